This is an optimization exercise on Yosys and OpenROAD, whose aim is small area, not a production implementation. Where RTL was checked, it was by simulation tests only, not by an equivalence proof against the original. The runs stand in the order in which they began. Some may have run side by side, so a run need not build on the results above it, and the first need not be the original design. Some runs may be left out. An edit can pass the tests and still lose a function that they never use. Function not checked in run 1: the RTL went through the layout flow alone. Power and IR drop assume default switching activity. The clock port is modelled as an ideal driver; clocking choices that lean on that would not hold on a real chip.

File: flow/config.mk
export PLATFORM = sky130hd
export DESIGN_NAME = SCALER_TOPv2
export DESIGN_NICKNAME = SCALER_TOPv2
export VERILOG_FILES = /design/flow/design.v
export SDC_FILE = /design/flow/constraint.sdc
export NUM_CORES = 4
export LEC_CHECK = 0
export CAP_MARGIN = 20
export CORE_MARGIN = 2
export CORE_UTILIZATION = 40
export PLACE_DENSITY = 0.6
export SLEW_MARGIN = 20
File: flow/constraint.sdc
create_clock -name core_clock -period 10.0 [get_ports {clk33_i}]
set_input_delay 2.0000 -clock core_clock [delete_from_list [all_inputs] [get_ports {clk33_i}]]
set_output_delay 2.0000 -clock core_clock [all_outputs]
set_load 0.01 [all_outputs]
File: flow/design.v
`timescale 1ns / 1ps
module SCALER_CLOCK_v2(
		input clk33_i,
		input rst_i,
		output khz_clk_o
    );
	localparam [15:0] MATCH = 33333;
	reg [15:0] counter;
	reg khz_clk;
	always @(posedge clk33_i) begin
		if (rst_i) begin
			counter <= {16{1'b0}};
			khz_clk <= 1'b0;
		end else begin
			if (khz_clk) counter <= {16{1'b0}};
			else counter <= counter + 1;
			khz_clk <= (counter == MATCH);
		end
	end
	assign khz_clk_o = khz_clk;
endmodule
`timescale 1ns / 1ps
module ANITA3_scaler(
		clk_i,
		rst_i,
		pps_i,
		count_i,
		scaler_o
    );
	parameter WIDTH = 8;
	parameter PRESCALE = 0;
	input clk_i;
	input rst_i;
	input pps_i;
	input count_i;
	output [WIDTH-1:0] scaler_o;
	reg [WIDTH+PRESCALE-1:0] counter;
	wire [WIDTH+PRESCALE:0] counter_plus_one = counter + 1;
	reg [WIDTH-1:0] scaler;
	always @(posedge clk_i) begin
		if (rst_i) begin
			counter <= {WIDTH+PRESCALE{1'b0}};
			scaler <= {WIDTH{1'b0}};
		end else begin
			if (pps_i) counter <= {WIDTH+PRESCALE{1'b0}};
			else if (count_i && !counter_plus_one[WIDTH+PRESCALE]) counter <= counter_plus_one;
			if (pps_i) scaler <= counter[PRESCALE +: WIDTH];
		end
	end
	assign scaler_o = scaler;
endmodule
`timescale 1ns / 1ps
module SCALER_TOPv2(
		input clk33_i,
		input rst_i,
		input [16:0] scal_i,
		input [4:0] scal_addr_i,
		input scal_rd_i,
		output [15:0] scal_dat_o,
		output [15:0] refpulse_cnt_o
    );
	wire update_scalers;
	SCALER_CLOCK_v2 u_clk(.clk33_i(clk33_i),
								 .rst_i(rst_i),
								 .khz_clk_o(update_scalers));
	wire [15:0] scaler_data_out[31:0];
	reg [1:0] ref_pulse_reg;
	reg [15:0] ref_pulse_counter;
	reg [15:0] ref_pulse_count;
	reg [15:0] gated_scaler;
	wire [15:0] ref_pulse_in = {16{scal_i[0]}};
	always @(posedge clk33_i) begin
		if (rst_i) begin
			gated_scaler <= {16{1'b0}};
			ref_pulse_reg <= {2{1'b0}};
			ref_pulse_counter <= {16{1'b0}};
			ref_pulse_count <= {16{1'b0}};
		end else begin
			gated_scaler <= ref_pulse_in & scal_i[16:1];
			ref_pulse_reg <= {ref_pulse_reg[0],scal_i[0]};
			if (update_scalers) ref_pulse_counter <= {16{1'b0}};
			else if (ref_pulse_reg[0] && !ref_pulse_reg[1]) ref_pulse_counter <= ref_pulse_counter + 1;
			if (update_scalers) ref_pulse_count <= ref_pulse_counter;
		end
	end
	generate
		genvar trig, ant;
		for (trig=0;trig<4;trig=trig+1) begin : L1
			ANITA3_scaler #(.WIDTH(16),.PRESCALE(0)) u_l1_scaler(.clk_i(clk33_i),
																				  .rst_i(rst_i),
																				  .pps_i(update_scalers),
																				  .count_i(scal_i[1+trig]),
																				  .scaler_o(scaler_data_out[12+trig]));
			ANITA3_scaler #(.WIDTH(16),.PRESCALE(0)) u_l1_mon_scaler(.clk_i(clk33_i),
																				  .rst_i(rst_i),
																				  .pps_i(update_scalers),
																				  .count_i(gated_scaler[trig]),
																				  .scaler_o(scaler_data_out[28+trig]));
		end
		for (ant=0;ant<12;ant=ant+1) begin : ANT
			ANITA3_scaler #(.WIDTH(16),.PRESCALE(0)) u_ant_scaler(.clk_i(clk33_i),
																					.rst_i(rst_i),
																					.pps_i(update_scalers),
																					.count_i(scal_i[5+ant]),
																					.scaler_o(scaler_data_out[ant]));
			ANITA3_scaler #(.WIDTH(16),.PRESCALE(0)) u_ant_mon_scaler(.clk_i(clk33_i),
																					.rst_i(rst_i),
																					.pps_i(update_scalers),
																					.count_i(gated_scaler[4+ant]),
																					.scaler_o(scaler_data_out[16+ant]));
		end
	endgenerate
	reg scaler_bank;
	reg [31:0] scaler_ram[63:0];
	reg [31:0] scaler_out;
	reg reading;
	reg updating;
	reg was_updating;
	reg maybe_reading_too_slow;
	reg [4:0] scaler_addr_count;
	wire [5:0] scaler_addr_count_plus_one = scaler_addr_count + 1;
	always @(posedge clk33_i) begin
		if (updating && !rst_i)
			scaler_ram[{scaler_bank,scaler_addr_count}] <= {ref_pulse_count,scaler_data_out[scaler_addr_count]};
		scaler_out <= scaler_ram[{!scaler_bank,scal_addr_i}];
	end
	always @(posedge clk33_i) begin	
		if (rst_i) begin
			scaler_bank <= 1'b0;
			reading <= 1'b0;
			updating <= 1'b0;
			was_updating <= 1'b0;
			maybe_reading_too_slow <= 1'b0;
			scaler_addr_count <= {5{1'b0}};
		end else begin
		if (update_scalers) updating <= 1;
		else if (scaler_addr_count_plus_one[5]) updating <= 0;
		if (updating) scaler_addr_count <= scaler_addr_count_plus_one;
		if ((scal_addr_i == {5{1'b0}}) && scal_rd_i)
			reading <= 1;
		else if ((scal_addr_i == {5{1'b1}}) && scal_rd_i) 
			reading <= 0;
		else if (update_scalers && maybe_reading_too_slow)
			reading <= 0;
		if (!reading) maybe_reading_too_slow <= 0;
		else if (update_scalers && reading) maybe_reading_too_slow <= 1;
		was_updating <= updating;
		if (!updating && was_updating && !reading) scaler_bank <= ~scaler_bank;		
		end
	end
	assign scal_dat_o = scaler_out[15:0];
	assign refpulse_cnt_o = scaler_out[31:16];
endmodule
File: flow/run.sh
#!/bin/bash
# synth_recipe.tcl (not shown) runs the flow's synth.tcl, then flattens the netlist and writes it again
# the make line also repeats each setting of config.mk as NAME=value (left out here)
make -C /OpenROAD-flow-scripts/flow DESIGN_CONFIG=/design/flow/config.mk WORK_HOME=/design/flow/orfs CLKGATE_MAP_FILE= SYNTH_SCRIPT=/design/flow/synth_recipe.tcl finish
==> results by group, run 1 <==
Status
  • Status: complete, no violations

Critical path
  • WS Path Type: flip-flop to flip-flop
  • CP startpoint kind: flip-flop
  • R2r setup slk: 4800 ps
  • CP arrival: 5800 ps
  • Worst setup EP type: flip-flop
  • CP peak stage delay: 660 ps
  • RR Startpoint: scaler_addr_count[3]
  • Worst flop-to-flop path endpoint: scaler_ram[48][15]
  • Cell repeated most along the worst path: buf_4
  • CP Max Fanout: 64
  • FF-to-FF path depth: 9
  • CP Cell Sequence: buf_4, buf_4, nor2b_2, buf_4, a222oi_1, o21ai_0, a2111oi_0, a41oi_4, buf_4
  • WP data required: 10610 ps
  • CP max-delay cell: buf_4

Cells and area
  • Largest Register: scaler_ram
  • # fillers: 28.02k
  • Final instance area: 146200 µm²
  • Share of cells above drive strength 1: 16.00%
  • Most frequent cells in the layout: edfxtp_1 (2048), dfxtp_1 (1113), nor2_1 (1033), mux2i_1 (754), mux4_2 (553)
  • Syn-to-layout area delta: 13.61%
  • Max FFs per register: 2048
  • Final net count: 8929
  • Commonest non-fill, non-tap cell in the layout: edfxtp_1

Drt
  • Vias per inst: 5.853
  • # DRC: 0
  • Routed len/inst: 28.22 µm
  • 1st-pass router iterations: 6
  • Vias: 78.77k
  • WL final: 379.8 mm
  • Drt first-iter violations: 9143
  • Post-route ant nets: 0

Place
  • GP Congestion: 0.9841
  • Placed cell area: 134700 µm²
  • DP HPWL: 229.6 mm
  • Port buffer count: 56

Hold path
  • Hold Path Stages: 2
  • WHS Endpoint: maybe_reading_too_slow
  • Hold Path Origin: maybe_reading_too_slow
  • Hold crit path type: flip-flop to flip-flop

Clocking
  • Post-CTS Resized: 0
  • CTS hold repair buffers: 0
  • Clk root buf: clkbuf_16
  • CTS Buf Count: 339
  • CTS tree: yes
  • Maximum clock path buffer count: 4
  • Sink Count: 3181
  • Post-CTS setup buffer count: 0
  • Clock Latency Late Sink: 940 ps
  • Htree depth: 5
  • Clock transition at path regs: 60 ps

STA
  • TNS Setup: 0 ps
  • Max Freq: 0.1924 GHz
  • Final Hold Viols: 0
  • Final setup skew: 86.76 ps
  • Min Tclk post-route: 5197 ps
  • RSZ-0062 raised after global routing: no
  • Final Max Slew Viols: 0
  • Final period util: 51.97%
  • Final setup violation count: 0
  • Least-Margin Pin Slew: 1206 ps
  • Slew headroom: 18.49%

Die
  • Die Ht: 571.2 µm
  • Core Rows: 208
  • Initial core utilization: 40.13%
  • Num ports: 57
  • Core ar.: 320600 µm²
  • Die X: 571.2 µm
  • Die Area: 326300 µm²

GRT
  • Largest net degree at the start of global routing: 181
  • Number of global-route vias before repair: 75.55k
  • First-pass GRT wire length: 541.4 mm
  • Initial antenna violation count: 18
  • GRT Total Usage: 22.73%
  • Global route overflow: 0

Synthesis
  • Synthesized area: 128700 µm²
  • Yosys cell types: 81
  • Syn_area_per_cell: 14.67 µm²
  • Mapped Cells: 8774
  • Ys Warns: 3
  • Asr flop ratio synth: 0%
  • Leading area contributor after synthesis: edfxtp_1
  • Post-synth EDFFs: 2048
  • Mapped Nets: 8840
  • FF+latch count, synth: 3181
  • Main synth FF type: edfxtp_1
  • Yosys top cell area share: 47.79%
  • Seq/Total Area, Yosys: 65.42%
  • Main area contributors after synthesis: edfxtp_1 (48%), dfxtp_1 (18%), mux4_2 (9.7%)

Power
  • PwrDens: 188.4 nW/µm²
  • Pleak: 46.90 nW
  • Peak supply drop: 136.8 µV
  • Total power: 27.54 mW

Flow run
  • Max-cap violations: 0
## worst max-delay path by stage
| stage | from | to | slack (ps) | cells past startpoint |
|---|---|---|---|---|
| after floorplan | scaler_addr_count[0] | scaler_ram[0][13] | 4630 | 13 |
| after global placement | scal_addr_i[0] | scaler_out[17] | 4030 | 8 |
| after detailed placement | scal_addr_i[0] | scaler_out[17] | 4000 | 8 |
| after CTS | scaler_addr_count[3] | scaler_ram[40][15] | 4870 | 9 |
| after global routing | scaler_addr_count[3] | scaler_ram[52][15] | 4720 | 9 |
| final | scaler_addr_count[3] | scaler_ram[48][15] | 4800 | 9 |
## critical path: cells and delay by family (launching register included)
kind	cells	cell delay [ps]
buffers and inverters	4	2030
DFF	1	600
AOI/OAI and AO/OA	4	1470
and+or+nand+nor	1	610
## cell usage after synthesis (all sizes together), types with 79 or more instances
cell type	instances
edfxtp	2048
dfxtp	1133
nor2	1102
mux2i	754
mux4	553
nand2	321
clkbuf	260
buf	236
nand3	210
xor2	174
xnor2	156
a21oi	151
nand4	143
o21ai	139
a22oi	112
a211oi	102
and3	93
and4	84
inv	79
## stage by stage
stage          cells  worst slack, ps  util, %  hold WS (ps)
2_1_floorplan   8774             4634        -         429.7
3_3_place_gp   12820             4030    42.00         443.4
3_5_place_dp   12830             3996    42.03         459.4
4_1_cts        13450             4874    45.58         480.9
5_1_grt        13450             4724    45.59         506.9
6_report       13460             4803    45.60         482.1
## per-layer routing
layer | vias to the layer above | track usage [%] | part of all wire (%)
met5 | - | 0 | 0.011
li1 | 34190 | - | -
met1 | 40470 | 30.73 | 41
met4 | 6 | 9.966 | 4.9
met2 | 3386 | 36.03 | 46
met3 | 726 | 3.888 | 7.7
## where the power goes
part | total [mW] | internal, mW | switching, mW | leakage, nW
clock | 12.8 | 7.56 | 5.25 | 5.57
sequential | 13.9 | 13.8 | 0.0654 | 28.1
combinational | 0.815 | 0.346 | 0.469 | 13.2
total | 27.5 | 21.8 | 5.78 | 46.9
## cell families after synthesis
kind of cell,share of synthesized area (%)
fa+ha+maj,0.3986
flops,65.42
compound gates,5.210
buf+inv,2.053
xor+xnor,2.246
mux,16.08
simple gates,8.599
## layout make-up
| cell class | instances | area [µm²] | area share [%] |
|---|---|---|---|
| inverter | 79 | 296.5 | 0.2028 |
| tap | 4305 | 5386 | 3.684 |
| sequential | 3181 | 84220 | 57.61 |
| clock inverter | 169 | 1999 | 1.368 |
| clock buffer | 454 | 9402 | 6.431 |
| multi-input combinational | 5018 | 42740 | 29.24 |
| timing repair buffer | 244 | 2131 | 1.457 |
| antenna | 9 | 22.52 | 0.01540 |
==> run 2, diff against run 1 <==
==> flow/design.v (replaced) <==
`timescale 1ns / 1ps
module SCALER_CLOCK_v2(
		input clk33_i,
		input rst_i,
		output khz_clk_o
    );
	localparam [15:0] MATCH = 33333;
	reg [15:0] counter;
	reg khz_clk;
	always @(posedge clk33_i) begin
		if (rst_i) begin
			counter <= {16{1'b0}};
			khz_clk <= 1'b0;
		end else begin
			if (khz_clk) counter <= {16{1'b0}};
			else counter <= counter + 1;
			khz_clk <= (counter == MATCH);
		end
	end
	assign khz_clk_o = khz_clk;
endmodule
`timescale 1ns / 1ps
module ANITA3_scaler(
		clk_i,
		rst_i,
		pps_i,
		count_i,
		scaler_o
    );
	parameter WIDTH = 8;
	parameter PRESCALE = 0;
	input clk_i;
	input rst_i;
	input pps_i;
	input count_i;
	output [WIDTH-1:0] scaler_o;
	reg [WIDTH+PRESCALE-1:0] counter;
	wire [WIDTH+PRESCALE:0] counter_plus_one = counter + 1;
	reg [WIDTH-1:0] scaler;
	always @(posedge clk_i) begin
		if (rst_i) begin
			counter <= {WIDTH+PRESCALE{1'b0}};
			scaler <= {WIDTH{1'b0}};
		end else begin
			if (pps_i) counter <= {WIDTH+PRESCALE{1'b0}};
			else if (count_i && !counter_plus_one[WIDTH+PRESCALE]) counter <= counter_plus_one;
			if (pps_i) scaler <= counter[PRESCALE +: WIDTH];
		end
	end
	assign scaler_o = scaler;
endmodule
`timescale 1ns / 1ps
module SCALER_TOPv2(
		input clk33_i,
		input rst_i,
		input [16:0] scal_i,
		input [4:0] scal_addr_i,
		input scal_rd_i,
		output [15:0] scal_dat_o,
		output [15:0] refpulse_cnt_o
    );
	localparam [15:0] MATCH = 33333;
	reg [15:0] tcnt;
	reg tick;
	always @(posedge clk33_i) begin
		if (rst_i) begin
			tcnt <= {16{1'b0}};
			tick <= 1'b0;
		end else begin
			if (tick) tcnt <= {16{1'b0}};
			else tcnt <= tcnt + 1;
			tick <= (tcnt == MATCH);
		end
	end
	wire pre_tick = (tcnt == MATCH);         
	wire at_e34 = (tcnt == 16'd32);
	wire at_e35 = (tcnt == 16'd33);
	reg reading;
	reg maybe_reading_too_slow;
	always @(posedge clk33_i) begin
		if (rst_i) begin
			reading <= 1'b0;
			maybe_reading_too_slow <= 1'b0;
		end else begin
			if ((scal_addr_i == {5{1'b0}}) && scal_rd_i)
				reading <= 1;
			else if ((scal_addr_i == {5{1'b1}}) && scal_rd_i)
				reading <= 0;
			else if (tick && maybe_reading_too_slow)
				reading <= 0;
			if (!reading) maybe_reading_too_slow <= 0;
			else if (tick && reading) maybe_reading_too_slow <= 1;
		end
	end
	reg swap;
	always @(posedge clk33_i) swap <= at_e34 && !reading;
	reg rp0;
	always @(posedge clk33_i) begin
		if (rst_i) rp0 <= 1'b0;
		else rp0 <= scal_i[0];
	end
	wire [32:0] cin;
	genvar k;
	generate
		for (k=0;k<16;k=k+1) begin : IN
			assign cin[k] = scal_i[1 + ((k+4) % 16)];
			assign cin[16+k] = scal_i[0] & scal_i[1 + ((k+4) % 16)];
		end
	endgenerate
	assign cin[32] = scal_i[0] && !rp0;
	wire clr_hi = rst_i | at_e35;
	wire clr_lo_u = rst_i | tick;
	wire clr_lo_g = rst_i | pre_tick;
	reg [15:0] rbuf [31:0];
	reg [15:0] rp_buf;
	generate
		for (k=0;k<33;k=k+1) begin : CNT
			wire grp_g = (k >= 16);
			wire clr_lo = grp_g ? clr_lo_g : clr_lo_u;
			wire snap = grp_g ? pre_tick : tick;
			reg [5:0] lo;
			reg [9:0] hi;
			reg [5:0] hold;
			wire [6:0] lo_inc = lo + cin[k];
			always @(posedge clk33_i) begin
				if (clr_lo) lo <= 6'd0;
				else lo <= lo_inc[5:0];
				if (clr_hi) hi <= 10'd0;
				else if (lo_inc[6] && !clr_lo) hi <= hi + 1;
				if (snap) hold <= lo;
			end
			if (k < 32) begin : RB
				always @(posedge clk33_i)
					if (swap) rbuf[k] <= {hi, hold};
			end else begin : RP
				always @(posedge clk33_i)
					if (swap) rp_buf <= {hi, hold};
			end
		end
	endgenerate
	reg [4:0] addr_q;
	always @(posedge clk33_i) addr_q <= scal_addr_i;
	assign scal_dat_o = rbuf[addr_q];
	assign refpulse_cnt_o = rp_buf;
endmodule
==> run 2 against run 1 <==
Against the previous run:
- still clean on timing, DRC and antenna
- via count shrank 61%
- power is 61% lower
- combinational power down 62%
- hold slack lost 83 ps
- first-iteration DRC count fell by 65%
- sequential share of layout area increased by 1.6 points
- routed wire length shrank 60%
- clock skew decreased by 42 ps
- synthesized area down 62%
- final cell count fell by 58%
- critical path type is now flip-flop to output pin
- critical endpoint is now scal_dat_o[5]
==> results by group, run 2 <==
Drt
  • # DRC: 0 (unchanged)
  • WL final: 152.2 mm (-60%)
  • Routed len/inst: 26.93 µm (-4.6%)
  • Vias per inst: 5.485 (-6.3%)
  • 1st-pass router iterations: 5 (-1)
  • Vias: 31.01k (-61%)
  • Drt first-iter violations: 3156 (-65%)
  • Post-route ant nets: 0 (unchanged)

GRT
  • Initial antenna violation count: 0 (-18)
  • Number of global-route vias before repair: 29.29k (-61%)
  • GRT Total Usage: 24.28% (+1.6 points)
  • Global route overflow: 0 (unchanged)
  • First-pass GRT wire length: 215.6 mm (-60%)
  • Largest net degree at the start of global routing: 187 (+3.3%)

Place
  • Placed cell area: 51250 µm² (-62%)
  • Place WS: 3855 ps (-140.6 ps)
  • DP HPWL: 110.9 mm (-52%)
  • Port buffer count: 56 (unchanged)
  • GP Congestion: 1.002 (+1.8%)

Power
  • PwrDens: 193.2 nW/µm² (+2.6%)
  • Total power: 10.74 mW (-61%)
  • Peak supply drop: 169.0 µV (+24%)
  • Pleak: 18.23 nW (-61%)

Cells and area
  • # fillers: 10.90k (-61%)
  • Most frequent cells in the layout: edfxtp_1 (726), dfxtp_1 (547), nor2_1 (497), xor2_1 (267), nand2_1 (201)
  • Biggest registers after layout: rbuf x512, CNT.hi x330
  • Share of cells above drive strength 1: 8.093% (-7.9 points)
  • Final net count: 4042 (-55%)
  • Final instance area: 55600 µm² (-62%)
  • Largest Register: rbuf
  • Max FFs per register: 512 (-75%)
  • Syn-to-layout area delta: 14.14%
  • Commonest non-fill, non-tap cell in the layout: edfxtp_1

Critical path
  • CP startpoint kind: flip-flop
  • CP arrival: 5110 ps (-690 ps)
  • CP Max Fanout: 32 (-50%)
  • WS Path Type: flip-flop to output pin
  • WP data required: 8000 ps (-2610 ps)
  • Worst setup EP type: output pin
  • CP peak stage delay: 1030 ps (+370 ps)
  • CP max-delay cell: nor2_1
  • Buf+Inv Stages, Crit Path: 3 (-1)
  • CP top delay family: simple AND/OR/NAND/NOR gates
  • CP Cell Sequence: buf_4, buf_4, nand2_1, nor2_1, a22oi_1, nand2_1, a2111oi_0, a21oi_1, clkdlybuf4s50_1

STA
  • Min Tclk post-route: 7114 ps (+1917 ps)
  • RSZ-0062 raised after global routing: no
  • Least-Margin Pin Slew: 1146 ps (-59.85 ps)
  • Slew headroom: 23.33% (+4.8 points)
  • Max Freq: 0.1406 GHz (-27%)
  • TNS Setup: 0 ps (unchanged)
  • Final setup skew: 44.31 ps (-42.44 ps)
  • Final setup violation count: 0 (unchanged)
  • Final period util: 71.14% (+19 points)
  • Final Hold Viols: 0 (unchanged)
  • Final Max Slew Viols: 0 (unchanged)
  • Fin worst setup slack: 2886 ps (-1917 ps)

Synthesis
  • Main synth FF type: edfxtp_1
  • Syn_area_per_cell: 12.86 µm² (-12%)
  • Count leader, synth: edfxtp_1
  • Synthesized area: 48710 µm² (-62%)
  • Mapped Cells: 3788 (-57%)
  • Ys Warns: 2 (-1)
  • Mapped Nets: 3915 (-56%)
  • Post-synth top cells: edfxtp_1 (726), dfxtp_1 (554), nor2_1 (504)
  • Yosys cell types: 65 (-20%)
  • Seq/Total Area, Yosys: 67.52% (+2.1 points)
  • Main area contributors after synthesis: edfxtp_1 (45%), dfxtp_1 (23%), xor2_1 (4.8%)
  • Leading area contributor after synthesis: edfxtp_1
  • FF+latch count, synth: 1280 (-60%)
  • Post-synth EDFFs: 726 (-65%)
  • Asr flop ratio synth: 0% (unchanged)
  • Yosys top cell area share: 44.75% (-3.0 points)

Clocking
  • Maximum clock path buffer count: 3 (-1)
  • Sink Count: 1280 (-60%)
  • CTS hold repair buffers: 0 (unchanged)
  • CTS Buf Count: 135 (-60%)
  • Clock transition at path regs: 60 ps (about the same)
  • Clock Latency Late Sink: 780 ps (-160 ps)
  • Post-CTS Resized: 0 (unchanged)
  • Clk root buf: clkbuf_16
  • Post-CTS setup buffer count: 0 (unchanged)
  • CTS tree: yes
  • Htree depth: 4 (-1)

Flow run
  • Max-cap violations: 0 (unchanged)

Die
  • Core ar.: 121200 µm² (-62%)
  • Die X: 353.0 µm (-38%)
  • Die Area: 124600 µm² (-62%)
  • Initial core utilization: 40.18% (+0.045 points)
  • Die Ht: 353.0 µm (-38%)
  • Core Rows: 128 (-38%)
  • Num ports: 57 (unchanged)

Status
  • Status: complete, no violations

Hold path
  • Hold crit path type: flip-flop to flip-flop
run 2: where the power goes:
part | switching [mW] | internal (mW) | total [mW]
combinational | 0.207 | 0.105 | 0.313
sequential | 0.0228 | 5.53 | 5.56
clock | 2.14 | 2.73 | 4.87
total | 2.37 | 8.37 | 10.7
run 2: cell type report:
type | count | area, µm² | share of cell area (%)
timing repair buffer | 123 | 1096 | 1.971
tap | 1625 | 2033 | 3.657
clock inverter | 69 | 635.6 | 1.143
inverter | 13 | 48.80 | 0.08776
antenna | 1 | 2.502 | 0.004500
multi-input combinational | 2362 | 15170 | 27.28
clock buffer | 181 | 3712 | 6.676
sequential | 1280 | 32910 | 59.18
run 2: path summary, 6_finish.rpt:
path | startpoint | end | slack (ps) | cells past startpoint
min reg2reg | CNT[20].hold[0] | rbuf[20][0] | 400 | 0
max | addr_q[2] | scal_dat_o[5] | 2890 | 9
min | CNT[20].hold[0] | rbuf[20][0] | 400 | 0
max reg2reg | tcnt[11] | CNT[26].hi[6] | 5950 | 8
run 2: worst reg2reg max path, cell delays in order (launching register included):
cell,delay (ps)
dfxtp_1,350
or4_1,590
nor4_4,210
buf_4,570
and3_1,320
a21o_4,140
buf_12,460
buf_4,1000
nor2_1,220
run 2: cell families after synthesis:
kind of cell,count (synthesis),share of synthesized area [%]
AOI/OAI and AO/OA,444,6.275
muxes,63,1.328
adders and majority gates,102,2.620
buffers and inverters,146,1.443
and+or+nand+nor,1370,13.93
xor gates and xnor gates,383,6.886
DFF,1280,67.52
run 2: per-stage QoR:
| step | cells | hold slack (ps) | util, % |
|---|---|---|---|
| floorplan | 3788 | 400.3 | - |
| global placement | 5403 | 400.6 | 42.26 |
| detailed placement | 5403 | 404.5 | 42.27 |
| CTS | 5653 | 404.5 | 45.86 |
| global route | 5653 | 410.2 | 45.86 |
| finish | 5654 | 399.0 | 45.86 |
run 2: per-layer routing:
layer	track usage, %	up-vias	wire, µm
met5	0	-	0
met4	11.31	0	7591
met3	4.667	294	10040
met2	37.82	1133	69140
met1	32.82	15440	65470
li1	-	14150	-
==> run 3, diff against run 2 <==
--- a/flow/design.v
+++ b/flow/design.v
@@ -119,15 +119,21 @@
 			wire clr_lo = grp_g ? clr_lo_g : clr_lo_u;
 			wire snap = grp_g ? pre_tick : tick;
-			reg [5:0] lo;
-			reg [9:0] hi;
+			reg [15:0] c;
 			reg [5:0] hold;
-			wire [6:0] lo_inc = lo + cin[k];
-			always @(posedge clk33_i) begin
-				if (clr_lo) lo <= 6'd0;
-				else lo <= lo_inc[5:0];
-				if (clr_hi) hi <= 10'd0;
-				else if (lo_inc[6] && !clr_lo) hi <= hi + 1;
-				if (snap) hold <= lo;
+			wire [16:0] t;
+			assign t[0] = cin[k];
+			genvar i;
+			for (i=0;i<16;i=i+1) begin : B
+				if (i == 5) begin : C5
+					assign t[i+1] = t[i] & c[i] & !clr_lo;
+				end else begin : CI
+					assign t[i+1] = t[i] & c[i];
+				end
+				wire clr = (i < 6) ? clr_lo : clr_hi;
+				always @(posedge clk33_i) c[i] <= !clr & (c[i] ^ t[i]);
 			end
+			always @(posedge clk33_i)
+				if (snap) hold <= c[5:0];
+			wire [9:0] hi = c[15:6];
 			if (k < 32) begin : RB
 				always @(posedge clk33_i)
--- a/flow/config.mk
+++ b/flow/config.mk
@@ -8,5 +8,8 @@
 export CAP_MARGIN = 20
 export CORE_MARGIN = 2
-export CORE_UTILIZATION = 40
-export PLACE_DENSITY = 0.6
+export CORE_UTILIZATION = 60
+export CTS_BUF_LIST = sky130_fd_sc_hd__clkbuf_8
+export CTS_CLUSTER_DIAMETER = 40
+export CTS_CLUSTER_SIZE = 14
+export PLACE_DENSITY = 0.75
 export SLEW_MARGIN = 20
==> run 3 against run 2 <==
Against the previous run:
- still clean
- die area down 35%
- final cell count down 21%
- clock skew down 4.9 ps
- largest power group unchanged
- hold slack better by 14 ps
==> results by group, run 3 <==
Synthesis
  • Syn_area_per_cell: 14.93 µm² (+16%)
  • Synthesized area: 47580 µm² (-2.3%)
  • Mux share of post-synthesis cell area: 0.2183% (-1.1 points)
  • Leading area contributor after synthesis: edfxtp_1
  • Yosys cell types: 58 (-11%)
  • Compound-Gate Fraction of Synth Area: 2.722% (-3.6 points)
  • Post-synth EDFFs: 726 (unchanged)
  • Count leader, synth: edfxtp_1
  • Ys Warns: 2 (unchanged)
  • Main area contributors after synthesis: edfxtp_1 (46%), dfxtp_1 (23%), ha_1 (13%)
  • Yosys top cell area share: 45.82% (+1.1 points)
  • FF+latch count, synth: 1280 (unchanged)
  • Asr flop ratio synth: 0% (unchanged)
  • Post-synth top cells: edfxtp_1 (726), dfxtp_1 (554), and2_1 (550)
  • Main synth FF type: edfxtp_1
  • Main combinational cell family by area after synthesis: adder cells
  • Synth Area in Adders: 13.10% (+10 points)
  • Mapped Nets: 3710 (-5.2%)
  • Seq/Total Area, Yosys: 69.13% (+1.6 points)
  • Post-Synth XOR/XNOR Area: 0.7915% (-6.1 points)
  • Simple-gate portion of the synthesized area: 12.85% (-1.1 points)
  • Mapped Cells: 3187 (-16%)

GRT
  • Number of global-route vias before repair: 26.64k (-9.1%)
  • Global route overflow: 0 (unchanged)
  • Largest net degree at the start of global routing: 298 (+59%)
  • First-pass GRT wire length: 167.2 mm (-22%)
  • GRT Total Usage: 28.19% (+3.9 points)
  • Initial antenna violation count: 3 (+3)

STA
  • Final setup violation count: 0 (unchanged)
  • Max Freq: 0.1432 GHz (+1.9%)
  • Final Hold Viols: 0 (unchanged)
  • Final setup skew: 39.40 ps (-4.908 ps)
  • TNS Setup: 0 ps (unchanged)
  • Final period util: 69.83% (-1.3 points)
  • RSZ-0062 raised after global routing: no
  • Min Tclk post-route: 6983 ps (-131.6 ps)
  • Least-Margin Pin Slew: 1180 ps (+34.32 ps)
  • Slew headroom: 21.04% (-2.3 points)
  • Final Max Slew Viols: 0 (unchanged)

Hold path
  • Hold crit path type: flip-flop to flip-flop

Flow run
  • Max-cap violations: 0 (unchanged)

Critical path
  • Buf+Inv Stages, Crit Path: 3 (unchanged)
  • WP data required: 8000 ps (about the same)
  • CP arrival: 4980 ps (-130 ps)
  • Cell repeated most along the worst path: buf_4
  • CP peak stage delay: 910 ps (-120 ps)
  • CP Cell Sequence: buf_4, nand3b_1, nor2_1, buf_4, a222oi_1, nand3_1, o32a_1, clkdlybuf4s50_1
  • CP Max Fanout: 18 (-44%)
  • CP startpoint kind: flip-flop
  • Worst setup EP type: output pin
  • CP top delay family: simple AND/OR/NAND/NOR gates
  • WS Path Type: flip-flop to output pin
  • CP max-delay cell: dfxtp_1

Cells and area
  • Syn-to-layout area delta: 10.30%
  • Max FFs per register: 528 (+3.1%)
  • Biggest registers after layout: CNT.c x528, rbuf x512, CNT.hold x198
  • Final net count: 3819 (-5.5%)
  • Commonest non-fill, non-tap cell in the layout: edfxtp_1
  • Share of cells above drive strength 1: 8.736% (+0.64 points)
  • Largest Register: CNT.c
  • Final instance area: 52480 µm² (-5.6%)
  • Most frequent cells in the layout: edfxtp_1 (726), dfxtp_1 (552), and2_1 (549), ha_1 (498), nand3_1 (214)

Drt
  • Post-route ant nets: 0 (unchanged)
  • Vias per inst: 5.903 (+7.6%)
  • WL final: 113.7 mm (-25%)
  • # DRC: 0 (unchanged)
  • Drt first-iter violations: 2474 (-22%)
  • Vias: 26.34k (-15%)
  • Routed len/inst: 25.48 µm (-5.4%)
  • 1st-pass router iterations: 7 (+2)

Place
  • Placed cell area: 49380 µm² (-3.6%)
  • Port buffer count: 56 (unchanged)
  • GP Congestion: 1.013 (+1.1%)
  • DP HPWL: 76.57 mm (-31%)

Status
  • Status: complete, no violations

Clocking
  • Clk root buf: clkbuf_8
  • Maximum clock path buffer count: 3 (unchanged)
  • Htree depth: 4 (unchanged)
  • CTS hold repair buffers: 0 (unchanged)
  • Post-CTS setup buffer count: 0 (unchanged)
  • Post-CTS Resized: 0 (unchanged)
  • CTS Buf Count: 142 (+5.2%)
  • Clock transition at path regs: 80 ps (+20 ps)
  • Sink Count: 1280 (unchanged)
  • Clock Latency Late Sink: 820 ps (+40 ps)
  • CTS tree: yes

Die
  • Num ports: 57 (unchanged)
  • Die X: 285.6 µm (-19%)
  • Die Area: 81570 µm² (-35%)
  • Core Rows: 103 (-20%)
  • Die Ht: 285.6 µm (-19%)
  • Core ar.: 78740 µm² (-35%)
  • Initial core utilization: 60.43% (+20 points)

Power
  • Pleak: 22.71 nW (+25%)
  • Peak supply drop: 118.3 µV (-30%)
  • PwrDens: 180.7 nW/µm² (-6.5%)
  • Total power: 9.484 mW (-12%)
-- run 3: cell count changes after synthesis, moves of 59 or more --
| cell | delta |
|---|---|
| nor2_1 | -425 |
| nand4_1 | -79 |
| ha_1 | +396 |
| xnor2_1 | -81 |
| nand2_1 | -186 |
| clkbuf_1 | +59 |
| and2_1 | +457 |
| a21oi_1 | -85 |
| xor2_1 | -259 |
| o21ai_0 | -72 |
-- run 3: cells by family after synthesis --
| logic type | after synthesis |
|---|---|
| DFF | 1280 |
| xor gates and xnor gates | 43 |
| adders and majority gates | 498 |
| buffers and inverters | 144 |
| AOI/OAI and AO/OA | 162 |
| and+or+nand+nor | 1050 |
| muxes | 10 |
-- run 3: worst paths after layout --
path / slack, ps / end / start / depth (start not counted)
hold / removal: 410 / rp_buf[1] / CNT[32].hold[1] / 0
hold reg to reg: 410 / rp_buf[1] / CNT[32].hold[1] / 0
setup / recovery: 3020 / scal_dat_o[5] / addr_q[1] / 8
setup reg to reg: 5050 / CNT[28].c[15] / tcnt[7] / 18
-- run 3: cell type report --
class / count / area [µm²]
Clock inverter: 107 / 977.2
Inverter: 4 / 15.01
Sequential cell: 1280 / 32900
Multi-Input combinational cell: 1763 / 14210
Antenna cell: 1 / 2.502
Timing Repair Buffer: 105 / 973.4
Fill cell: 5424 / 26260
Tap cell: 1050 / 1314
Clock buffer: 152 / 2092
-- run 3: stage by stage --
step,utilization [%],hold WS [ps],cells,setup slack [ps]
after floorplan,-,400.3,3187,2643
after global placement,62.71,401.9,4201,3340
after detailed placement,62.71,404.5,4201,3250
after CTS,66.61,404.5,4460,3102
after global routing,66.65,411.1,4462,2995
final,66.65,412.8,4462,3017
-- run 3: worst register-to-register path: stages, from the launching register on --
cell	delay, ps
dfxtp_1	360
nor4_1	300
nand3_1	230
nor3_4	270
buf_4	650
nor2_4	210
buf_4	420
and2_1	440
ha_1	190
ha_1	200
ha_1	190
ha_1	200
ha_1	190
ha_1	180
ha_1	190
ha_1	180
ha_1	200
xnor2_1	190
nor2_1	50
-- run 3: power by group --
part,internal [mW],leakage [nW],switching [mW]
Combinational,0.0682,9.23,0.157
Sequential,5.53,11.8,0.0193
Clock,1.79,1.65,1.93
-- run 3: per-layer routing --
layer	global-route usage, %	vias up	wire [µm]
met4	17.83	0	7941
met5	0	-	0
met1	34.79	12860	43730
met2	46.04	1211	53680
met3	5.279	341	8349
li1	-	11930	-
==> run 4, diff against run 3 <==
--- a/flow/config.mk
+++ b/flow/config.mk
@@ -9,7 +9,7 @@
 export CORE_MARGIN = 2
 export CORE_UTILIZATION = 60
-export CTS_BUF_LIST = sky130_fd_sc_hd__clkbuf_8
-export CTS_CLUSTER_DIAMETER = 40
-export CTS_CLUSTER_SIZE = 14
+export CTS_BUF_LIST = sky130_fd_sc_hd__clkbuf_16
+export CTS_CLUSTER_DIAMETER = 60
+export CTS_CLUSTER_SIZE = 24
 export PLACE_DENSITY = 0.75
 export SLEW_MARGIN = 20
==> run 4 against run 3 <==
Against the previous run:
- final area fell by 1.3%
- sequential share of layout area rose by 0.82 points
- hold slack got worse by 8.3 ps
- sequential power barely moved
- die area did not move
- worst setup slack improved by 170 ps
- flip-flop and latch count did not move
- critical endpoint is now scal_dat_o[4]
- largest cell class unchanged
==> results by group, run 4 <==
Cells and area
  • Largest Register: CNT.c
  • # fillers: 5486 (+1.1%)
  • Final net count: 3751 (-1.8%)
  • Syn-to-layout area delta: 8.870%
  • Most frequent cells in the layout: edfxtp_1 (726), dfxtp_1 (552), and2_1 (549), ha_1 (498), nand3_1 (214)
  • Footprint of the multi-input gates: 14210 µm² (unchanged)
  • Antenna cells: 0 (-1)
  • Biggest registers after layout: CNT.c x528, rbuf x512, CNT.hold x198
  • Max FFs per register: 528 (unchanged)
  • Register area: 32900 µm² (unchanged)
  • Commonest non-fill, non-tap cell in the layout: edfxtp_1
  • Share of cells above drive strength 1: 5.659% (-3.1 points)
  • Final instance area: 51800 µm² (-1.3%)

STA
  • RSZ-0062 raised after global routing: no
  • Max Freq: 0.1468 GHz (+2.5%)
  • Final Max Slew Viols: 0 (unchanged)
  • TNS Setup: 0 ps (unchanged)
  • Final period util: 68.13% (-1.7 points)
  • Final Hold Viols: 0 (unchanged)
  • Min Tclk post-route: 6813 ps (-169.7 ps)
  • Final setup skew: 29.28 ps (-10.12 ps)
  • Slew headroom: 19.60% (-1.4 points)
  • Least-Margin Pin Slew: 1202 ps (+21.50 ps)
  • Final setup violation count: 0 (unchanged)

Clocking
  • Clock Latency Late Sink: 650 ps (-170 ps)
  • Maximum clock path buffer count: 3 (unchanged)
  • CTS Buf Count: 74 (-48%)
  • Post-CTS Resized: 0 (unchanged)
  • Htree depth: 3 (-1)
  • CTS tree: yes
  • CTS hold repair buffers: 0 (unchanged)
  • Sink Count: 1280 (unchanged)
  • Post-CTS setup buffer count: 0 (unchanged)
  • Clock transition at path regs: 90 ps (about the same)
  • Clk root buf: clkbuf_16

Place
  • DP HPWL: 76.57 mm (unchanged)
  • Placed cell area: 49380 µm² (unchanged)
  • GP Congestion: 1.013 (unchanged)
  • Port buffer count: 56 (unchanged)

Synthesis
  • Seq/Total Area, Yosys: 69.13% (unchanged)
  • Asr flop ratio synth: 0% (unchanged)
  • FF+latch count, synth: 1280 (unchanged)
  • Leading area contributor after synthesis: edfxtp_1
  • Main synth FF type: edfxtp_1
  • Syn_area_per_cell: 14.93 µm² (unchanged)
  • Main area contributors after synthesis: edfxtp_1 (46%), dfxtp_1 (23%), ha_1 (13%)
  • Synth Area in Adders: 13.10% (unchanged)
  • Mapped Nets: 3710 (unchanged)
  • Ys Warns: 2 (unchanged)
  • Compound-Gate Fraction of Synth Area: 2.722% (unchanged)
  • Yosys cell types: 58 (unchanged)
  • Synthesized area: 47580 µm² (unchanged)
  • Mux share of post-synthesis cell area: 0.2183% (unchanged)
  • Mapped Cells: 3187 (unchanged)
  • Yosys top cell area share: 45.82% (unchanged)
  • Main combinational cell family by area after synthesis: adder cells
  • Post-Synth XOR/XNOR Area: 0.7915% (unchanged)
  • Post-synth top cells: edfxtp_1 (726), dfxtp_1 (554), and2_1 (550)
  • Simple-gate portion of the synthesized area: 12.85% (unchanged)
  • Count leader, synth: edfxtp_1
  • Post-synth EDFFs: 726 (unchanged)

Die
  • Die X: 285.6 µm (unchanged)
  • Core ar.: 78740 µm² (unchanged)
  • Num ports: 57 (unchanged)
  • Die Ht: 285.6 µm (unchanged)
  • Initial core utilization: 60.43% (unchanged)
  • Core Rows: 103 (unchanged)
  • Die Area: 81570 µm² (unchanged)

Status
  • Status: complete, no violations

Critical path
  • WP data required: 8000 ps (about the same)
  • WS Path Type: flip-flop to output pin
  • CP startpoint kind: flip-flop
  • Crit path launch: addr_q[1]
  • CP Max Fanout: 23 (+5)
  • RR Startpoint: tcnt[7]
  • Worst setup EP type: output pin
  • CP arrival: 4810 ps (-170 ps)

GRT
  • Initial antenna violation count: 4 (+1)
  • Number of global-route vias before repair: 26.00k (-2.4%)
  • First-pass GRT wire length: 165.6 mm (-0.97%)
  • GRT Total Usage: 27.84% (-0.35 points)
  • Largest net degree at the start of global routing: 298 (unchanged)
  • Global route overflow: 0 (unchanged)

Power
  • Peak supply drop: 141.2 µV (+19%)
  • Pleak: 22.31 nW (-1.8%)
  • PwrDens: 174.4 nW/µm² (-3.5%)

Drt
  • Vias per inst: 5.963 (+1.0%)
  • Post-route ant nets: 0 (unchanged)
  • # DRC: 0 (unchanged)
  • Vias: 25.86k (-1.8%)
  • 1st-pass router iterations: 5 (-2)
  • WL final: 112.8 mm (-0.82%)
  • Drt first-iter violations: 2834 (+15%)
  • Routed len/inst: 26.00 µm (+2.0%)

Flow run
  • Max-cap violations: 0 (unchanged)

Hold path
  • Hold crit path type: flip-flop to flip-flop
  • Hold Path Origin: CNT[5].hold[0]
## run 4: final cells by class
cell class | instances | share of cell area [%]
Inverter | 4 | 0.02898
Sequential cell | 1280 | 63.51
Clock inverter | 59 | 0.9444
Multi-Input combinational cell | 1763 | 27.43
Tap cell | 1050 | 2.536
Timing Repair Buffer | 105 | 1.879
Clock buffer | 76 | 3.671
## run 4: per-layer routing
layer | wire length, µm | track usage, %
met4 | 7653 | 16.16
met5 | 10 | 0
met2 | 53640 | 46.08
met1 | 43270 | 35.16
met3 | 8198 | 4.131
## run 4: final timing paths
check	endpoint	slack, ps	cells past startpoint
max reg2reg	CNT[30].c[15]	5040	18
min reg2reg	rbuf[5][0]	400	0
max	scal_dat_o[4]	3190	8
min	rbuf[5][0]	400	0
## run 4: cells by family (layout without fill, tap and decap cells)
family | count (synthesis) | after routing
flip-flops | 1280 | 1280
adder cells (fa/ha/maj) | 498 | 498
AND/OR/NAND/NOR | 1050 | 1050
AO/OA/AOI/OAI | 162 | 162
XOR/XNOR | 43 | 43
buffers and inverters | 144 | 244
multiplexers | 10 | 10
## run 4: stage by stage
stage               hold WS, ps  setup slack, ps  std cells  utilization (%)  total power [mW]
detailed placement        404.5             3250       4201            62.71             5.887
finish                    404.5             3187       4337            65.79             9.034
CTS                       410.8             3257       4336            65.75             9.073
global route              414.5             3202       4337            65.79             9.282
floorplan                 400.3             2643       3187                -             5.774
global placement          401.9             3340       4201            62.71             5.878
## run 4: worst max-delay path, cell delays in order (launching register included)
cell             delay (ps)
dfxtp_1                 900
buf_4                   470
nor3b_2                 100
buf_4                   260
and3_1                  250
a2111oi_0               810
nand4_1                 380
o31a_1                  430
clkdlybuf4s50_1         520
## run 4: power breakdown
group,switching (mW),internal [mW]
combinational,0.157,0.0681
clock,1.78,1.48
sequential,0.0193,5.53
total,1.96,7.07
==> run 5, diff against run 4 <==
==> flow/flow/run.sh (new file) <==
#!/bin/bash
# The standard layout (standard.sh), with three changes:
#  - synthesis maps the logic with flow/abc_speed.script (same passes as
#    ORFS's speed script, with delay relaxation so the mapper favours area);
#    registers are mapped before abc, so they are the standard synthesis's;
#  - port buffers are buf_1;
#  - the clock tree is built without dummy loads.
set -e
here=$(pwd)
rm -rf scripts_mod
cp -r "$FLOW_HOME/scripts" scripts_mod
cp flow/abc_speed.script scripts_mod/abc_speed.script
export SCRIPTS_DIR="$here/scripts_mod"
export BUFFER_PORTS_ARGS="-buffer_cell sky130_fd_sc_hd__buf_1"
export CTS_ARGS="-sink_clustering_enable -repair_clock_nets -dont_use_dummy_load -buf_list sky130_fd_sc_hd__clkbuf_16 -sink_clustering_size 24 -sink_clustering_max_diameter 60"
bash standard.sh finish > standard.log 2>&1
==> flow/flow/abc_speed.script (new file) <==
&get -n
&st
&dch
&nf -R 1000
&st
&syn2
&if -g -K 6
&synch2
&nf -R 1000
&put
buffer -c
topo
stime -c
upsize -c
dnsize -c
==> flow/standard.sh (new file) <==
#!/bin/bash
# synth_recipe.tcl (not shown) runs the flow's synth.tcl, then flattens the netlist and writes it again
# the make line also repeats each setting of config.mk as NAME=value (left out here)
make -C /OpenROAD-flow-scripts/flow DESIGN_CONFIG=/design/flow/config.mk WORK_HOME=/design/flow/orfs CLKGATE_MAP_FILE= SYNTH_SCRIPT=/design/flow/synth_recipe.tcl "${@:-finish}"
removed: flow/run.sh
==> run 5 against run 4 <==
Against the previous run:
- global-route usage is 2.5 points lower
- still clean
- critical path depth is 1 higher
- critical endpoint is now scal_dat_o[12]
- hold slack worse by 27 ps
- clock-buffer cell count is 1 higher
==> results by group, run 5 <==
Status
  • Status: complete, no violations

Cells and area
  • Biggest registers after layout: CNT.c x528, rbuf x512, CNT.hold x198
  • Footprint of the multi-input gates: 13320 µm² (-6.3%)
  • Layout Cells excl Fill: 4057 (-6.5%)
  • Share of cells above drive strength 1: 4.842% (-0.82 points)
  • # fillers: 5419 (-1.2%)
  • Syn-to-layout area delta: 7.562%
  • Largest Register: CNT.c
  • Register area: 32900 µm² (unchanged)
  • Final net count: 3540 (-5.6%)
  • Most frequent cells in the layout: edfxtp_1 (726), dfxtp_1 (552), and2_1 (546), ha_1 (498), a22oi_1 (90)
  • Max FFs per register: 528 (unchanged)
  • Commonest non-fill, non-tap cell in the layout: edfxtp_1

Drt
  • Routed len/inst: 24.60 µm (-5.4%)
  • Vias per inst: 5.815 (-2.5%)
  • Vias: 23.59k (-8.8%)
  • Post-route ant nets: 0 (unchanged)
  • Drt first-iter violations: 2326 (-18%)
  • 1st-pass router iterations: 5 (unchanged)
  • WL final: 99.80 mm (-12%)
  • # DRC: 0 (unchanged)

STA
  • Max Freq: 0.1731 GHz (+18%)
  • Final period util: 57.76% (-10 points)
  • Min Tclk post-route: 5776 ps (-1036 ps)
  • Final setup skew: 70.81 ps (+41.53 ps)
  • Least-Margin Pin Slew: 1089 ps (-112.6 ps)
  • Final Hold Viols: 0 (unchanged)
  • Final setup violation count: 0 (unchanged)
  • TNS Setup: 0 ps (unchanged)
  • Final Max Slew Viols: 0 (unchanged)
  • RSZ-0062 raised after global routing: no
  • Slew headroom: 27.13% (+7.5 points)

Die
  • Initial core utilization: 60.32% (-0.10 points)
  • Die Ht: 282.6 µm (-1.0%)
  • Die X: 282.6 µm (-1.0%)
  • Num ports: 57 (unchanged)
  • Core Rows: 102 (-0.97%)
  • Die Area: 79870 µm² (-2.1%)
  • Core ar.: 77210 µm² (-1.9%)

Critical path
  • Buf+Inv Stages, Crit Path: 2 (-1)
  • Crit path depth: 9 (+1)
  • CP top delay family: simple AND/OR/NAND/NOR gates
  • CP arrival: 3780 ps (-1030 ps)
  • CP Max Fanout: 13 (-43%)
  • CP max-delay cell: nor2_1
  • WS Path Type: flip-flop to output pin
  • R2r setup slk: 5730 ps (+690 ps)
  • CP Cell Sequence: or3_1, nor2_1, buf_4, a21oi_1, o31ai_1, a221oi_1, nand4_1, o22a_1, buf_1
  • Worst setup EP type: output pin
  • CP startpoint kind: flip-flop
  • CP peak stage delay: 710 ps (-190 ps)
  • FF-to-FF path depth: 17 (-1)
  • WP data required: 8000 ps (about the same)

Clocking
  • Post-CTS Resized: 0 (unchanged)
  • CTS tree: yes
  • CTS hold repair buffers: 0 (unchanged)
  • Htree depth: 3 (unchanged)
  • Post-CTS setup buffer count: 0 (unchanged)
  • Clk root buf: clkbuf_16
  • CTS Buf Count: 77 (+4.1%)
  • Sink Count: 1280 (unchanged)
  • Clock Latency Late Sink: 650 ps (about the same)
  • Maximum clock path buffer count: 3 (unchanged)
  • Clock transition at path regs: 90 ps (about the same)

Place
  • DP HPWL: 67.31 mm (-12%)
  • GP Congestion: 0.8680 (-14%)
  • DP Cell Count: 3975 (-5.4%)
  • Port buffer count: 56 (unchanged)

Synthesis
  • Yosys cell types: 47 (-19%)
  • Post-synth top cells: edfxtp_1 (726), dfxtp_1 (554), and2_1 (546)
  • FF+latch count, synth: 1280 (unchanged)
  • Leading area contributor after synthesis: edfxtp_1
  • Mapped Nets: 3463 (-6.7%)
  • Mapped Cells: 2940 (-7.8%)
  • Syn_area_per_cell: 15.84 µm² (+6.1%)
  • Synthesized area: 46580 µm² (-2.1%)
  • Ys Warns: 2 (unchanged)
  • Seq/Total Area, Yosys: 70.62% (+1.5 points)
  • Asr flop ratio synth: 0% (unchanged)
  • Main synth FF type: edfxtp_1
  • Yosys top cell area share: 46.81% (+0.99 points)
  • Post-synth EDFFs: 726 (unchanged)
  • Main area contributors after synthesis: edfxtp_1 (47%), dfxtp_1 (24%), ha_1 (13%)
  • Count leader, synth: edfxtp_1

Hold path
  • Hold Path Stages: 0 (unchanged)
  • Hold crit path type: flip-flop to flip-flop

GRT
  • Largest net degree at the start of global routing: 297 (-0.34%)
  • Global route overflow: 0 (unchanged)
  • First-pass GRT wire length: 146.7 mm (-11%)
  • Initial antenna violation count: 2 (-2)
  • Number of global-route vias before repair: 24.15k (-7.1%)
  • GRT Total Usage: 25.37% (-2.5 points)

Flow run
  • Max-cap violations: 0 (unchanged)

Power
  • Peak supply drop: 131.3 µV (-7.1%)
  • PwrDens: 172.5 nW/µm² (-1.1%)
  • Pleak: 21.32 nW (-4.4%)
[run 5: cell types whose count changed after synthesis, sizes merged, moves of 7 or more]
cell,change
a22o,+66
clkbuf,-47
nand3,-197
mux2i,-7
a221oi,+65
or4,-12
buf,+9
a22oi,+22
and3,-48
a32oi,-12
nand4,-33
a21oi,+7
a2111oi,-15
[run 5: layout make-up]
type	instances	share of cell area [%]
antenna	2	0.009990
clock buffer	77	3.846
multi-input combinational	1554	26.59
tap	1040	2.597
timing repair buffer	100	1.259
sequential	1280	65.67
inverter	4	0.02997
[run 5: final timing paths]
kind             startpoint        endpoint
max               addr_q[4]  scal_dat_o[12]
min          CNT[5].hold[2]      rbuf[5][2]
max reg2reg         tcnt[7]   CNT[18].c[15]
min reg2reg  CNT[5].hold[2]      rbuf[5][2]
[run 5: cells by family (layout without fill, tap and decap cells)]
group | after synthesis | count (layout) | synth area share [%]
other | 0 | 2 | 0
buffers and inverters | 106 | 181 | 0.9294
xor gates and xnor gates | 43 | 43 | 0.8086
DFF | 1280 | 1280 | 70.62
adders and majority gates | 498 | 498 | 13.38
and+or+nand+nor | 734 | 734 | 9.367
AOI/OAI and AO/OA | 279 | 279 | 4.900
[run 5: metrics by stage]
| step | power [mW] | area (µm²) | hold slack (ps) | setup WS [ps] | util [%] |
|---|---|---|---|---|---|
| after floorplan | 5.748 | 46580 | 400.3 | 2640 | - |
| after global placement | 5.814 | 48090 | 400.4 | 3823 | 62.29 |
| after detailed placement | 5.824 | 48090 | 404.5 | 3763 | 62.29 |
| after CTS | 8.689 | 50020 | 379.5 | 4215 | 64.78 |
| after global routing | 8.886 | 50090 | 381.4 | 4129 | 64.88 |
| final | 8.642 | 50100 | 377.4 | 4224 | 64.89 |
[run 5: per-layer routing]
| metal | part of all wire, % | vias up | global-route usage, % |
|---|---|---|---|
| met5 | 0.014 | - | 0 |
| li1 | - | 10910 | - |
| met4 | 5.1 | 2 | 12.12 |
| met1 | 39 | 11660 | 31.34 |
| met2 | 50 | 792 | 43.80 |
| met3 | 6.2 | 226 | 3.948 |
[run 5: where the power goes]
part / total, mW / leakage [nW] / internal, mW / switching, mW
Sequential: 5.55 / 11.8 / 5.53 / 0.0174
Clock: 2.94 / 0.949 / 1.37 / 1.57
Combinational: 0.160 / 8.54 / 0.0488 / 0.111
==> run 6, diff against run 5 <==
==> flow/flow/run.sh (replaced) <==
#!/bin/bash
# The standard layout (standard.sh), with these changes:
#  - synthesis maps the logic with flow/abc_speed.script (area-oriented
#    mapping with relaxed delay, no buffering; the layout buffers later) and
#    without the half/full-adder extraction step (ADDER_MAP_FILE empty), so
#    abc maps the counters' adders together with their clears. Registers
#    are mapped before abc, so they are the standard synthesis's;
#  - port buffers are buf_1;
#  - the clock tree is built without dummy loads.
set -e
here=$(pwd)
rm -rf scripts_mod
cp -r "$FLOW_HOME/scripts" scripts_mod
cp flow/abc_speed.script scripts_mod/abc_speed.script
export SCRIPTS_DIR="$here/scripts_mod"
export ADDER_MAP_FILE=
export BUFFER_PORTS_ARGS="-buffer_cell sky130_fd_sc_hd__buf_1"
export CTS_ARGS="-sink_clustering_enable -repair_clock_nets -dont_use_dummy_load -buf_list sky130_fd_sc_hd__clkbuf_16 -sink_clustering_size 24 -sink_clustering_max_diameter 60"
bash standard.sh finish > standard.log 2>&1
==> flow/flow/abc_speed.script (replaced) <==
&get -n
&st
&dch -f
&nf -R 1000 -F 8 -A 4 -a
&put
topo
dnsize -c
==> run 6 against run 5 <==
Against the previous run:
- still clean on timing, DRC and antenna
- clock skew decreased by 19 ps
- flip-flop and latch count unchanged
- combinational power decreased by 7%
- largest power group unchanged
==> results by group, run 6 <==
Power
  • Switching component of the power: 1.676 mW (-1.2%)
  • Switch share: 19.68% (+0.048 points)
  • Pleak: 17.05 nW (-20%)
  • Logic pwr share: 1.7% (about the same)
  • Peak supply drop: 146.2 µV (+11%)
  • PwrDens: 181.6 nW/µm² (+5.3%)
  • Internal power: 6.842 mW (-1.5%)
  • Clock Power Share: 33.2% (-0.8 points)
  • Sequential share of power: 65.1% (+0.9 points)

Critical path
  • WP data required: 8000 ps (about the same)
  • CP Max Fanout: 26 (+13)
  • CP peak stage delay: 990 ps (+280 ps)
  • CP startpoint kind: flip-flop
  • CP top delay family: compound AO/OA/AOI/OAI gates
  • Buf+Inv Stages, Crit Path: 3 (+1)
  • CP arrival: 4120 ps (+340 ps)
  • CP max-delay cell: dfxtp_1
  • CP Cell Sequence: or3_1, nor2_1, buf_4, a222oi_1, clkinv_1, a221oi_1, nand4_1, o22a_1, buf_1
  • Worst setup EP type: output pin
  • WS Path Type: flip-flop to output pin

Clocking
  • Sink Count: 1280 (unchanged)
  • Clock transition at path regs: 90 ps (about the same)
  • CTS Buf Count: 72 (-6.5%)
  • Post-CTS setup buffer count: 0 (unchanged)
  • Clock Latency Late Sink: 640 ps (about the same)
  • Clk root buf: clkbuf_16
  • Post-CTS Resized: 0 (unchanged)
  • CTS tree: yes
  • Htree depth: 3 (unchanged)
  • Maximum clock path buffer count: 3 (unchanged)
  • CTS hold repair buffers: 0 (unchanged)

Place
  • Port buffer count: 56 (unchanged)
  • DP HPWL: 60.40 mm (-10%)
  • GP Congestion: 0.8519 (-1.9%)
  • Place WS: 4610 ps (+846.8 ps)
  • DP Cell Count: 4148 (+4.4%)

STA
  • Least-Margin Pin Slew: 1129 ps (+39.89 ps)
  • Min Tclk post-route: 6118 ps (+341.8 ps)
  • Hold Slack: 391.5 ps (+14.12 ps)
  • TNS Setup: 0 ps (unchanged)
  • Max Freq: 0.1634 GHz (-5.6%)
  • Final Max Slew Viols: 0 (unchanged)
  • Final setup skew: 51.47 ps (-19.34 ps)
  • Final setup violation count: 0 (unchanged)
  • Slew headroom: 24.74% (-2.4 points)
  • RSZ-0062 raised after global routing: no
  • Fin worst setup slack: 3882 ps (-341.8 ps)
  • Final Hold Viols: 0 (unchanged)
  • Final period util: 61.18% (+3.4 points)

Synthesis
  • Yosys cell types: 34 (-28%)
  • Yosys top cell area share: 50.39% (+3.6 points)
  • Synthesized area: 43260 µm² (-7.1%)
  • Ys Warns: 2 (unchanged)
  • Post-synth EDFFs: 726 (unchanged)
  • Post-synth top cells: edfxtp_1 (726), dfxtp_1 (554), a21oi_1 (419)
  • Main area contributors after synthesis: edfxtp_1 (50%), dfxtp_1 (26%), a21oi_1 (4.8%)
  • Seq/Total Area, Yosys: 76.03% (+5.4 points)
  • FF+latch count, synth: 1280 (unchanged)
  • Syn_area_per_cell: 13.93 µm² (-12%)
  • Leading area contributor after synthesis: edfxtp_1
  • Count leader, synth: edfxtp_1
  • Mapped Nets: 3131 (-9.6%)
  • Asr flop ratio synth: 0% (unchanged)
  • Mapped Cells: 3106 (+5.6%)
  • Main synth FF type: edfxtp_1

Drt
  • Vias per inst: 6.336 (+9.0%)
  • Drt first-iter violations: 3169 (+36%)
  • WL final: 93.62 mm (-6.2%)
  • Routed len/inst: 22.17 µm (-9.9%)
  • Post-route ant nets: 0 (unchanged)
  • 1st-pass router iterations: 8 (+3)
  • # DRC: 0 (unchanged)
  • Vias: 26.75k (+13%)

GRT
  • Largest net degree at the start of global routing: 162 (-45%)
  • Number of global-route vias before repair: 25.96k (+7.5%)
  • First-pass GRT wire length: 143.7 mm (-2.0%)
  • Initial antenna violation count: 5 (+3)
  • GRT Total Usage: 24.96% (-0.41 points)
  • Global route overflow: 0 (unchanged)

Cells and area
  • Share of cells above drive strength 1: 4.005% (-0.84 points)
  • Max FFs per register: 528 (unchanged)
  • Syn-to-layout area delta: 8.416%
  • Largest Register: CNT.c
  • Final net count: 3298 (-6.8%)
  • Most frequent cells in the layout: edfxtp_1 (726), dfxtp_1 (552), a21oi_1 (419), o21ai_0 (249), nor3_1 (243)
  • Finished Core Util: 65.61% (+0.72 points)
  • Layout Cells excl Fill: 4222 (+4.1%)
  • Commonest non-fill, non-tap cell in the layout: edfxtp_1
  • Biggest registers after layout: CNT.c x528, rbuf x512, CNT.hold x198

Die
  • Core Rows: 98 (-3.9%)
  • Die Area: 74270 µm² (-7.0%)
  • Die X: 272.5 µm (-3.6%)
  • Die Ht: 272.5 µm (-3.6%)
  • Num ports: 57 (unchanged)
  • Core ar.: 71490 µm² (-7.4%)
  • Initial core utilization: 60.52% (+0.19 points)

Status
  • Status: complete, no violations

Flow run
  • Max-cap violations: 0 (unchanged)

Hold path
  • Hold crit path type: flip-flop to flip-flop
-- run 6: cell type report --
type	count	area (µm²)
antenna	1	2.502
clock buffer	72	1802
fill	5002	24580
inverter	3	11.26
multi-input combinational	1823	10480
sequential	1280	32900
tap	950	1189
timing repair buffer	93	520.5
-- run 6: power by group through the flow --
stage	Combinational, mW	Clock [mW]	Sequential, mW
2_1_floorplan	0.0737	0	5.66
3_3_place_gp	0.142	0	5.66
3_5_place_dp	0.147	0	5.66
4_1_cts	0.148	2.85	5.54
5_1_grt	0.160	3.02	5.55
6_report	0.149	2.83	5.54
-- run 6: final timing paths --
path | startpoint | endpoint | slack, ps | cells past startpoint
setup reg to reg | tcnt[8] | CNT[31].c[15] | 6150 | 13
hold / removal | CNT[0].hold[2] | rbuf[0][2] | 390 | 0
setup / recovery | addr_q[4] | scal_dat_o[10] | 3880 | 9
hold reg to reg | CNT[0].hold[2] | rbuf[0][2] | 390 | 0
-- run 6: worst reg2reg max path, cell delays in order, from the launching register on --
cell,delay [ps]
dfxtp_1,330
nor4_1,400
nand2_1,180
nor4_4,150
buf_4,610
nor2_4,30
buf_4,330
and3_1,350
and3_1,250
and3_1,240
and2_0,280
and3_1,300
and3_1,200
nor3_1,110
-- run 6: kinds of logic after synthesis --
group / synth area share [%]
AOI/OAI and AO/OA: 12.05
xor gates and xnor gates: 0.7086
buffers and inverters: 0.02603
DFF: 76.03
and+or+nand+nor: 11.19
-- run 6: per-stage QoR --
step	total power [mW]	instance area, µm²
after floorplan	5.729	43280
after global placement	5.801	45070
after detailed placement	5.808	45070
after CTS	8.542	46870
after global routing	8.726	46900
final	8.518	46900
-- run 6: per-layer routing --
| metal | vias up | part of all wire [%] | GRT usage (%) |
|---|---|---|---|
| li1 | 12450 | - | - |
| met1 | 13130 | 41 | 33.81 |
| met2 | 988 | 49 | 41.60 |
| met3 | 174 | 7.4 | 3.805 |
| met4 | 8 | 3.3 | 8.589 |
| met5 | - | 0.061 | 0 |
==> run 7, diff against run 6 <==
--- a/flow/flow/run.sh
+++ b/flow/flow/run.sh
@@ -16,4 +16,4 @@
 export ADDER_MAP_FILE=
 export BUFFER_PORTS_ARGS="-buffer_cell sky130_fd_sc_hd__buf_1"
-export CTS_ARGS="-sink_clustering_enable -repair_clock_nets -dont_use_dummy_load -buf_list sky130_fd_sc_hd__clkbuf_16 -sink_clustering_size 24 -sink_clustering_max_diameter 60"
+export CTS_ARGS="-sink_clustering_enable -repair_clock_nets -dont_use_dummy_load -buf_list sky130_fd_sc_hd__clkbuf_16 -sink_clustering_size 30 -sink_clustering_max_diameter 50"
 bash standard.sh finish > standard.log 2>&1
==> run 7 against run 6 <==
Against the previous run:
- register-to-register slack improved by 20 ps
- worst setup slack gained 56 ps
- hold slack lost 8.5 ps
- synthesized cell count is the same
- flip-flop and latch count unchanged
- combinational power about the same
- routed wire length grew 1.5%
- clock power rose by 22%
- critical path type unchanged
- highest routed layer unchanged
==> results by group, run 7 <==
Die
  • Core ar.: 71490 µm² (unchanged)
  • Initial core utilization: 60.52% (unchanged)
  • Die X: 272.5 µm (unchanged)
  • Num ports: 57 (unchanged)
  • Die Area: 74270 µm² (unchanged)
  • Die Ht: 272.5 µm (unchanged)
  • Core Rows: 98 (unchanged)

Cells and area
  • Final net count: 3328 (+0.91%)
  • Largest Register: CNT.c
  • Commonest non-fill, non-tap cell in the layout: edfxtp_1
  • Max FFs per register: 528 (unchanged)
  • # fillers: 4930 (-1.4%)
  • Biggest registers after layout: CNT.c x528, rbuf x512, CNT.hold x198
  • Most frequent cells in the layout: edfxtp_1 (726), dfxtp_1 (552), a21oi_1 (419), o21ai_0 (249), nor3_1 (243)
  • Share of cells above drive strength 1: 4.877% (+0.87 points)
  • Footprint of the multi-input gates: 10480 µm² (unchanged)
  • Syn-to-layout area delta: 10.14%
  • Register area: 32900 µm² (unchanged)

STA
  • Final Hold Viols: 0 (unchanged)
  • RSZ-0062 raised after global routing: no
  • Min Tclk post-route: 6062 ps (-56.14 ps)
  • TNS Setup: 0 ps (unchanged)
  • Slew headroom: 24.07% (-0.67 points)
  • Fin worst setup slack: 3938 ps (+56.14 ps)
  • Max Freq: 0.1650 GHz (+0.93%)
  • Final setup skew: 45.56 ps (-5.905 ps)
  • Final Max Slew Viols: 0 (unchanged)
  • Least-Margin Pin Slew: 1139 ps (+10.03 ps)
  • Final period util: 60.62% (-0.56 points)
  • Final setup violation count: 0 (unchanged)

Drt
  • 1st-pass router iterations: 6 (-2)
  • Post-route ant nets: 0 (unchanged)
  • Routed len/inst: 22.35 µm (+0.78%)
  • WL final: 95.05 mm (+1.5%)
  • # DRC: 0 (unchanged)
  • Vias: 27.02k (+1.0%)
  • Vias per inst: 6.353 (+0.28%)
  • Drt first-iter violations: 3329 (+5.0%)

Place
  • DP HPWL: 60.40 mm (unchanged)
  • Port buffer count: 56 (unchanged)
  • GP Congestion: 0.8519 (unchanged)
  • Place WS: 4610 ps (unchanged)

Clocking
  • Clk root buf: clkbuf_16
  • Clock Latency Late Sink: 660 ps (+20 ps)
  • Maximum clock path buffer count: 3 (unchanged)
  • Post-CTS setup buffer count: 0 (unchanged)
  • CTS Buf Count: 102 (+42%)
  • CTS hold repair buffers: 0 (unchanged)
  • CTS tree: yes
  • Post-CTS Resized: 0 (unchanged)
  • Sink Count: 1280 (unchanged)
  • Htree depth: 3 (unchanged)
  • Clock transition at path regs: 60 ps (-30 ps)

Synthesis
  • FF+latch count, synth: 1280 (unchanged)
  • Mapped Cells: 3106 (unchanged)
  • Yosys cell types: 34 (unchanged)
  • Asr flop ratio synth: 0% (unchanged)
  • Synthesized area: 43260 µm² (unchanged)
  • Post-synth top cells: edfxtp_1 (726), dfxtp_1 (554), a21oi_1 (419)
  • Mapped Nets: 3131 (unchanged)
  • Yosys top cell area share: 50.39% (unchanged)
  • Syn_area_per_cell: 13.93 µm² (unchanged)
  • Ys Warns: 2 (unchanged)
  • Count leader, synth: edfxtp_1
  • Leading area contributor after synthesis: edfxtp_1
  • Main area contributors after synthesis: edfxtp_1 (50%), dfxtp_1 (26%), a21oi_1 (4.8%)
  • Main synth FF type: edfxtp_1
  • Post-synth EDFFs: 726 (unchanged)
  • Seq/Total Area, Yosys: 76.03% (unchanged)

Power
  • Sequential share of power: 60.7% (-4.4 points)
  • Logic pwr share: 1.6% (about the same)
  • Internal power: 7.349 mW (+7.4%)
  • Peak supply drop: 138.6 µV (-5.2%)
  • Switch share: 19.53% (-0.15 points)
  • Pleak: 17.42 nW (+2.1%)
  • Switching component of the power: 1.784 mW (+6.4%)
  • Clock Power Share: 37.6% (+4.4 points)
  • PwrDens: 191.7 nW/µm² (+5.5%)

Critical path
  • CP arrival: 4060 ps (-60 ps)
  • CP peak stage delay: 970 ps (-20 ps)
  • CP max-delay cell: dfxtp_1
  • CP Max Fanout: 26 (unchanged)
  • CP startpoint kind: flip-flop
  • WS Path Type: flip-flop to output pin
  • CP top delay family: compound AO/OA/AOI/OAI gates
  • WP data required: 8000 ps (about the same)
  • Buf+Inv Stages, Crit Path: 3 (unchanged)
  • CP Cell Sequence: or3_1, nor2_1, buf_4, a222oi_1, clkinv_1, a221oi_1, nand4_1, o22a_1, buf_1
  • Worst setup EP type: output pin

GRT
  • Global route overflow: 0 (unchanged)
  • Initial antenna violation count: 5 (unchanged)
  • Number of global-route vias before repair: 26.35k (+1.5%)
  • First-pass GRT wire length: 146.3 mm (+1.8%)
  • GRT Total Usage: 25.37% (+0.41 points)
  • Largest net degree at the start of global routing: 162 (unchanged)

Flow run
  • Max-cap violations: 0 (unchanged)

Status
  • Status: complete, no violations

Hold path
  • Hold crit path type: flip-flop to flip-flop
## run 7: cell counts after synthesis
Identical to the previous run, type by type.
## run 7: worst paths after layout
path / start / to / slack, ps / depth (start not counted)
min: CNT[24].hold[0] / rbuf[24][0] / 380 / 0
min reg2reg: CNT[24].hold[0] / rbuf[24][0] / 380 / 0
max: addr_q[4] / scal_dat_o[10] / 3940 / 9
max reg2reg: tcnt[6] / CNT[31].c[15] / 6170 / 13
## run 7: logic make-up (layout without fill, tap and decap cells)
kind of cell | count (synthesis) | in the layout | share of synthesized area (%)
and+or+nand+nor | 905 | 905 | 11.19
DFF | 1280 | 1280 | 76.03
AOI/OAI and AO/OA | 883 | 883 | 12.05
buffers and inverters | 3 | 198 | 0.02603
xor gates and xnor gates | 35 | 35 | 0.7086
other | 0 | 2 | 0
## run 7: worst register-to-register path: cells and delay by family (launching register included)
kind                   cells  cell delay, ps
flip-flops                 1             330
AND/OR/NAND/NOR           11            2510
buffers and inverters      2             930
## run 7: final cells by class
cell class,count,share of cell area (%)
clock buffer,102,5.357
multi-input combinational,1823,21.99
antenna,2,0.01050
sequential,1280,69.05
inverter,3,0.02363
timing repair buffer,93,1.074
tap,950,2.495
## run 7: per-layer routing
| metal | global-route usage, % | wire length, µm | up-vias |
|---|---|---|---|
| met5 | 0 | 53 | - |
| met3 | 4.631 | 7209 | 181 |
| met2 | 42.10 | 46270 | 1070 |
| li1 | - | - | 12530 |
| met1 | 33.88 | 38570 | 13240 |
| met4 | 9.051 | 2947 | 8 |
## run 7: power groups by stage
| stage | logic [mW] | registers, mW | clock network (mW) |
|---|---|---|---|
| 6_report | 0.149 | 5.55 | 3.44 |
| 2_1_floorplan | 0.0737 | 5.66 | 0 |
| 4_1_cts | 0.148 | 5.55 | 3.47 |
| 5_1_grt | 0.160 | 5.55 | 3.66 |
| 3_5_place_dp | 0.147 | 5.66 | 0 |
| 3_3_place_gp | 0.142 | 5.66 | 0 |
## run 7: stage by stage
step	util [%]	std cells	hold WS (ps)	area [µm²]	total power, mW
4_1_cts	66.62	4250	381.3	47620	9.163
2_1_floorplan	-	3106	400.3	43280	5.729
3_5_place_dp	63.04	4148	404.5	45070	5.808
5_1_grt	66.65	4251	386.5	47640	9.366
3_3_place_gp	63.04	4148	400.7	45070	5.801
6_report	66.65	4253	383.0	47650	9.132
==> run 8, diff against run 7 <==
--- a/flow/flow/run.sh
+++ b/flow/flow/run.sh
@@ -16,4 +16,4 @@
 export ADDER_MAP_FILE=
 export BUFFER_PORTS_ARGS="-buffer_cell sky130_fd_sc_hd__buf_1"
-export CTS_ARGS="-sink_clustering_enable -repair_clock_nets -dont_use_dummy_load -buf_list sky130_fd_sc_hd__clkbuf_16 -sink_clustering_size 30 -sink_clustering_max_diameter 50"
+export CTS_ARGS="-sink_clustering_enable -repair_clock_nets -dont_use_dummy_load -buf_list sky130_fd_sc_hd__clkbuf_16 -sink_clustering_size 32 -sink_clustering_max_diameter 70"
 bash standard.sh finish > standard.log 2>&1
==> run 8 against run 7 <==
Against the previous run:
- clock power decreased by 31%
- combinational power barely moved
- clock skew increased by 44 ps
- flip-flop and latch count did not move
- non-clock buffer count up 1
- utilization decreased by 1.7 points
- routed wire length shrank 2.5%
- die area stayed put
- power decreased by 11%
- sequential share of layout area up 1.8 points
- register-to-register slack got worse by 90 ps
- global-route usage shrank 0.75 points
==> results by group, run 8 <==
Die
  • Num ports: 57 (unchanged)
  • Core ar.: 71490 µm² (unchanged)
  • Die X: 272.5 µm (unchanged)
  • Die Area: 74270 µm² (unchanged)
  • Die Ht: 272.5 µm (unchanged)
  • Initial core utilization: 60.52% (unchanged)
  • Core Rows: 98 (unchanged)

Cells and area
  • Syn-to-layout area delta: 7.306%
  • Commonest non-fill, non-tap cell in the layout: edfxtp_1
  • Max FFs per register: 528 (unchanged)
  • Final net count: 3279 (-1.5%)
  • Biggest registers after layout: CNT.c x528, rbuf x512, CNT.hold x198
  • Most frequent cells in the layout: edfxtp_1 (726), dfxtp_1 (552), a21oi_1 (419), o21ai_0 (249), nor3_1 (243)
  • Finished Core Util: 64.94% (-1.7 points)
  • Largest Register: CNT.c
  • Share of cells above drive strength 1: 3.444% (-1.4 points)

Flow run
  • Max-cap violations: 0 (unchanged)

Critical path
  • Worst setup EP type: output pin
  • Worst flop-to-flop path endpoint: CNT[31].c[15]
  • CP Cell Sequence: or3_1, nor2_1, buf_4, a222oi_1, clkinv_1, a221oi_1, nand4_1, o22a_1, buf_1
  • CP max-delay cell: dfxtp_1
  • CP Max Fanout: 26 (unchanged)
  • CP arrival: 4110 ps (+50 ps)
  • CP startpoint kind: flip-flop
  • WS Path Type: flip-flop to output pin
  • CP top delay family: compound AO/OA/AOI/OAI gates
  • CP peak stage delay: 990 ps (+20 ps)
  • R2r setup slk: 6080 ps (-90 ps)
  • Buf+Inv Stages, Crit Path: 3 (unchanged)
  • FF-to-FF path depth: 13 (unchanged)
  • WP data required: 8000 ps (about the same)
  • RR Startpoint: tcnt[6]

Clocking
  • Clk root buf: clkbuf_16
  • Htree depth: 2 (-1)
  • Clock transition at path regs: 110 ps (+50 ps)
  • Sink Count: 1280 (unchanged)
  • CTS tree: yes
  • Post-CTS Resized: 0 (unchanged)
  • Post-CTS setup buffer count: 0 (unchanged)
  • CTS hold repair buffers: 0 (unchanged)
  • Maximum clock path buffer count: 3 (unchanged)
  • Clock Latency Late Sink: 670 ps (about the same)
  • CTS Buf Count: 52 (-49%)

Place
  • DP HPWL: 60.40 mm (unchanged)
  • Place WS: 4610 ps (unchanged)
  • Port buffer count: 56 (unchanged)
  • GP Congestion: 0.8519 (unchanged)

Status
  • Status: complete, no violations

Synthesis
  • Count leader, synth: edfxtp_1
  • Leading area contributor after synthesis: edfxtp_1
  • Post-synth top cells: edfxtp_1 (726), dfxtp_1 (554), a21oi_1 (419)
  • Seq/Total Area, Yosys: 76.03% (unchanged)
  • Ys Warns: 2 (unchanged)
  • Main area contributors after synthesis: edfxtp_1 (50%), dfxtp_1 (26%), a21oi_1 (4.8%)
  • Main synth FF type: edfxtp_1
  • Syn_area_per_cell: 13.93 µm² (unchanged)
  • Mapped Nets: 3131 (unchanged)
  • FF+latch count, synth: 1280 (unchanged)
  • Asr flop ratio synth: 0% (unchanged)
  • Yosys top cell area share: 50.39% (unchanged)
  • Yosys cell types: 34 (unchanged)
  • Synthesized area: 43260 µm² (unchanged)
  • Post-synth EDFFs: 726 (unchanged)
  • Mapped Cells: 3106 (unchanged)

GRT
  • Initial antenna violation count: 5 (unchanged)
  • Largest net degree at the start of global routing: 162 (unchanged)
  • GRT Total Usage: 24.62% (-0.75 points)
  • Global route overflow: 0 (unchanged)
  • Number of global-route vias before repair: 25.81k (-2.1%)
  • First-pass GRT wire length: 142.7 mm (-2.4%)

Hold path
  • Hold Path Stages: 0 (unchanged)
  • WHS Endpoint: rbuf[8][2]
  • Hold Path Origin: CNT[8].hold[2]
  • Hold crit path type: flip-flop to flip-flop

STA
  • Final setup skew: 89.93 ps (+44.37 ps)
  • Least-Margin Pin Slew: 1135 ps (-4.264 ps)
  • Min Tclk post-route: 6107 ps (+45.06 ps)
  • RSZ-0062 raised after global routing: no
  • Slew headroom: 24.36% (+0.28 points)
  • Final period util: 61.07% (+0.45 points)
  • Final Max Slew Viols: 0 (unchanged)
  • Max Freq: 0.1637 GHz (-0.74%)
  • Final Hold Viols: 0 (unchanged)
  • Fin worst setup slack: 3893 ps (-45.06 ps)
  • Final setup violation count: 0 (unchanged)
  • TNS Setup: 0 ps (unchanged)

Power
  • Logic pwr share: 1.8% (+0.2 points)
  • Peak supply drop: 160.1 µV (+16%)
  • Pleak: 16.82 nW (-3.5%)
  • Sequential share of power: 68.6% (+7.9 points)
  • Internal power: 6.493 mW (-12%)
  • Total power: 8.083 mW (-11%)
  • Switching component of the power: 1.590 mW (-11%)
  • Clock Power Share: 29.6% (-8.0 points)
  • Switch share: 19.67% (+0.14 points)
  • PwrDens: 174.1 nW/µm² (-9.2%)

Drt
  • Vias: 26.72k (-1.1%)
  • Drt first-iter violations: 3107 (-6.7%)
  • WL final: 92.71 mm (-2.5%)
  • # DRC: 0 (unchanged)
  • Vias per inst: 6.354 (about the same)
  • Post-route ant nets: 0 (unchanged)
  • 1st-pass router iterations: 6 (unchanged)
  • Routed len/inst: 22.05 µm (-1.3%)
-- run 8: cell counts after synthesis --
Identical to the previous run, type by type.
-- run 8: area by class of cell --
| type | count | area, µm² |
|---|---|---|
| Inverter | 3 | 11.26 |
| Fill cell | 5065 | 25060 |
| Tap cell | 950 | 1189 |
| Sequential cell | 1280 | 32900 |
| Multi-Input combinational cell | 1823 | 10480 |
| Clock buffer | 52 | 1301 |
| Timing Repair Buffer | 94 | 535.5 |
| Antenna cell | 3 | 7.507 |
-- run 8: cell families (layout without fill, tap and decap cells) --
family                    count (synthesis)  after routing  synth area share, %
AOI/OAI and AO/OA                       883            883                12.05
xor gates and xnor gates                 35             35               0.7086
buffers and inverters                     3            149              0.02603
DFF                                    1280           1280                76.03
other                                     0              3                    0
and+or+nand+nor                         905            905                11.19
-- run 8: how the worst max path moves through the flow --
stage,startpoint,end,slack (ps),cells past startpoint
2_1_floorplan,tcnt[10],CNT[16].c[15],2320,11
3_3_place_gp,addr_q[4],scal_dat_o[10],4670,9
3_5_place_dp,addr_q[4],scal_dat_o[10],4610,9
4_1_cts,addr_q[4],scal_dat_o[10],3920,9
5_1_grt,addr_q[4],scal_dat_o[10],3670,9
6_report,addr_q[4],scal_dat_o[10],3890,9
-- run 8: metrics by stage --
| stage | area [µm²] | instances | hold WS, ps |
|---|---|---|---|
| global placement | 45070 | 4148 | 400.7 |
| global route | 46410 | 4202 | 396.3 |
| finish | 46420 | 4205 | 398.5 |
| CTS | 46370 | 4200 | 401.0 |
| detailed placement | 45070 | 4148 | 404.5 |
| floorplan | 43280 | 3106 | 400.3 |
-- run 8: per-layer routing --
metal	wire length (µm)	global-route usage, %	vias up
met5	45	0	-
met4	2848	8.097	6
met3	7166	3.304	151
met2	45270	41.40	975
met1	37380	33.50	13170
li1	-	-	12410
-- run 8: power groups by stage --
stage,clock (mW),sequential [mW],combinational [mW]
2_1_floorplan,0,5.66,0.0737
3_3_place_gp,0,5.66,0.142
3_5_place_dp,0,5.66,0.147
4_1_cts,2.42,5.54,0.148
5_1_grt,2.59,5.55,0.160
6_report,2.39,5.54,0.149
==> run 9, diff against run 8 <==
--- a/flow/design.v
+++ b/flow/design.v
@@ -131,5 +131,9 @@
 				end
 				wire clr = (i < 6) ? clr_lo : clr_hi;
-				always @(posedge clk33_i) c[i] <= !clr & (c[i] ^ t[i]);
+				if (k == 32 && i == 15) begin : Z
+					always @(posedge clk33_i) c[i] <= 1'b0;
+				end else begin : U
+					always @(posedge clk33_i) c[i] <= !clr & (c[i] ^ t[i]);
+				end
 			end
 			always @(posedge clk33_i)
--- a/flow/flow/run.sh
+++ b/flow/flow/run.sh
@@ -16,4 +16,4 @@
 export ADDER_MAP_FILE=
 export BUFFER_PORTS_ARGS="-buffer_cell sky130_fd_sc_hd__buf_1"
-export CTS_ARGS="-sink_clustering_enable -repair_clock_nets -dont_use_dummy_load -buf_list sky130_fd_sc_hd__clkbuf_16 -sink_clustering_size 32 -sink_clustering_max_diameter 70"
+export CTS_ARGS="-sink_clustering_enable -repair_clock_nets -dont_use_dummy_load -buf_list sky130_fd_sc_hd__clkbuf_16 -sink_clustering_size 28 -sink_clustering_max_diameter 70"
 bash standard.sh finish > standard.log 2>&1
==> flow/flow/abc_speed.script (replaced) <==
&get -n
&st
&dch -f
&nf -R 1000 -F 8 -A 4 -a
&st
&dch -f
&nf -R 1000 -F 8 -A 4 -a
&put
topo
dnsize -c
==> run 9 against run 8 <==
Against the previous run:
- clock-buffer cell count rose by 2
- worst setup slack got worse by 26 ps
- critical path depth did not move
- power rose by 1.6%
- routed wire length rose by 19%
- clock power rose by 3%
- via count rose by 4.0%
- largest cell class unchanged
- largest power group unchanged
==> results by group, run 9 <==
Status
  • Status: complete, no violations

Drt
  • # DRC: 0 (unchanged)
  • Vias: 27.79k (+4.0%)
  • WL final: 109.9 mm (+19%)
  • Post-route ant nets: 0 (unchanged)
  • Routed len/inst: 26.13 µm (+19%)
  • 1st-pass router iterations: 8 (+2)
  • Drt first-iter violations: 3862 (+24%)
  • Vias per inst: 6.606 (+4.0%)

Cells and area
  • Syn-to-layout area delta: 7.653%
  • Final net count: 3284 (+0.15%)
  • Share of cells above drive strength 1: 4.053% (+0.61 points)
  • Antenna cells: 0 (-3)
  • Largest Register: CNT.c
  • Commonest non-fill, non-tap cell in the layout: edfxtp_1
  • # fillers: 5165 (+2.0%)
  • Footprint of the multi-input gates: 10370 µm² (-1.1%)
  • Layout Cells excl Fill: 4207 (+0.048%)
  • Biggest registers after layout: CNT.c x527, rbuf x512, CNT.hold x198
  • Finished Core Util: 65.13% (+0.19 points)
  • Register area: 32850 µm² (-0.15%)
  • Final instance area: 46400 µm² (about the same)
  • Most frequent cells in the layout: edfxtp_1 (725), dfxtp_1 (551), a21oi_1 (476), nor3_1 (295), and3_1 (282)
  • Max FFs per register: 527 (-0.19%)

Critical path
  • Crit path launch: addr_q[4]
  • Critical path endpoint: scal_dat_o[6]
  • CP Max Fanout: 26 (unchanged)
  • CP startpoint kind: flip-flop
  • Worst setup EP type: output pin
  • FF-to-FF path depth: 13 (unchanged)
  • CP arrival: 4130 ps (+20 ps)
  • R2r setup slk: 5580 ps (-500 ps)
  • WP data required: 8000 ps (about the same)
  • WS Path Type: flip-flop to output pin
  • RR Startpoint: tcnt[10]
  • Worst flop-to-flop path endpoint: CNT[16].c[15]

STA
  • TNS Setup: 0 ps (unchanged)
  • Final Max Slew Viols: 0 (unchanged)
  • Min Tclk post-route: 6133 ps (+26.01 ps)
  • Fin worst setup slack: 3867 ps (-26.01 ps)
  • Hold Slack: 409.5 ps (+10.98 ps)
  • Slew headroom: 19.46% (-4.9 points)
  • Least-Margin Pin Slew: 1208 ps (+73.48 ps)
  • Final period util: 61.33% (+0.26 points)
  • RSZ-0062 raised after global routing: no
  • Final setup violation count: 0 (unchanged)
  • Final setup skew: 77.36 ps (-12.58 ps)
  • Final Hold Viols: 0 (unchanged)
  • Max Freq: 0.1630 GHz (-0.42%)

Power
  • Internal power: 6.543 mW (+0.76%)
  • Peak supply drop: 145.7 µV (-9.0%)
  • PwrDens: 176.9 nW/µm² (+1.6%)
  • Pleak: 15.39 nW (-8.5%)
  • Clock Power Share: 29.9% (+0.3 points)
  • Logic pwr share: 2.7% (+0.9 points)
  • Switching component of the power: 1.666 mW (+4.8%)
  • Sequential share of power: 67.4% (-1.2 points)
  • Switch share: 20.30% (+0.63 points)
  • Total power: 8.209 mW (+1.6%)

Place
  • Port buffer count: 55 (-1.8%)
  • Placed cell area: 45040 µm² (about the same)
  • DP HPWL: 72.33 mm (+20%)
  • Place WS: 4514 ps (-96.58 ps)
  • GP Congestion: 0.9219 (+8.2%)
  • DP Cell Count: 4153 (+0.12%)

Synthesis
  • Mapped Cells: 3096 (-0.32%)
  • Yosys top cell area share: 50.52% (+0.12 points)
  • Seq/Total Area, Yosys: 76.20% (+0.17 points)
  • Mapped Nets: 3121 (-0.32%)
  • Synthesized area: 43100 µm² (-0.38%)
  • Ys Warns: 2 (unchanged)
  • Yosys cell types: 35 (+2.9%)
  • Post-synth top cells: edfxtp_1 (725), dfxtp_1 (553), a21oi_1 (476)
  • Asr flop ratio synth: 0% (unchanged)
  • Syn_area_per_cell: 13.92 µm² (about the same)
  • Leading area contributor after synthesis: edfxtp_1
  • Count leader, synth: edfxtp_1
  • Main synth FF type: edfxtp_1
  • FF+latch count, synth: 1278 (-0.16%)
  • Main area contributors after synthesis: edfxtp_1 (51%), dfxtp_1 (26%), a21oi_1 (5.5%)
  • Post-synth EDFFs: 725 (-0.14%)

Clocking
  • Post-CTS Resized: 0 (unchanged)
  • Sink Count: 1278 (-0.16%)
  • CTS Buf Count: 54 (+3.8%)
  • Clk root buf: clkbuf_16
  • Maximum clock path buffer count: 3 (unchanged)
  • Clock Latency Late Sink: 660 ps (about the same)
  • Htree depth: 2 (unchanged)
  • CTS hold repair buffers: 0 (unchanged)
  • Post-CTS setup buffer count: 0 (unchanged)
  • Clock transition at path regs: 100 ps (about the same)
  • CTS tree: yes

GRT
  • GRT Total Usage: 29.48% (+4.9 points)
  • Global route overflow: 0 (unchanged)
  • First-pass GRT wire length: 162.9 mm (+14%)
  • Initial antenna violation count: 1 (-4)
  • Largest net degree at the start of global routing: 176 (+8.6%)
  • Number of global-route vias before repair: 26.53k (+2.8%)

Die
  • Initial core utilization: 60.50% (about the same)
  • Die X: 272.0 µm (-0.19%)
  • Core Rows: 98 (unchanged)
  • Die Area: 73990 µm² (-0.37%)
  • Num ports: 57 (unchanged)
  • Die Ht: 272.0 µm (-0.19%)
  • Core ar.: 71240 µm² (-0.34%)

Flow run
  • Max-cap violations: 0 (unchanged)

Hold path
  • Hold crit path type: flip-flop to flip-flop
-- run 9: cell count changes after synthesis, moves of 25 or more --
cell / previous run / this run
nand2_1: 42 / 75
nor3_1: 253 / 306
nand3_1: 35 / 5
and2_0: 101 / 37
and3_1: 234 / 283
o21ai_0: 249 / 224
nor2_1: 153 / 104
a21oi_1: 419 / 476
-- run 9: worst min path at each step --
stage | start | to | slack, ps | cells past startpoint
after floorplan | CNT[0].hold[0] | rbuf[0][0] | 400 | 0
after global placement | CNT[25].hold[3] | rbuf[25][3] | 400 | 0
after detailed placement | CNT[17].hold[2] | rbuf[17][2] | 400 | 0
after CTS | CNT[9].hold[3] | rbuf[9][3] | 410 | 0
after global routing | CNT[9].hold[3] | rbuf[9][3] | 420 | 0
final | CNT[9].hold[3] | rbuf[9][3] | 410 | 0
-- run 9: critical path, cell delays in order, from the launching register on --
cell and delay, ps:
dfxtp_1 960, or3_1 300, or3_1 120, buf_4 440, nand2_1 260, a221oi_1 520
nand4_1 170, nor3_1 420, nor2_1 130, buf_1 150
-- run 9: power groups by stage --
stage                     Clock (mW)  Combinational, mW  Sequential, mW
after detailed placement           0              0.217            5.65
after CTS                       2.47              0.218            5.53
after global routing            2.64              0.231            5.54
final                           2.45              0.219            5.53
after global placement             0              0.211            5.65
after floorplan                    0              0.109            5.65
-- run 9: kinds of logic (layout without fill, tap and decap cells) --
family	after synthesis	in the layout	share of synthesized area (%)
xor gates and xnor gates	33	33	0.6706
and+or+nand+nor	882	882	10.89
AOI/OAI and AO/OA	900	900	12.20
buffers and inverters	2	163	0.02613
DFF	1278	1278	76.20
other	1	1	0.008701
-- run 9: metal layers --
layer / share of wire [%] / routed length, µm / GRT usage [%]
met5: 0 / 0 / 0
met4: 6.0 / 6616 / 14.82
met3: 8.8 / 9688 / 4.020
met2: 48 / 52570 / 48.58
met1: 37 / 41070 / 38.82
-- run 9: area by class of cell --
class | count | share of cell area (%)
Inverter | 1 | 0.008090
Multi-Input combinational cell | 1816 | 22.35
Tap cell | 950 | 2.562
Timing Repair Buffer | 108 | 1.367
Sequential cell | 1278 | 70.80
Clock buffer | 54 | 2.913
==> run 10, diff against run 9 <==
==> flow/flow/abc_speed.script (replaced) <==
&get -n
&st
&dch -f
&nf -R 1000 -F 8 -A 4 -a
&put
topo
dnsize -c
==> run 10 against run 9 <==
Against the previous run:
- still clean on timing, DRC and antenna
- synthesized area grew 0.24%
- die area grew 0.23%
- critical path depth shrank 2
- worst setup slack gained 150 ps
- synthesized cell count is essentially flat
- largest cell class unchanged
- largest power group unchanged
- highest routed layer unchanged
==> results by group, run 10 <==
Status
  • Status: complete, no violations

STA
  • RSZ-0062 raised after global routing: no
  • Final setup violation count: 0 (unchanged)
  • Max Freq: 0.1671 GHz (+2.5%)
  • Slew headroom: 20.23% (+0.77 points)
  • Final setup skew: 51.51 ps (-25.84 ps)
  • Final Max Slew Viols: 0 (unchanged)
  • Min Tclk post-route: 5983 ps (-150.1 ps)
  • Final Hold Viols: 0 (unchanged)
  • TNS Setup: 0 ps (unchanged)
  • Final period util: 59.83% (-1.5 points)
  • Least-Margin Pin Slew: 1197 ps (-11.58 ps)

Power
  • Switch share: 19.60% (-0.69 points)
  • Clock Power Share: 29.9% (about the same)
  • PwrDens: 174.8 nW/µm² (-1.2%)
  • Internal power: 6.517 mW (-0.40%)
  • Sequential share of power: 68.3% (+0.9 points)
  • Pleak: 16.79 nW (+9.1%)
  • Logic pwr share: 1.8% (-0.9 points)
  • Peak supply drop: 142.9 µV (-1.9%)
  • Switching component of the power: 1.589 mW (-4.6%)

Drt
  • Drt first-iter violations: 3110 (-19%)
  • # DRC: 0 (unchanged)
  • WL final: 89.49 mm (-19%)
  • Vias per inst: 6.237 (-5.6%)
  • Vias: 26.16k (-5.9%)
  • 1st-pass router iterations: 8 (unchanged)
  • Routed len/inst: 21.34 µm (-18%)
  • Post-route ant nets: 0 (unchanged)

Die
  • Core ar.: 71360 µm² (+0.17%)
  • Die Area: 74160 µm² (+0.23%)
  • Num ports: 57 (unchanged)
  • Die X: 272.3 µm (+0.12%)
  • Core Rows: 98 (unchanged)
  • Initial core utilization: 60.53% (about the same)
  • Die Ht: 272.3 µm (+0.12%)

Synthesis
  • Main area contributors after synthesis: edfxtp_1 (50%), dfxtp_1 (26%), a21oi_1 (4.9%)
  • Leading area contributor after synthesis: edfxtp_1
  • Post-synth top cells: edfxtp_1 (725), dfxtp_1 (553), a21oi_1 (419)
  • Post-synth EDFFs: 725 (unchanged)
  • Main synth FF type: edfxtp_1
  • Count leader, synth: edfxtp_1
  • Seq/Total Area, Yosys: 76.02% (-0.18 points)
  • Mapped Nets: 3122 (+0.032%)
  • Asr flop ratio synth: 0% (unchanged)
  • Mapped Cells: 3097 (+0.032%)
  • Yosys top cell area share: 50.40% (-0.12 points)
  • Yosys cell types: 35 (unchanged)
  • Ys Warns: 2 (unchanged)
  • Synthesized area: 43200 µm² (+0.24%)
  • Syn_area_per_cell: 13.95 µm² (+0.20%)
  • FF+latch count, synth: 1278 (unchanged)

Critical path
  • CP Max Fanout: 26 (unchanged)
  • WP data required: 8000 ps (about the same)
  • CP Cell Sequence: and3_1, a221oi_1, nand4_1, nor2_1, nand3_1, o22a_1, buf_1
  • Buf+Inv Stages, Crit Path: 1 (-1)
  • WS Path Type: flip-flop to output pin
  • CP arrival: 3980 ps (-150 ps)
  • CP top delay family: simple AND/OR/NAND/NOR gates
  • CP max-delay cell: and3_1
  • Crit path depth: 7 (-2)
  • RR Startpoint: tcnt[12]
  • FF-to-FF path depth: 7 (-6)
  • CP peak stage delay: 1090 ps (+130 ps)
  • Worst setup EP type: output pin
  • CP startpoint kind: flip-flop
  • Crit path launch: addr_q[4]

GRT
  • Initial antenna violation count: 0 (-1)
  • GRT Total Usage: 23.81% (-5.7 points)
  • First-pass GRT wire length: 138.4 mm (-15%)
  • Number of global-route vias before repair: 25.02k (-5.7%)
  • Global route overflow: 0 (unchanged)
  • Largest net degree at the start of global routing: 157 (-11%)

Cells and area
  • Max FFs per register: 527 (unchanged)
  • Final net count: 3271 (-0.40%)
  • Share of cells above drive strength 1: 3.545% (-0.51 points)
  • Syn-to-layout area delta: 7.357%
  • Largest Register: CNT.c
  • Layout Cells excl Fill: 4194 (-0.31%)
  • Biggest registers after layout: CNT.c x527, rbuf x512, CNT.hold x198
  • Most frequent cells in the layout: edfxtp_1 (725), dfxtp_1 (551), a21oi_1 (419), o21ai_0 (248), nor3_1 (238)
  • Finished Core Util: 64.99% (-0.14 points)
  • Commonest non-fill, non-tap cell in the layout: edfxtp_1
  • Antenna cells: 0 (unchanged)

Clocking
  • Maximum clock path buffer count: 3 (unchanged)
  • CTS hold repair buffers: 0 (unchanged)
  • CTS Buf Count: 54 (unchanged)
  • Clk root buf: clkbuf_16
  • CTS tree: yes
  • Post-CTS setup buffer count: 0 (unchanged)
  • Clock Latency Late Sink: 650 ps (about the same)
  • Post-CTS Resized: 0 (unchanged)
  • Sink Count: 1278 (unchanged)
  • Htree depth: 2 (unchanged)
  • Clock transition at path regs: 100 ps (about the same)

Hold path
  • Hold crit path type: flip-flop to flip-flop
  • Hold Path Origin: CNT[4].hold[1]
  • Hold Path Stages: 0 (unchanged)

Place
  • GP Congestion: 0.8567 (-7.1%)
  • Port buffer count: 55 (unchanged)
  • DP HPWL: 58.56 mm (-19%)
  • DP Cell Count: 4140 (-0.31%)

Flow run
  • Max-cap violations: 0 (unchanged)
-- run 10: cell types whose count changed after synthesis, moves of 27 or more --
| cell | change |
|---|---|
| nand3_1 | +27 |
| a21oi_1 | -57 |
| nor2_1 | +50 |
| nor3_1 | -58 |
| nand2_1 | -38 |
| and2_0 | +64 |
| and3_1 | -51 |
-- run 10: metal layers --
metal	vias up	wire length (µm)	GRT usage [%]
met1	12830	38250	34.04
met3	109	6023	2.821
met2	836	43410	39.51
met4	0	1810	5.552
li1	12380	-	-
met5	-	0	0
-- run 10: cells by family after synthesis --
group	synth area share (%)
flip-flops	76.02
AND/OR/NAND/NOR	11.13
AO/OA/AOI/OAI	12.08
XOR/XNOR	0.7299
buffers and inverters	0.02607
other	0.008681
-- run 10: final cells by class --
cell class	instances	area, µm²
flip-flops and latches	1278	32850
fillers	5100	24990
multi-input cells	1817	10460
clock buffers	54	1351
well taps	950	1189
repair buffers	94	524.3
inverters	1	3.754
-- run 10: per-stage QoR --
stage	power (mW)	instance area (µm²)	setup WS (ps)	hold slack, ps
floorplan	5.720	43220	2316	400.3
global placement	5.794	45020	4707	400.2
detailed placement	5.800	45020	4691	404.5
CTS	8.139	46370	3992	415.0
global route	8.324	46380	3845	409.1
finish	8.105	46380	4017	411.3
-- run 10: final timing paths --
kind | end | slack, ps
setup / recovery | scal_dat_o[4] | 4020
hold / removal | rbuf[4][1] | 410
setup reg to reg | CNT[28].c[13] | 5760
hold reg to reg | rbuf[4][1] | 410
-- run 10: power groups by stage --
stage	clock, mW	combinational (mW)	sequential, mW
6_report	2.42	0.149	5.53
2_1_floorplan	0	0.0739	5.65
3_5_place_dp	0	0.147	5.65
4_1_cts	2.46	0.148	5.53
3_3_place_gp	0	0.143	5.65
5_1_grt	2.63	0.159	5.54
==> run 11, diff against run 10 <==
==> flow/config.mk (replaced) <==
export PLATFORM = sky130hd
export DESIGN_NAME = SCALER_TOPv2
export DESIGN_NICKNAME = SCALER_TOPv2
export VERILOG_FILES = /design/flow/design.v
export SDC_FILE = /design/flow/constraint.sdc
export NUM_CORES = 4
export LEC_CHECK = 0
export CAP_MARGIN = 5
export CORE_MARGIN = 2
export CORE_UTILIZATION = 60
export PLACE_DENSITY = 0.75
export SLEW_MARGIN = 5
==> run 11 against run 10 <==
Against the previous run:
- power about the same
- final cell count stayed put
- non-clock buffer count unchanged
- global-route usage did not move
- synthesized area is the same
- utilization hardly changed
- worst setup slack about the same
- synthesized cell count unchanged
- sequential power barely moved
- routed wire length did not move
==> results by group, run 11 <==
STA
  • Max Freq: 0.1672 GHz (about the same)
  • Final setup skew: 51.36 ps (-0.1591 ps)
  • Final setup violation count: 0 (unchanged)
  • Slew headroom: 20.24% (about the same)
  • RSZ-0062 raised after global routing: no
  • Least-Margin Pin Slew: 1196 ps (-0.1139 ps)
  • Final Hold Viols: 0 (unchanged)
  • Final period util: 59.83% (about the same)
  • Min Tclk post-route: 5983 ps (-0.4700 ps)
  • Final Max Slew Viols: 0 (unchanged)
  • TNS Setup: 0 ps (unchanged)

Synthesis
  • FF+latch count, synth: 1278 (unchanged)
  • Yosys cell types: 35 (unchanged)
  • Mapped Nets: 3122 (unchanged)
  • Yosys top cell area share: 50.40% (unchanged)
  • Asr flop ratio synth: 0% (unchanged)
  • Syn_area_per_cell: 13.95 µm² (unchanged)
  • Main area contributors after synthesis: edfxtp_1 (50%), dfxtp_1 (26%), a21oi_1 (4.9%)
  • Leading area contributor after synthesis: edfxtp_1
  • Post-synth top cells: edfxtp_1 (725), dfxtp_1 (553), a21oi_1 (419)
  • Seq/Total Area, Yosys: 76.02% (unchanged)
  • Synthesized area: 43200 µm² (unchanged)
  • Count leader, synth: edfxtp_1
  • Ys Warns: 2 (unchanged)
  • Post-synth EDFFs: 725 (unchanged)
  • Mapped Cells: 3097 (unchanged)
  • Main synth FF type: edfxtp_1

Drt
  • Post-route ant nets: 0 (unchanged)
  • Drt first-iter violations: 3110 (unchanged)
  • WL final: 89.49 mm (unchanged)
  • # DRC: 0 (unchanged)
  • Vias: 26.15k (-0.011%)
  • Routed len/inst: 21.34 µm (unchanged)
  • 1st-pass router iterations: 9 (+1)
  • Vias per inst: 6.236 (about the same)

Place
  • DP HPWL: 58.56 mm (unchanged)
  • Port buffer count: 55 (unchanged)
  • GP Congestion: 0.8567 (unchanged)

Power
  • Pleak: 16.79 nW (about the same)
  • Total power: 8.106 mW (about the same)
  • Clock Power Share: 29.9% (about the same)
  • Sequential share of power: 68.3% (about the same)
  • Peak supply drop: 142.8 µV (about the same)
  • Internal power: 6.517 mW (about the same)
  • Switching component of the power: 1.589 mW (about the same)
  • PwrDens: 174.8 nW/µm² (about the same)
  • Logic pwr share: 1.8% (about the same)
  • Switch share: 19.61% (about the same)

Clocking
  • CTS Buf Count: 54 (unchanged)
  • Post-CTS Resized: 0 (unchanged)
  • Clock transition at path regs: 100 ps (about the same)
  • CTS tree: yes
  • Post-CTS setup buffer count: 0 (unchanged)
  • Clock Latency Late Sink: 650 ps (about the same)
  • CTS hold repair buffers: 0 (unchanged)
  • Maximum clock path buffer count: 3 (unchanged)
  • Clk root buf: clkbuf_16
  • Sink Count: 1278 (unchanged)
  • Htree depth: 2 (unchanged)

Cells and area
  • Share of cells above drive strength 1: 3.545% (unchanged)
  • Most frequent cells in the layout: edfxtp_1 (725), dfxtp_1 (551), a21oi_1 (419), o21ai_0 (248), nor3_1 (238)
  • Largest Register: CNT.c
  • Register area: 32850 µm² (unchanged)
  • Max FFs per register: 527 (unchanged)
  • Syn-to-layout area delta: 7.351% (about the same)
  • Commonest non-fill, non-tap cell in the layout: edfxtp_1
  • Final net count: 3271 (unchanged)
  • Antenna cells: 0 (unchanged)
  • # fillers: 5100 (unchanged)
  • Biggest registers after layout: CNT.c x527, rbuf x512, CNT.hold x198
  • Footprint of the multi-input gates: 10460 µm² (about the same)

Critical path
  • FF-to-FF path depth: 7 (unchanged)
  • Worst flop-to-flop path endpoint: CNT[28].c[13]
  • R2r setup slk: 5760 ps (about the same)
  • WS Path Type: flip-flop to output pin
  • WP data required: 8000 ps (about the same)
  • CP arrival: 3980 ps (about the same)
  • CP Max Fanout: 26 (unchanged)
  • RR Startpoint: tcnt[12]
  • Worst setup EP type: output pin
  • CP startpoint kind: flip-flop

Hold path
  • Hold crit path type: flip-flop to flip-flop
  • WHS Endpoint: rbuf[4][1]
  • Hold Path Origin: CNT[4].hold[1]
  • Hold Path Stages: 0 (unchanged)

Die
  • Core Rows: 98 (unchanged)
  • Die Ht: 272.3 µm (unchanged)
  • Core ar.: 71360 µm² (unchanged)
  • Num ports: 57 (unchanged)
  • Die X: 272.3 µm (unchanged)
  • Die Area: 74160 µm² (unchanged)
  • Initial core utilization: 60.53% (unchanged)

GRT
  • First-pass GRT wire length: 138.4 mm (unchanged)
  • Largest net degree at the start of global routing: 157 (unchanged)
  • Initial antenna violation count: 0 (unchanged)
  • GRT Total Usage: 23.81% (unchanged)
  • Number of global-route vias before repair: 25.02k (unchanged)
  • Global route overflow: 0 (unchanged)

Status
  • Status: complete, no violations

Flow run
  • Max-cap violations: 0 (unchanged)
==> run 11: cell counts after synthesis <==
No cell type changed its count.
==> run 11: worst max-delay path by stage <==
stage                         start             to  depth (start not counted)
final                     addr_q[4]  scal_dat_o[4]                          7
after global routing      addr_q[2]  scal_dat_o[1]                          9
after CTS                 addr_q[2]  scal_dat_o[1]                          9
after detailed placement  addr_q[2]  scal_dat_o[1]                          9
after global placement    addr_q[2]  scal_dat_o[1]                          9
after floorplan            tcnt[10]  CNT[16].c[15]                         11
==> run 11: power groups by stage <==
stage          clock (mW)  combinational, mW  sequential (mW)
2_1_floorplan           0             0.0739             5.65
3_3_place_gp            0              0.143             5.65
3_5_place_dp            0              0.147             5.65
4_1_cts              2.46              0.148             5.53
5_1_grt              2.63              0.159             5.54
6_report             2.42              0.148             5.53
==> run 11: layout make-up <==
type                       instances  share of cell area [%]
sequential                      1278                   70.83
multi-input combinational       1817                   22.55
clock buffer                      54                   2.914
tap                              950                   2.563
timing repair buffer              94                   1.130
inverter                           1                0.008094
==> run 11: logic make-up after synthesis <==
family,share of synthesized area [%]
flip-flops,76.02
other,0.008681
AND/OR/NAND/NOR,11.13
XOR/XNOR,0.7299
AO/OA/AOI/OAI,12.08
buffers and inverters,0.02607
==> run 11: routing by layer <==
metal,share of wire [%],track usage [%]
met1,43,34.04
met4,2.0,5.552
met5,0,0
met2,48,39.51
met3,6.7,2.821
==> run 11: per-stage QoR <==
stage	instance area, µm²	setup WS [ps]	util (%)	hold slack (ps)	cells
6_report	46370	4017	64.98	411.3	4194
2_1_floorplan	43220	2316	-	400.3	3097
3_3_place_gp	45020	4707	63.09	400.2	4140
5_1_grt	46370	3845	64.98	409.1	4194
3_5_place_dp	45020	4691	63.09	404.5	4140
4_1_cts	46370	3992	64.98	415.0	4194
==> run 11: worst max-delay path, stage by stage (launching register included) <==
cell and delay [ps]:
dfxtp_1 970, and3_1 1090, a221oi_1 380, nand4_1 200, nor2_1 90, nand3_1 100
o22a_1 300, buf_1 200
==> run 12, diff against run 11 <==
--- a/flow/flow/run.sh
+++ b/flow/flow/run.sh
@@ -16,4 +16,4 @@
 export ADDER_MAP_FILE=
 export BUFFER_PORTS_ARGS="-buffer_cell sky130_fd_sc_hd__buf_1"
-export CTS_ARGS="-sink_clustering_enable -repair_clock_nets -dont_use_dummy_load -buf_list sky130_fd_sc_hd__clkbuf_16 -sink_clustering_size 28 -sink_clustering_max_diameter 70"
+export CTS_ARGS="-sink_clustering_enable -repair_clock_nets -dont_use_dummy_load -buf_list sky130_fd_sc_hd__clkbuf_16 -sink_clustering_size 32 -sink_clustering_max_diameter 60"
 bash standard.sh finish > standard.log 2>&1
--- a/flow/config.mk
+++ b/flow/config.mk
@@ -6,7 +6,7 @@
 export NUM_CORES = 4
 export LEC_CHECK = 0
-export CAP_MARGIN = 5
+export CAP_MARGIN = 20
 export CORE_MARGIN = 2
-export CORE_UTILIZATION = 60
-export PLACE_DENSITY = 0.75
-export SLEW_MARGIN = 5
+export CORE_UTILIZATION = 75
+export PLACE_DENSITY = 0.85
+export SLEW_MARGIN = 20
==> run 12 against run 11 <==
Against the previous run:
- power rose by 0.41%
- routed wire length rose by 2.9%
- still clean
- maximum frequency fell by 1.1%
- register-to-register slack improved by 280 ps
- sequential power barely moved
- first-iteration DRC count rose by 1.7%
- clock power rose by 2%
- clock-buffer cell count rose by 2
- combinational power barely moved
- non-clock buffer count fell by 3
- clock skew rose by 10 ps
- critical path type unchanged
- flip-flop and latch count did not move
==> results by group, run 12 <==
Flow run
  • Max-cap violations: 0 (unchanged)

Die
  • Die Ht: 244.0 µm (-10%)
  • Die X: 244.0 µm (-10%)
  • Num ports: 57 (unchanged)
  • Initial core utilization: 76.17% (+16 points)
  • Core ar.: 56710 µm² (-21%)
  • Die Area: 59530 µm² (-20%)
  • Core Rows: 87 (-11%)

Critical path
  • WP data required: 8000 ps (about the same)
  • CP top delay family: compound AO/OA/AOI/OAI gates
  • CP startpoint kind: flip-flop
  • FF-to-FF path depth: 10 (+3)
  • Cell repeated most along the worst path: nand4_1
  • CP arrival: 4050 ps (+70 ps)
  • CP Cell Sequence: or3_1, nor2_1, buf_4, a222oi_1, nand4_1, a211oi_1, nand4_1, o22a_1, buf_1
  • R2r setup slk: 6040 ps (+280 ps)
  • WS Path Type: flip-flop to output pin
  • Worst flop-to-flop path endpoint: CNT[6].c[15]
  • CP max-delay cell: dfxtp_1
  • CP peak stage delay: 980 ps (-110 ps)
  • RR Startpoint: tick
  • CP Max Fanout: 26 (unchanged)
  • Worst setup EP type: output pin
  • Buf+Inv Stages, Crit Path: 2 (+1)

GRT
  • Global route overflow: 0 (unchanged)
  • First-pass GRT wire length: 143.2 mm (+3.5%)
  • Largest net degree at the start of global routing: 193 (+23%)
  • Number of global-route vias before repair: 26.52k (+6.0%)
  • Initial antenna violation count: 0 (unchanged)
  • GRT Total Usage: 30.87% (+7.1 points)

Cells and area
  • Antenna cells: 0 (unchanged)
  • Syn-to-layout area delta: 6.856%
  • Most frequent cells in the layout: edfxtp_1 (725), dfxtp_1 (551), a21oi_1 (419), o21ai_0 (248), nor3_1 (238)
  • Final net count: 3270 (-0.031%)
  • Biggest registers after layout: CNT.c x527, rbuf x512, CNT.hold x198
  • Largest Register: CNT.c
  • Share of cells above drive strength 1: 3.484% (-0.061 points)
  • Max FFs per register: 527 (unchanged)
  • Finished Core Util: 81.39% (+16 points)
  • Commonest non-fill, non-tap cell in the layout: edfxtp_1
  • Final instance area: 46160 µm² (-0.46%)

Drt
  • Post-route ant nets: 0 (unchanged)
  • Vias per inst: 6.760 (+8.4%)
  • 1st-pass router iterations: 8 (-1)
  • # DRC: 0 (unchanged)
  • WL final: 92.09 mm (+2.9%)
  • Drt first-iter violations: 3163 (+1.7%)
  • Vias: 27.03k (+3.4%)
  • Routed len/inst: 23.03 µm (+7.9%)

Synthesis
  • FF+latch count, synth: 1278 (unchanged)
  • Asr flop ratio synth: 0% (unchanged)
  • Post-synth EDFFs: 725 (unchanged)
  • Mapped Cells: 3097 (unchanged)
  • Count leader, synth: edfxtp_1
  • Main area contributors after synthesis: edfxtp_1 (50%), dfxtp_1 (26%), a21oi_1 (4.9%)
  • Syn_area_per_cell: 13.95 µm² (unchanged)
  • Main synth FF type: edfxtp_1
  • Synthesized area: 43200 µm² (unchanged)
  • Mapped Nets: 3122 (unchanged)
  • Yosys cell types: 35 (unchanged)
  • Seq/Total Area, Yosys: 76.02% (unchanged)
  • Leading area contributor after synthesis: edfxtp_1
  • Post-synth top cells: edfxtp_1 (725), dfxtp_1 (553), a21oi_1 (419)
  • Ys Warns: 2 (unchanged)
  • Yosys top cell area share: 50.40% (unchanged)

Place
  • Port buffer count: 55 (unchanged)
  • Place WS: 4361 ps (-329.8 ps)
  • Placed cell area: 44760 µm² (-0.59%)
  • DP HPWL: 59.60 mm (+1.8%)
  • GP Congestion: 0.9513 (+11%)

STA
  • RSZ-0062 raised after global routing: no
  • Fin worst setup slack: 3951 ps (-66.26 ps)
  • Final period util: 60.49% (+0.66 points)
  • Min Tclk post-route: 6049 ps (+66.26 ps)
  • Slew headroom: 23.86% (+3.6 points)
  • Final setup skew: 61.48 ps (+10.12 ps)
  • Final setup violation count: 0 (unchanged)
  • Least-Margin Pin Slew: 1142 ps (-54.35 ps)
  • Final Max Slew Viols: 0 (unchanged)
  • TNS Setup: 0 ps (unchanged)
  • Max Freq: 0.1653 GHz (-1.1%)
  • Final Hold Viols: 0 (unchanged)

Power
  • PwrDens: 176.3 nW/µm² (+0.88%)
  • Pleak: 16.80 nW (about the same)
  • Peak supply drop: 168.1 µV (+18%)
  • Total power: 8.139 mW (+0.41%)

Clocking
  • Post-CTS setup buffer count: 0 (unchanged)
  • Post-CTS Resized: 0 (unchanged)
  • Sink Count: 1278 (unchanged)
  • CTS tree: yes
  • Clk root buf: clkbuf_16
  • Clock transition at path regs: 110 ps (about the same)
  • Maximum clock path buffer count: 3 (unchanged)
  • Htree depth: 2 (unchanged)
  • Clock Latency Late Sink: 670 ps (+20 ps)
  • CTS Buf Count: 56 (+3.7%)
  • CTS hold repair buffers: 0 (unchanged)

Status
  • Status: complete, no violations

Hold path
  • Hold Path Stages: 0 (unchanged)
  • Hold Path Origin: CNT[19].hold[4]
  • WHS Endpoint: rbuf[19][4]
  • Hold crit path type: flip-flop to flip-flop
-- run 12: cell counts after synthesis --
Identical to the previous run, type by type.
-- run 12: how the worst max path moves through the flow --
stage / start / endpoint / slack (ps) / cells after the start
after floorplan: tcnt[10] / CNT[16].c[15] / 2320 / 11
after global placement: rst_i / CNT[3].c[15] / 4640 / 11
after detailed placement: rst_i / CNT[5].c[15] / 4360 / 11
after CTS: addr_q[4] / scal_dat_o[3] / 3910 / 9
after global routing: addr_q[4] / scal_dat_o[3] / 3830 / 9
final: addr_q[4] / scal_dat_o[3] / 3950 / 9
-- run 12: metal layers --
metal  global-route usage (%)  vias up  part of all wire, %
li1                         -    12350                    -
met1                    43.22    13230                   40
met2                    50.33     1222                   48
met3                    3.753      228                  8.0
met4                    12.46        0                  4.1
met5                        0        -                    0
-- run 12: layout make-up --
type	instances	area (µm²)
flip-flops and latches	1278	32850
fillers	2983	10550
multi-input cells	1817	10460
clock buffers	56	1401
well taps	756	945.9
repair buffers	91	505.5
inverters	1	3.754
-- run 12: stage by stage --
| step | cells | hold WS [ps] |
|---|---|---|
| finish | 3999 | 390.5 |
| global route | 3999 | 401.1 |
| CTS | 3999 | 374.2 |
| detailed placement | 3943 | 404.5 |
| global placement | 3943 | 400.7 |
| floorplan | 3097 | 400.3 |
-- run 12: kinds of logic (layout without fill, tap and decap cells) --
group,after synthesis,in the layout,synth area share (%)
xor gates and xnor gates,36,36,0.7299
buffers and inverters,2,148,0.02607
DFF,1278,1278,76.02
and+or+nand+nor,896,896,11.13
AOI/OAI and AO/OA,884,884,12.08
other,1,1,0.008681
-- run 12: power breakdown --
part           switching (mW)  leakage, nW  internal (mW)
sequential             0.0209         12.0           5.51
clock                    1.46        0.690           1.00
combinational           0.111         4.13         0.0363
==> run 13, diff against run 12 <==
--- a/flow/flow/run.sh
+++ b/flow/flow/run.sh
@@ -16,4 +16,4 @@
 export ADDER_MAP_FILE=
 export BUFFER_PORTS_ARGS="-buffer_cell sky130_fd_sc_hd__buf_1"
-export CTS_ARGS="-sink_clustering_enable -repair_clock_nets -dont_use_dummy_load -buf_list sky130_fd_sc_hd__clkbuf_16 -sink_clustering_size 32 -sink_clustering_max_diameter 60"
+export CTS_ARGS="-sink_clustering_enable -repair_clock_nets -dont_use_dummy_load -buf_list sky130_fd_sc_hd__clkbuf_16 -sink_clustering_size 32 -sink_clustering_max_diameter 70"
 bash standard.sh finish > standard.log 2>&1
--- a/flow/config.mk
+++ b/flow/config.mk
@@ -8,5 +8,8 @@
 export CAP_MARGIN = 20
 export CORE_MARGIN = 2
-export CORE_UTILIZATION = 75
-export PLACE_DENSITY = 0.85
+export CORE_UTILIZATION = 60
+export CTS_BUF_LIST = sky130_fd_sc_hd__clkbuf_16
+export CTS_CLUSTER_DIAMETER = 60
+export CTS_CLUSTER_SIZE = 24
+export PLACE_DENSITY = 0.75
 export SLEW_MARGIN = 20
==> run 13 against run 12 <==
Against the previous run:
- still clean on timing, DRC and antenna
- power is 1.1% lower
- sequential share of layout area is 0.22 points lower
- worst setup slack better by 75 ps
- die area is 25% higher
- critical endpoint is now scal_dat_o[4]
- largest power group unchanged
==> results by group, run 13 <==
Hold path
  • Hold crit path type: flip-flop to flip-flop

GRT
  • Largest net degree at the start of global routing: 157 (-19%)
  • Initial antenna violation count: 0 (unchanged)
  • First-pass GRT wire length: 138.2 mm (-3.5%)
  • Number of global-route vias before repair: 24.91k (-6.1%)
  • GRT Total Usage: 23.80% (-7.1 points)
  • Global route overflow: 0 (unchanged)

Cells and area
  • # fillers: 5112 (+71%)
  • Max FFs per register: 527 (unchanged)
  • Final net count: 3268 (-0.061%)
  • Largest Register: CNT.c
  • Share of cells above drive strength 1: 3.456% (-0.029 points)
  • Commonest non-fill, non-tap cell in the layout: edfxtp_1
  • Layout Cells excl Fill: 4191 (+4.8%)
  • Antenna cells: 0 (unchanged)
  • Syn-to-layout area delta: 7.183%
  • Biggest registers after layout: CNT.c x527, rbuf x512, CNT.hold x198
  • Most frequent cells in the layout: edfxtp_1 (725), dfxtp_1 (551), a21oi_1 (419), o21ai_0 (248), nor3_1 (238)

Drt
  • Post-route ant nets: 0 (unchanged)
  • Routed len/inst: 21.27 µm (-7.6%)
  • 1st-pass router iterations: 10 (+2)
  • Vias: 26.18k (-3.1%)
  • Vias per inst: 6.248 (-7.6%)
  • Drt first-iter violations: 2899 (-8.3%)
  • WL final: 89.14 mm (-3.2%)
  • # DRC: 0 (unchanged)

Place
  • GP Congestion: 0.8567 (-9.9%)
  • DP Cell Count: 4140 (+5.0%)
  • Port buffer count: 55 (unchanged)
  • DP HPWL: 58.56 mm (-1.8%)
  • Place WS: 4691 ps (+329.8 ps)

Clocking
  • Post-CTS setup buffer count: 0 (unchanged)
  • Htree depth: 2 (unchanged)
  • CTS tree: yes
  • Clk root buf: clkbuf_16
  • CTS hold repair buffers: 0 (unchanged)
  • Clock transition at path regs: 110 ps (about the same)
  • Clock Latency Late Sink: 650 ps (-20 ps)
  • Maximum clock path buffer count: 3 (unchanged)
  • CTS Buf Count: 51 (-8.9%)
  • Post-CTS Resized: 0 (unchanged)
  • Sink Count: 1278 (unchanged)

STA
  • Final period util: 59.74% (-0.75 points)
  • Final Max Slew Viols: 0 (unchanged)
  • Final setup violation count: 0 (unchanged)
  • Fin worst setup slack: 4026 ps (+75.25 ps)
  • Least-Margin Pin Slew: 1145 ps (+2.777 ps)
  • Slew headroom: 23.67% (-0.19 points)
  • Final Hold Viols: 0 (unchanged)
  • Max Freq: 0.1674 GHz (+1.3%)
  • Final setup skew: 54.62 ps (-6.860 ps)
  • RSZ-0062 raised after global routing: no
  • Min Tclk post-route: 5974 ps (-75.25 ps)
  • TNS Setup: 0 ps (unchanged)

Flow run
  • Max-cap violations: 0 (unchanged)

Die
  • Die Ht: 272.3 µm (+12%)
  • Num ports: 57 (unchanged)
  • Core ar.: 71360 µm² (+26%)
  • Initial core utilization: 60.53% (-16 points)
  • Die Area: 74160 µm² (+25%)
  • Die X: 272.3 µm (+12%)
  • Core Rows: 98 (+13%)

Synthesis
  • Main synth FF type: edfxtp_1
  • Asr flop ratio synth: 0% (unchanged)
  • Mapped Cells: 3097 (unchanged)
  • Seq/Total Area, Yosys: 76.02% (unchanged)
  • Yosys top cell area share: 50.40% (unchanged)
  • Yosys cell types: 35 (unchanged)
  • FF+latch count, synth: 1278 (unchanged)
  • Count leader, synth: edfxtp_1
  • Leading area contributor after synthesis: edfxtp_1
  • Mapped Nets: 3122 (unchanged)
  • Syn_area_per_cell: 13.95 µm² (unchanged)
  • Synthesized area: 43200 µm² (unchanged)
  • Post-synth EDFFs: 725 (unchanged)
  • Ys Warns: 2 (unchanged)
  • Post-synth top cells: edfxtp_1 (725), dfxtp_1 (553), a21oi_1 (419)
  • Main area contributors after synthesis: edfxtp_1 (50%), dfxtp_1 (26%), a21oi_1 (4.9%)

Critical path
  • CP peak stage delay: 1050 ps (+70 ps)
  • Buf+Inv Stages, Crit Path: 1 (-1)
  • WS Path Type: flip-flop to output pin
  • CP max-delay cell: and3_1
  • CP arrival: 3970 ps (-80 ps)
  • CP Max Fanout: 26 (unchanged)
  • WP data required: 8000 ps (about the same)
  • CP Cell Sequence: and3_1, a221oi_1, nand4_1, nor2_1, nand3_1, o22a_1, buf_1
  • CP startpoint kind: flip-flop
  • CP top delay family: simple AND/OR/NAND/NOR gates
  • Worst setup EP type: output pin

Power
  • Pleak: 16.75 nW (-0.27%)
  • Peak supply drop: 128.8 µV (-23%)
  • Total power: 8.050 mW (-1.1%)
  • PwrDens: 173.9 nW/µm² (-1.4%)

Status
  • Status: complete, no violations
[run 13: worst paths after layout]
| check | from | endpoint | cells after the start | slack, ps |
|---|---|---|---|---|
| min reg2reg | CNT[17].hold[0] | rbuf[17][0] | 0 | 380 |
| max | addr_q[4] | scal_dat_o[4] | 7 | 4030 |
| min | CNT[17].hold[0] | rbuf[17][0] | 0 | 380 |
| max reg2reg | tcnt[12] | CNT[28].c[13] | 7 | 5790 |
[run 13: where the power goes]
group	internal, mW	leakage, nW	switching, mW
Clock	0.917	0.628	1.45
Combinational	0.0369	4.15	0.111
Sequential	5.51	12.0	0.0206
Total	6.47	16.8	1.58
[run 13: metal layers]
layer,vias up,wire [µm],global-route usage (%)
li1,12380,-,-
met1,12830,38090,33.93
met2,859,43100,39.44
met3,121,5935,2.751
met4,0,2014,6.001
met5,-,0,0
[run 13: layout make-up]
class	count	area [µm²]	share of cell area [%]
Timing Repair Buffer	94	524.3	1.132
Clock buffer	51	1276	2.756
Sequential cell	1278	32850	70.95
Inverter	1	3.754	0.008107
Tap cell	950	1189	2.567
Multi-Input combinational cell	1817	10460	22.59
[run 13: cell families (layout without fill, tap and decap cells)]
family / after synthesis / in the layout / synth area share, %
simple gates: 896 / 896 / 11.13
flops: 1278 / 1278 / 76.02
xor+xnor: 36 / 36 / 0.7299
compound gates: 884 / 884 / 12.08
buf+inv: 2 / 146 / 0.02607
other cells: 1 / 1 / 0.008681
[run 13: worst register-to-register path, delay by kind of cell (launching register included)]
kind | cells | cell delay [ps]
flip-flops | 1 | 350
buffers and inverters | 2 | 1570
AND/OR/NAND/NOR | 5 | 2170
[run 13: metrics by stage]
step / utilization, % / hold slack, ps / area (µm²)
after global placement: 63.09 / 400.2 / 45020
after global routing: 64.88 / 397.3 / 46300
final: 64.88 / 380.6 / 46300
after detailed placement: 63.09 / 404.5 / 45020
after floorplan: - / 400.3 / 43220
after CTS: 64.88 / 388.2 / 46300

-- separate check: timing with driven ports --
No port has a modelled driver above. Below, the same layouts with a new extraction and two added sets of constraints.
Step 1 (the two cells are an assumption about what drives the block):
set clk [get_ports {clk33_i}]
set_driving_cell -lib_cell sky130_fd_sc_hd__clkbuf_16 $clk
set_driving_cell -lib_cell sky130_fd_sc_hd__buf_2 [delete_from_list [all_inputs] $clk]
Step 2 also shifts input and output timing later by t, the mid clock arrival at the registers, as if the neighbouring blocks saw the same clock.
Slacks: no drivers / after step 1 / after step 2; pairs: no drivers / after step 1.
| run | t, ns | setup slack, ns | hold slack, ns | slew at the worst register clock pin (ns) | worst slew at a driven data input, ns |
|---|---|---|---|---|---|
| run 1 | 0.998 | 4.803 / 4.803 / 4.170 | 0.482 / 0.482 / 0.482 | 0.07 / 0.07 | 0.20 |
| run 2 | 0.838 | 2.886 / 2.812 / 3.649 | 0.399 / 0.399 / 0.399 | 0.07 / 0.07 | 0.07 |
| run 3 | 0.862 | 3.017 / 2.952 / 3.251 | 0.413 / 0.413 / 0.413 | 0.09 / 0.09 | 0.03 |
| run 4 | 0.707 | 3.187 / 3.116 / 3.249 | 0.404 / 0.404 / 0.404 | 0.10 / 0.10 | 0.03 |
| run 5 | 0.684 | 4.224 / 4.158 / 3.755 | 0.377 / 0.377 / 0.377 | 0.09 / 0.09 | 0.03 |
| run 6 | 0.678 | 3.882 / 3.818 / 4.496 | 0.391 / 0.391 / 0.391 | 0.09 / 0.09 | 0.13 |
| run 7 | 0.708 | 3.938 / 3.872 / 4.547 | 0.383 / 0.383 / 0.383 | 0.09 / 0.09 | 0.14 |
| run 8 | 0.691 | 3.893 / 3.826 / 4.516 | 0.399 / 0.399 / 0.399 | 0.11 / 0.11 | 0.14 |
| run 9 | 0.682 | 3.867 / 3.804 / 4.459 | 0.410 / 0.410 / 0.410 | 0.11 / 0.11 | 0.10 |
| run 10 | 0.687 | 4.017 / 3.952 / 4.639 | 0.411 / 0.411 / 0.411 | 0.11 / 0.11 | 0.07 |
| run 11 | 0.686 | 4.017 / 3.952 / 4.639 | 0.411 / 0.411 / 0.411 | 0.11 / 0.11 | 0.07 |
| run 12 | 0.709 | 3.951 / 3.884 / 4.299 | 0.391 / 0.391 / 0.391 | 0.12 / 0.12 | 0.06 |
| run 13 | 0.688 | 4.026 / 3.960 / 4.611 | 0.381 / 0.381 / 0.381 | 0.12 / 0.12 | 0.07 |
After both steps setup and hold are still met in every run listed. The setup slack of run 1, which loses most, moves by 0.000 ns with the drivers and by -0.633 ns with both steps.
